What follows belongs to an exercise in optimizing a design on an open flow for small area; a production flow would make more cautious choices.
Where RTL was checked, it was by simulation tests only, not by an equivalence proof against the original.
The runs stand in the order in which they began. Some may have run side by side, so a run need not build on the results above it, and the first need not be the original design.
Some runs may be left out. An edit can pass the tests and still lose a function that they never use.
No functional check of the RTL was part of run 8.
In runs 10 to 15 the design's own scripts or RTL, not TritonCTS, make the clock network.
The clock port is modelled as an ideal driver, which makes a skipped or thinned clock tree look cheaper than it is; a real chip needs a root buffer or a tree.

==> design.v <==
module frequency_meter #(parameter INVERT_RST = 1, DEBOUNCE_THRESHOLD = 5000, SEGMENTOS = 7, BIT_SIZE = 20, FREQ = 1, DATA_IN_SIZE = 6)(
    input clk,                     
    input rst,                     
    input signal_in,               
    output [0:SEGMENTOS-1] un, dec, cen, un_millar, dec_millar, cen_millar  
);
    wire clean_rst;
    debouncer_one_shot #(.INVERT_LOGIC(INVERT_RST), .DEBOUNCE_THRESHOLD(DEBOUNCE_THRESHOLD)) DEB_ONE_SHOT_RST (
        .clk(clk),
        .signal(rst),
        .signal_one_shot(clean_rst)
    );
    wire edge_pulse;
    signal_processor SIGNAL_PROC (
        .clock(clk),
        .raw_signal(signal_in),
        .pos_pulse(edge_pulse)
    );
    wire [BIT_SIZE-1:0] freq_result;
    frequency_measurement FREQ_MEASURE (
        .clock(clk),
        .clear_all(clean_rst),
        .edge_detected(edge_pulse),
        .freq_value(freq_result)
    );
    bcd_decoder #(.N(BIT_SIZE)) DISPLAY(
        .switches(freq_result),
        .display_unidades(un),
        .display_decenas(dec),
        .display_centenas(cen),
        .display_unidades_millar(un_millar),
        .display_decenas_millar(dec_millar),
        .display_centenas_millar(cen_millar)
    );
endmodule
module debouncer_one_shot #(parameter INVERT_LOGIC = 0, DEBOUNCE_THRESHOLD = 5000)(
    input clk, 
	 input signal,
    output signal_one_shot
);
wire debouncer_out;
debouncer #(.INVERT_LOGIC(INVERT_LOGIC), .DEBOUNCE_THRESHOLD(DEBOUNCE_THRESHOLD)) DEBOUNCER (
    .clk(clk),
    .debouncer_in(signal),
    .debouncer_out(debouncer_out)
);
one_shot ONE_SHOT(
    .clk(clk),
    .boton_a(debouncer_out),
    .signal_with_one_shot(signal_one_shot)
);
endmodule
module debouncer #(parameter DEBOUNCE_THRESHOLD = 5000, INVERT_LOGIC = 0)(
	input clk, 					 
		  debouncer_in,			 
	output reg debouncer_out	 
);
wire [ceillog2(DEBOUNCE_THRESHOLD) - 1: 0] counter_out;  
wire counter_match;						   
wire debouncer_in_processed;
assign debouncer_in_processed = (INVERT_LOGIC) ? ~debouncer_in : debouncer_in;  
counter_debouncer #(.STABILITY_TIME(DEBOUNCE_THRESHOLD)) CONTADOR_ESTABILIDAD(
	.clock(clk),
	.tick_count(counter_out),
	.stability_flag(counter_match)
);
always @(posedge clk)
begin
	if(counter_match)
		debouncer_out <= debouncer_in_processed; 	 
	else
		debouncer_out <= debouncer_out;  
end
function integer ceillog2;
	input integer data;
	integer i, result;
	begin
		for(i = 0; 2**i < data; i = i + 1)
			result = i + 1;
		ceillog2 = result;
	end
endfunction
endmodule
module counter_debouncer #(parameter STABILITY_TIME = 5000)(
	input clock,                                           
    output reg [calculate_bits(STABILITY_TIME)-1:0] tick_count,
    output reg stability_flag                              
);
always @(posedge clock)  
begin
    if(tick_count >= STABILITY_TIME - 1)  
    begin
        tick_count <= 0;        
        stability_flag <= 1;    
    end
    else
    begin
        tick_count <= tick_count + 1;  
        stability_flag <= 0;           
    end
end
function integer calculate_bits;
	input integer data;
	integer i, result;
	begin
		for(i = 0; 2**i < data; i = i + 1)
			result = i + 1;
		calculate_bits = result;
	end
endfunction
endmodule
module one_shot(
    input clk,                    
    input boton_a,                
    output reg signal_with_one_shot    
);
reg delay_boton_a;                
reg signal_clk;                   
always @(posedge clk) begin
    delay_boton_a <= boton_a;     
    signal_clk = delay_boton_a ^ 1'b1;  
    signal_with_one_shot = signal_clk & boton_a;  
end
endmodule
module signal_processor(
    input clock,                     
    input raw_signal,                
    output pos_pulse                 
);
    reg intermediate;
    reg clean_signal;
    reg data_prev;
    always @(posedge clock) begin
        intermediate <= raw_signal;    
        clean_signal <= intermediate;  
    end
    always @(posedge clock) begin
        data_prev <= clean_signal;
    end
    assign pos_pulse = clean_signal & ~data_prev;
endmodule
module frequency_measurement(
    input clock,                      
    input clear_all,                  
    input edge_detected,              
    output reg [19:0] freq_value      
);
    reg [23:0] time_counter;          
    reg [23:0] last_edge_time;        
    reg initial_edge;                 
    reg [23:0] time_measure;          
    always @(posedge clock) begin
        if (clear_all) begin
            time_counter <= 0;
            last_edge_time <= 0;
            time_measure <= 0;
            initial_edge <= 1;        
            freq_value <= 0;          
        end else begin
            time_counter <= time_counter + 1;
            if (edge_detected) begin
                if (initial_edge) begin
                    last_edge_time <= time_counter;
                    initial_edge <= 0;
                end else begin
                    time_measure <= time_counter - last_edge_time;
                    last_edge_time <= time_counter;
                    if (time_counter != last_edge_time)  
                        freq_value <= 50000000 / (time_counter - last_edge_time);
                end
            end
        end
    end
endmodule
module bcd_decoder #(parameter N = 10, SEG = 7)(
    input [N-1:0] switches,  
    output [0:SEG -1] display_unidades,  
    output [0:SEG -1] display_decenas, 
    output [0:SEG -1] display_centenas, 
    output [0:SEG -1] display_unidades_millar,
    output [0:SEG -1] display_decenas_millar,
    output [0:SEG -1] display_centenas_millar
);
wire [3:0] unidades;
wire [3:0] decenas;
wire [3:0] centenas; 
wire [3:0] unidades_millar; 
wire [3:0] decenas_millar;
wire [3:0] centenas_millar;
bin_a_dec #(.N(N)) DUT(
    .bin(switches),
	 .cm(centenas_millar),
	 .dm(decenas_millar),
    .um(unidades_millar),
    .cen(centenas),
    .dec(decenas),
    .un(unidades)
);
decoder_7_seg DISPLAY_UM (
    .decoder_in(unidades_millar),
    .decoder_out(display_unidades_millar)
);
decoder_7_seg DISPLAY_CEN (
    .decoder_in(centenas),
    .decoder_out(display_centenas)
);
decoder_7_seg DISPLAY_DEC ( 
    .decoder_in(decenas),
    .decoder_out(display_decenas)
);
decoder_7_seg DISPLAY_UN (
    .decoder_in(unidades),
    .decoder_out(display_unidades)
);
decoder_7_seg DISPALY_DM(
	 .decoder_in(decenas_millar),
    .decoder_out(display_decenas_millar)
);
decoder_7_seg DISPALY_CM(
	 .decoder_in(centenas_millar),
    .decoder_out(display_centenas_millar)
);
endmodule
module bin_a_dec #(parameter N = 17, SEG = 7)(
    input [N-1:0] bin,
    output reg [3:0] cm, dm, um, cen, dec, un
);
    always @(*) begin
        cm = (bin / 100000) % 10;
        dm = (bin / 10000) % 10;
        um = (bin / 1000) % 10;
        cen = (bin / 100) % 10;
        dec = (bin / 10) % 10;
        un = bin % 10;
    end
endmodule
module decoder_7_seg(
    input wire [3:0] decoder_in,      
    output reg [0:6] decoder_out      
);
    always @(*) begin
        case (decoder_in)
            4'h0: decoder_out = 7'b1000000;  
            4'h1: decoder_out = 7'b1111001;  
            4'h2: decoder_out = 7'b0100100;  
            4'h3: decoder_out = 7'b0110000;  
            4'h4: decoder_out = 7'b0011001;  
            4'h5: decoder_out = 7'b0010010;  
            4'h6: decoder_out = 7'b0000010;  
            4'h7: decoder_out = 7'b1111000;  
            4'h8: decoder_out = 7'b0000000;  
            4'h9: decoder_out = 7'b0010000;  
            default: decoder_out = 7'b1111111;  
        endcase
    end
endmodule
==> run.sh <==
#!/bin/bash
# synth_recipe.tcl (not shown) runs the flow's synth.tcl, then flattens the netlist and writes it again
# the make line also repeats each setting of config.mk as NAME=value (left out here)
make -C /OpenROAD-flow-scripts/flow DESIGN_CONFIG=/design/flow/config.mk WORK_HOME=/design/flow/orfs CLKGATE_MAP_FILE= SYNTH_SCRIPT=/design/flow/synth_recipe.tcl finish
==> config.mk <==
export PLATFORM = sky130hd
export DESIGN_NAME = frequency_meter
export DESIGN_NICKNAME = frequency_meter
export VERILOG_FILES = /design/flow/design.v
export SDC_FILE = /design/flow/constraint.sdc
export NUM_CORES = 4
export LEC_CHECK = 0
export CAP_MARGIN = 20
export CORE_MARGIN = 2
export CORE_UTILIZATION = 40
export SLEW_MARGIN = 20
==> constraint.sdc <==
create_clock -name core_clock -period 140.0 [get_ports {clk}]
set_input_delay 28.0000 -clock core_clock [delete_from_list [all_inputs] [get_ports {clk}]]
set_output_delay 28.0000 -clock core_clock [all_outputs]
set_load 0.01 [all_outputs]
==> impl_metrics.py, run 1 <==
metrics = {
    "status": {
        "run_status": "no timing/DRC/antenna violations",
    },
    "worst_hold_path": {
        "whs_path_depth": 0,
        "hp-class": "reg2reg",
        "hold_end": "SIGNAL_PROC.clean_signal",
        "hold_start": "SIGNAL_PROC.intermediate",
    },
    "floorplan": {
        "die-area_sq_um": 112000,
        "die_h_microns": 334,
        "top_level_ports": 45,
        "die_w_microns": 334,
        "placementRows": 121,
        "core_area_sq_um": 109000,
        "start_util_pct": 40.2,
    },
    "place": {
        "hpwl_microns": 111000,
        "gp_congestion": 0.937,
        "port_buffers": 44,
    },
    "global_routing": {
        "grt_start_max_net_pins": 69,
        "grt_usage_pct": 25.1,
        "grt_pass1_wl_microns": 233000,
        "grt_pass1_vias": 44090,
        "antenna_found_initial": 0,
        "grt_remaining_overflow": 0,
    },
    "timing": {
        "hold_viol": 0,
        "finalCritPeriodShare_pct": 84.2,
        "slew_viol_final": 0,
        "fin_skew_ps": 4.67,
        "fmaxAchievable_mhz": 8.48,
        "period_needed_ps": 117870,
        "rsz0062_at_grt": "no",
        "tightest_slew_ps": 1080,
        "setup_viol": 0,
        "finalSetupTns_ps": 0,
        "slew_headroom_pct": 27.9,
    },
    "cts": {
        "clock-sinks": 89,
        "numCtsBuffers": 9,
        "cts_tree": "yes",
        "postCtsSetupBuffers": 0,
        "cts_hold_buf": 0,
        "clk_pin_slew_worst_paths_ps": 80,
        "cts_resized": 0,
        "cts_max_level": 3,
        "clock_latency_ps": 390,
        "root_buffer": "clkbuf_16",
        "cts_buffer_depth": 2,
    },
    "yosys": {
        "yosys_warnings": 7,
        "postSynthAreaPerCell_sq_um": 6.76,
        "syn_inst": 6462,
        "synthArstFlopShare_pct": 0,
        "ys.flop_type": "dfxtp_1",
        "seq_area_frac_synth_pct": 4.10,
        "synth.distinct_cells": 131,
        "syn-cell-area_sq_um": 43700,
        "ys_ff_latch": 89,
        "syn_nets": 7041,
        "synth_edf_count": 1,
    },
    "setup_path": {
        "rr_endpoint": "FREQ_MEASURE.freq_value[0]",
        "critPathLaunchType": "register",
        "worstSetupPathType": "reg2reg",
        "reg2reg_from": "FREQ_MEASURE.time_counter[0]",
        "critical_path.startpoint": "FREQ_MEASURE.time_counter[0]",
        "critPathBufInv": 16,
        "r2r_slack_ps": 22130,
        "crit_arrival_ps": 118160,
        "critical_path.endpoint": "FREQ_MEASURE.freq_value[0]",
        "max_stage_delay_ps": 660,
        "worst-path-max-fanout": 54,
        "worst-path-stages": 658,
        "cp_slowest_cell": "a21oi_1",
        "critPathCaptureType": "register",
        "critical_path_required_ps": 140280,
        "crit_top_cell": "a21oi_1",
        "r2r_cells": 658,
        "cpLargestDelayFamily": "compound AO/OA/AOI/OAI gates",
    },
    "drt": {
        "post-route-drc-count": 0,
        "drt_iter0_markers": 3807,
        "wl_per_cell_microns": 18.8,
        "via_count": 47064,
        "antenna_left": 0,
        "wl_microns": 146000,
        "drt-pass1-iter-count": 6,
        "drt-vias-per-instance": 6.08,
    },
    "finish": {
        "drive_gt1_share_pct": 5.88,
        "fillers": 11344,
        "final_common_cell": "nor2_1",
        "antenna_cells": 0,
        "area_delta_synth_final_pct": 4.90,
        "layout_common_cells": "671 x nor2_1, 590 x nand2_1, 574 x ha_1",
        "nets": 6903,
    },
    "job": {
        "cap_viol_max_count": 0,
    },
}
-- cells in the mapped netlist, types with 16 or more instances --
master	n	area (sq um)
nor2b_1	99	619
a31oi_1	84	526
or3_1	58	363
ha_1	575	7190
nand2_1	590	2210
mux2i_1	63	631
o31ai_1	55	413
buf_1	29	109
nand4_1	90	563
a21boi_0	19	143
a211oi_1	61	458
o21bai_1	189	1420
o31a_1	23	201
nor4_1	46	288
nor2_1	672	2520
o221ai_1	28	245
o21ai_1	28	140
o211ai_1	56	420
o211a_1	16	160
a31o_2	16	140
xor2_1	144	1260
a21oi_1	565	2830
or2_2	29	181
nand2b_1	137	857
nor3_1	176	881
o22ai_1	31	194
buf_2	30	150
xnor2_1	384	3360
dfxtp_1	88	1760
and2_1	55	344
mux2_2	102	1150
inv_1	350	1310
o21ai_0	353	1770
and3_1	54	338
clkbuf_1	206	773
a211o_1	22	193
nand3_1	163	816
o21a_1	169	1270
a311oi_1	16	140
a21o_1	202	1520
-- final cells by class --
| class | instances | area, sq um | area share (%) |
|---|---|---|---|
| Multi-Input combinational cell | 5726 | 39500 | 86.1 |
| Inverter | 360 | 1350 | 2.95 |
| Clock inverter | 6 | 58.8 | 0.128 |
| Sequential cell | 89 | 1790 | 3.91 |
| Tap cell | 1414 | 1770 | 3.86 |
| Timing Repair Buffer | 138 | 1150 | 2.50 |
| Clock buffer | 10 | 239 | 0.521 |
-- metrics by stage --
step	setup slack, ps	util, %	cells	instance area [sq um]	hold WS [ps]
final	22130	42.2	7743	45800	347
after global routing	10020	42.2	7743	45800	350
after CTS	23360	42.2	7743	45800	355
after detailed placement	23970	41.9	7727	45500	333
after global placement	26570	41.9	7727	45500	315
after floorplan	34050	-	6462	43700	310
-- registers in the layout (all words and copies together) (netlist names), named ones only --
| name | cells |
|---|---|
| FREQ_MEASURE.last_edge_time | 24 |
| FREQ_MEASURE.time_counter | 24 |
| FREQ_MEASURE.freq_value | 20 |
| DEB_ONE_SHOT_RST.DEBOUNCER.CONTADOR_ESTABILIDAD.tick_count | 13 |
| DEB_ONE_SHOT_RST.DEBOUNCER.debouncer_out | 1 |
| DEB_ONE_SHOT_RST.ONE_SHOT.delay_boton_a | 1 |
| DEB_ONE_SHOT_RST.ONE_SHOT.signal_with_one_shot | 1 |
| FREQ_MEASURE.initial_edge | 1 |
| SIGNAL_PROC.clean_signal | 1 |
| SIGNAL_PROC.data_prev | 1 |
| SIGNAL_PROC.intermediate | 1 |
-- cells by family after synthesis --
logic type	share of synthesized area, %
AOI/OAI and AO/OA	33.5
xor gates and xnor gates	10.8
adders and majority gates	16.9
buffers and inverters	5.91
DFF	4.10
muxes	4.22
other	0.00858
and+or+nand+nor	24.6
-- per-layer routing --
| metal | vias up | GRT usage (%) | routed length (microns) |
|---|---|---|---|
| met2 | 1400 | 44.6 | 69900 |
| li1 | 23363 | - | - |
| met5 | - | 0 | 0 |
| met3 | 256 | 2.06 | 7620 |
| met4 | 0 | 7.33 | 4230 |
| met1 | 22045 | 32.1 | 64100 |
Power of run 1 is not shown: the default activity estimate is doubtful for this run.
==> run 2: changes to the inputs <==
--- a/design.v
+++ b/design.v
@@ -2,36 +2,77 @@
     input clk,                     
     input rst,                     
     input signal_in,               
-    output [0:SEGMENTOS-1] un, dec, cen, un_millar, dec_millar, cen_millar  
-);
-    wire clean_rst;
-    debouncer_one_shot #(.INVERT_LOGIC(INVERT_RST), .DEBOUNCE_THRESHOLD(DEBOUNCE_THRESHOLD)) DEB_ONE_SHOT_RST (
-        .clk(clk),
-        .signal(rst),
-        .signal_one_shot(clean_rst)
-    );
-    wire edge_pulse;
-    signal_processor SIGNAL_PROC (
-        .clock(clk),
-        .raw_signal(signal_in),
-        .pos_pulse(edge_pulse)
-    );
-    wire [BIT_SIZE-1:0] freq_result;
-    frequency_measurement FREQ_MEASURE (
-        .clock(clk),
-        .clear_all(clean_rst),
-        .edge_detected(edge_pulse),
-        .freq_value(freq_result)
-    );
-    bcd_decoder #(.N(BIT_SIZE)) DISPLAY(
-        .switches(freq_result),
-        .display_unidades(un),
-        .display_decenas(dec),
-        .display_centenas(cen),
-        .display_unidades_millar(un_millar),
-        .display_decenas_millar(dec_millar),
-        .display_centenas_millar(cen_millar)
-    );
+    output [0:SEGMENTOS-1] un, dec, cen, un_millar, dec_millar, cen_millar
+);
+    reg        prev_rst;
+    reg        prev_sig;
+    reg        first;              
+    reg  [4:0] step;               
+    reg [21:0] period;             
+    reg [21:0] rem_n;              
+    reg [22:0] work;               
+    reg [22:0] shown;              
+    wire clear = prev_rst & ~rst;            
+    wire rise  = signal_in & ~prev_sig;      
+    wire idle  = ~|step;
+    wire last  = &step;
+    localparam [31:0] DBITS = 32'h0087afa0;
+    wire dbit = DBITS[step];
+    wire [5:0] sc;
+    wire [4:0] step_inc;
+    assign sc[0] = ~idle | rise;
+    genvar i;
+    generate for (i = 0; i < 5; i = i + 1) begin : g_step
+        assign step_inc[i] = step[i] ^ sc[i];
+        assign sc[i+1]     = step[i] & sc[i];
+    end endgenerate
+    wire [22:0] pc;
+    wire [21:0] period_inc;
+    assign pc[0] = idle;
+    generate for (i = 0; i < 22; i = i + 1) begin : g_period
+        assign period_inc[i] = period[i] ^ pc[i];
+        assign pc[i+1]       = period[i] & pc[i];
+    end endgenerate
+    wire [22:0] trial_n = {rem_n, ~dbit};
+    wire [22:0] sum;
+    wire [23:0] cy;
+    assign cy[0] = 1'b0;
+    generate for (i = 0; i < 23; i = i + 1) begin : g_sub
+        wire pb = (i < 22) ? period[i] : 1'b0;
+        assign sum[i]  = trial_n[i] ^ pb ^ cy[i];
+        assign cy[i+1] = (trial_n[i] & pb) | (trial_n[i] & cy[i]) | (pb & cy[i]);
+    end endgenerate
+    wire qbit = ~cy[23] & ~idle;
+    wire [22:0] adj;
+    assign adj[22:20] = work[22:20];
+    generate for (i = 0; i < 5; i = i + 1) begin : g_dabble
+        wire [3:0] d = work[4*i+3:4*i];
+        wire c = ~idle & (d[3] | (d[2] & (d[1] | d[0])));
+        assign adj[4*i+3] = d[3] | c;
+        assign adj[4*i+2] = d[2] ^ (c & (d[2] | d[0]));
+        assign adj[4*i+1] = d[1] ^ (c & ~d[0]);
+        assign adj[4*i]   = d[0] ^ c;
+    end endgenerate
+    always @(posedge clk) begin
+        prev_rst <= rst;
+        prev_sig <= signal_in;
+        step     <= step_inc;
+        period   <= last ? 22'd31 : period_inc;
+        rem_n    <= qbit ? sum[21:0] : trial_n[21:0];
+        work     <= {adj[21:0], qbit};
+        if (clear || (last && !first))
+            shown <= work;
+        if (clear)
+            first <= 1'b1;
+        else if (last)
+            first <= 1'b0;
+    end
+    decoder_7_seg SEG_CM (.decoder_in({1'b0, shown[22:20]}), .decoder_out(cen_millar));
+    decoder_7_seg SEG_DM (.decoder_in(shown[19:16]), .decoder_out(dec_millar));
+    decoder_7_seg SEG_UM (.decoder_in(shown[15:12]), .decoder_out(un_millar));
+    decoder_7_seg SEG_C  (.decoder_in(shown[11:8]),  .decoder_out(cen));
+    decoder_7_seg SEG_D  (.decoder_in(shown[7:4]),   .decoder_out(dec));
+    decoder_7_seg SEG_U  (.decoder_in(shown[3:0]),   .decoder_out(un));
 endmodule
 module debouncer_one_shot #(parameter INVERT_LOGIC = 0, DEBOUNCE_THRESHOLD = 5000)(
     input clk, 
@@ -236,21 +277,16 @@
 endmodule
 module decoder_7_seg(
     input wire [3:0] decoder_in,      
-    output reg [0:6] decoder_out      
-);
-    always @(*) begin
-        case (decoder_in)
-            4'h0: decoder_out = 7'b1000000;  
-            4'h1: decoder_out = 7'b1111001;  
-            4'h2: decoder_out = 7'b0100100;  
-            4'h3: decoder_out = 7'b0110000;  
-            4'h4: decoder_out = 7'b0011001;  
-            4'h5: decoder_out = 7'b0010010;  
-            4'h6: decoder_out = 7'b0000010;  
-            4'h7: decoder_out = 7'b1111000;  
-            4'h8: decoder_out = 7'b0000000;  
-            4'h9: decoder_out = 7'b0010000;  
-            default: decoder_out = 7'b1111111;  
-        endcase
-    end
-endmodule
+    output wire [0:6] decoder_out     
+);
+    wire b3 = decoder_in[3], b2 = decoder_in[2], b1 = decoder_in[1], b0 = decoder_in[0];
+    wire low1 = ~b3 & ~b2 & ~b1;       
+    wire x    = b1 ^ b0;
+    assign decoder_out[0] = low1 | (b2 & b1 & b0);
+    assign decoder_out[1] = (~b2 & b1) | (b1 & b0) | (~b3 & ~b2 & b0);
+    assign decoder_out[2] = b0 | (b2 & ~b1);
+    assign decoder_out[3] = (b2 & ~x) | (low1 & b0);
+    assign decoder_out[4] = ~b2 & b1 & ~b0;
+    assign decoder_out[5] = b2 & x;
+    assign decoder_out[6] = (b2 & ~b1 & ~b0) | (low1 & b0);
+endmodule
==> run 2 against run 1 <==
Clock skew is 9.3 ps higher. Final area is 89% lower. Synthesized cell count is 94% lower. Sequential cell count is 9 higher. Hold slack better by 9.2 ps. Register-to-register slack better by 110000 ps. Die area is 89% lower. Sequential share of layout area is 38 points higher. Critical endpoint is now dec[3].
==> impl_metrics.py, run 2 <==
metrics = {
    "status": {
        "run_status": "no timing/DRC/antenna violations",
    },
    "timing": {
        "setup_viol": 0,
        "slew_headroom_pct": 51.7,
        "fmaxAchievable_mhz": 33.4,
        "finalCritPeriodShare_pct": 21.4,
        "rsz0062_at_grt": "no",
        "period_needed_ps": 29940,
        "slew_viol_final": 0,
        "finalSetupTns_ps": 0,
        "tightest_slew_ps": 721,
        "fin_skew_ps": 13.9,
        "hold_viol": 0,
    },
    "yosys": {
        "synth_top_area_cell": "dfxtp_1",
        "syn-cell-area_sq_um": 4420,
        "synth_edf_count": 23,
        "synth.top_cells.by_count": "75 x dfxtp_1, 38 x ha_1, 26 x inv_1",
        "yosysTopAreaCellShare_pct": 33.9,
        "synthArstFlopShare_pct": 0,
        "yosys_warnings": 1,
        "syn_nets": 423,
        "syn_inst": 361,
        "ys_ff_latch": 98,
        "ys.flop_type": "dfxtp_1",
        "synthTopCellsByArea": "dfxtp_1 34%, edfxtp_1 16%, ha_1 11%, fa_1 9.5%, mux2_1 4.8%",
        "synth.distinct_cells": 31,
        "seq_area_frac_synth_pct": 49.5,
        "yosysMostFrequentCell": "dfxtp_1",
        "postSynthAreaPerCell_sq_um": 12.3,
    },
    "drt": {
        "drt-pass1-iter-count": 4,
        "wl_microns": 6150,
        "via_count": 2576,
        "drt_iter0_markers": 86,
        "wl_per_cell_microns": 11.2,
        "antenna_left": 0,
        "drt-vias-per-instance": 4.68,
        "post-route-drc-count": 0,
    },
    "finish": {
        "drive_gt1_share_pct": 8.27,
        "fin_cells": 551,
        "nets": 468,
        "layout_common_cells": "75 x dfxtp_1, 44 x clkdlybuf4s50_1, 38 x ha_1",
        "antenna_cells": 0,
        "fin_util_pct": 48.1,
        "final_common_cell": "dfxtp_1",
        "reg_top3": "shown x23, work x23",
        "fillers": 995,
        "area_delta_synth_final_pct": 17.3,
    },
    "floorplan": {
        "die_h_microns": 109,
        "placementRows": 38,
        "start_util_pct": 41.0,
        "core_area_sq_um": 10800,
        "die_w_microns": 109,
        "die-area_sq_um": 11900,
        "top_level_ports": 45,
    },
    "cts": {
        "root_buffer": "clkbuf_8",
        "postCtsSetupBuffers": 0,
        "cts_max_level": 3,
        "cts_buffer_depth": 2,
        "clock_latency_ps": 360,
        "cts_tree": "yes",
        "cts_resized": 0,
        "clock-sinks": 98,
        "clk_pin_slew_worst_paths_ps": 100,
        "numCtsBuffers": 9,
        "cts_hold_buf": 0,
    },
    "setup_path": {
        "worst-path-max-fanout": 6,
        "crit_arrival_ps": 1940,
        "worstSetupPathType": "reg2out",
        "max_stage_delay_ps": 570,
        "critPathCaptureType": "output port",
        "path_cells": "ha_1 -> nand2b_1 -> o31ai_1 -> clkdlybuf4s50_1",
        "critPathBufInv": 1,
        "critPathLaunchType": "register",
        "cp_slowest_cell": "clkdlybuf4s50_1",
        "critical_path_required_ps": 112000,
        "cpLargestDelayFamily": "buffers and inverters",
    },
    "global_routing": {
        "grt_usage_pct": 11.1,
        "grt_start_max_net_pins": 25,
        "antenna_found_initial": 0,
        "grt_pass1_vias": 2475,
        "grt_pass1_wl_microns": 10400,
        "grt_remaining_overflow": 0,
    },
    "place": {
        "gp_congestion": 0.739,
        "hpwl_microns": 4540,
        "placed_cells": 534,
        "port_buffers": 44,
    },
    "job": {
        "cap_viol_max_count": 0,
    },
    "worst_hold_path": {
        "hp-class": "reg2reg",
    },
}
==> run 2: changes by cell type after synthesis, sizes merged, moves of 195 or more <==
cell,delta
a21oi,-560
nand2,-590
clkbuf,-198
nor2,-667
a21o,-195
o21ai,-369
ha,-537
inv,-329
xnor2,-384
==> run 2: final timing paths <==
| kind | to | slack [ps] | cells after the start | startpoint |
|---|---|---|---|---|
| setup / recovery | dec[3] | 110060 | 4 | shown[4] |
| hold / removal | work[22] | 360 | 0 | work[21] |
| hold reg to reg | work[22] | 360 | 0 | work[21] |
| setup reg to reg | rem_n[5] | 129510 | 27 | step[0] |
==> run 2: logic make-up after synthesis <==
family                   after synthesis  synth area share, %
AND/OR/NAND/NOR                       76                 10.1
multiplexers                          28                 7.10
adder cells (fa/ha/maj)               59                 20.2
buffers and inverters                 38                 3.62
AO/OA/AOI/OAI                         53                 7.58
XOR/XNOR                               9                 1.78
flip-flops                            98                 49.5
==> run 2: metrics by stage <==
step	hold slack (ps)	setup slack [ps]	cell area [sq um]
floorplan	327	110630	4420
global placement	335	110470	4990
detailed placement	338	110440	5000
CTS	358	110040	5180
global route	361	109940	5190
finish	356	110060	5190
==> run 2: layout make-up <==
cell class | instances | area [sq um] | share of cell area [%]
clock inverters | 7 | 58.8 | 1.13
repair buffers | 46 | 459 | 8.85
multi-input cells | 225 | 2080 | 40.1
clock buffers | 9 | 124 | 2.39
well taps | 140 | 175 | 3.38
inverters | 26 | 97.6 | 1.88
flip-flops and latches | 98 | 2190 | 42.2
==> run 2: routing by layer <==
metal | global-route usage [%] | up-vias | part of all wire (%)
li1 | - | 1334 | -
met1 | 13.4 | 1188 | 45
met2 | 19.2 | 45 | 49
met3 | 1.97 | 9 | 4.1
met4 | 5.15 | 0 | 1.7
met5 | 0 | - | 0
Power of run 2 is not shown: the default activity estimate is doubtful for this run.
==> run 3: changes to the inputs <==
==> flow/run.sh (new file) <==
#!/bin/bash
# Standard layout, but the port buffers use the smallest buffer cell.
set -euo pipefail
export BUFFER_PORTS_ARGS="-buffer_cell sky130_fd_sc_hd__buf_1"
bash standard.sh > standard.log 2>&1
==> standard.sh (new file) <==
#!/bin/bash
# synth_recipe.tcl (not shown) runs the flow's synth.tcl, then flattens the netlist and writes it again
# the make line also repeats each setting of config.mk as NAME=value (left out here)
make -C /OpenROAD-flow-scripts/flow DESIGN_CONFIG=/design/flow/config.mk WORK_HOME=/design/flow/orfs CLKGATE_MAP_FILE= SYNTH_SCRIPT=/design/flow/synth_recipe.tcl "${@:-finish}"
removed: run.sh
==> run 3 against run 2 <==
Largest cell class unchanged. Routed wire length is 0.15% lower. Worst setup slack better by 390 ps. Synthesized cell count stayed put. Clock-buffer cell count is 1 higher. Hold slack worse by 0.53 ps. Die area stayed put. Via count is 0.35% higher. Still clean on timing, DRC and antenna. Final area is 4.8% lower. Highest routed layer unchanged.
==> impl_metrics.py, run 3 <==
metrics = {
    "cts": {
        "clock-sinks": 98,
        "cts_max_level": 3,
        "numCtsBuffers": 9,
        "cts_resized": 0,
        "cts_buffer_depth": 2,
        "cts_tree": "yes",
        "root_buffer": "clkbuf_8",
        "cts_hold_buf": 0,
        "clock_latency_ps": 350,
        "clk_pin_slew_worst_paths_ps": 100,
        "postCtsSetupBuffers": 0,
    },
    "timing": {
        "period_needed_ps": 29550,
        "slew_viol_final": 0,
        "setup_viol": 0,
        "holdWs_ps": 355,
        "fmaxAchievable_mhz": 33.8,
        "finalCritPeriodShare_pct": 21.1,
        "finalSetupTns_ps": 0,
        "fin_skew_ps": 15.3,
        "rsz0062_at_grt": "no",
        "tightest_slew_ps": 877,
        "hold_viol": 0,
        "slew_headroom_pct": 41.4,
    },
    "floorplan": {
        "die_w_microns": 109,
        "die_h_microns": 109,
        "die-area_sq_um": 11900,
        "top_level_ports": 45,
        "start_util_pct": 41.0,
        "placementRows": 38,
        "core_area_sq_um": 10800,
    },
    "finish": {
        "nets": 467,
        "final_common_cell": "dfxtp_1",
        "area_delta_synth_final_pct": 11.7,
        "antenna_cells": 0,
        "fillers": 976,
        "reg_top3": "shown x23, work x23",
        "layout_common_cells": "75 x dfxtp_1, 44 x buf_1, 38 x ha_1",
        "drive_gt1_share_pct": 7.80,
    },
    "global_routing": {
        "grt_remaining_overflow": 0,
        "grt_pass1_vias": 2552,
        "grt_pass1_wl_microns": 10600,
        "grt_start_max_net_pins": 25,
        "antenna_found_initial": 0,
        "grt_usage_pct": 11.1,
    },
    "place": {
        "port_buffers": 44,
        "gp_congestion": 0.745,
        "hpwl_microns": 4450,
    },
    "drt": {
        "wl_per_cell_microns": 11.2,
        "post-route-drc-count": 0,
        "drt-vias-per-instance": 4.70,
        "drt_iter0_markers": 70,
        "drt-pass1-iter-count": 4,
        "antenna_left": 0,
        "via_count": 2585,
        "wl_microns": 6150,
    },
    "yosys": {
        "synth_edf_count": 23,
        "postSynthAreaPerCell_sq_um": 12.3,
        "seq_area_frac_synth_pct": 49.5,
        "synth.top_cells.by_count": "75 x dfxtp_1, 38 x ha_1, 26 x inv_1",
        "synthArstFlopShare_pct": 0,
        "yosysMostFrequentCell": "dfxtp_1",
        "synth_top_area_cell": "dfxtp_1",
        "synth.distinct_cells": 31,
        "syn-cell-area_sq_um": 4420,
        "yosys_warnings": 1,
        "syn_inst": 361,
        "yosysTopAreaCellShare_pct": 33.9,
        "syn_nets": 423,
        "ys.flop_type": "dfxtp_1",
        "synthTopCellsByArea": "dfxtp_1 34%, edfxtp_1 16%, ha_1 11%, fa_1 9.5%, mux2_1 4.8%",
        "ys_ff_latch": 98,
    },
    "setup_path": {
        "crit_arrival_ps": 1550,
        "critPathCaptureType": "output port",
        "critPathLaunchType": "register",
        "worstSetupPathType": "reg2out",
        "critical_path_required_ps": 112000,
        "worst-path-max-fanout": 6,
    },
    "worst_hold_path": {
        "hp-class": "reg2reg",
    },
    "job": {
        "cap_viol_max_count": 0,
    },
    "status": {
        "run_status": "no timing/DRC/antenna violations",
    },
}
run 3: cell count changes in the layout (fill, tap and decap cells not counted), sizes merged:
cell           delta
clkbuf            +1
clkdlybuf4s50    -44
buf              +43
inv               -3
bufinv            +2
run 3: logic make-up (layout without fill, tap and decap cells):
family                     count (synthesis)  in the layout  synth area share [%]
and+or+nand+nor                           76             76                  10.1
xor gates and xnor gates                   9              9                  1.78
muxes                                     28             28                  7.10
DFF                                       98             98                  49.5
adders and majority gates                 59             59                  20.2
buffers and inverters                     38             87                  3.62
AOI/OAI and AO/OA                         53             53                  7.58
run 3: critical path, stage by stage (launching register included):
cell and delay [ps]:
edfxtp_1 470, ha_1 340, nand2b_1 140, o31ai_1 60
buf_1 180
run 3: per-layer routing:
layer	vias up	GRT usage (%)	part of all wire [%]	wire, microns
met5	-	0	0	0
met4	0	4.88	0.96	59
met3	5	2.33	4.1	252
met2	40	20.3	49	2990
met1	1211	12.5	46	2850
li1	1329	-	-	-
run 3: through the flow:
stage / setup slack, ps / util (%) / area [sq um] / cells
after floorplan: 110630 / - / 4420 / 361
after global placement: 110870 / 43.6 / 4710 / 533
after detailed placement: 110830 / 43.6 / 4710 / 533
after CTS: 110430 / 45.6 / 4920 / 549
after global routing: 110350 / 45.8 / 4940 / 550
final: 110450 / 45.8 / 4940 / 550
run 3: area by class of cell:
| cell class | instances | area, sq um | area share [%] |
|---|---|---|---|
| Clock inverter | 6 | 90.1 | 1.82 |
| Clock buffer | 10 | 128 | 2.58 |
| Multi-Input combinational cell | 225 | 2080 | 42.2 |
| Inverter | 26 | 97.6 | 1.97 |
| Sequential cell | 98 | 2190 | 44.4 |
| Tap cell | 140 | 175 | 3.54 |
| Timing Repair Buffer | 45 | 176 | 3.57 |
run 3: path summary, 6_finish.rpt:
check / from / end / slack [ps] / cells after the start
max reg2reg: step[0] / rem_n[9] / 129550 / 27
max: shown[4] / dec[3] / 110450 / 4
min reg2reg: work[20] / work[21] / 360 / 0
min: work[20] / work[21] / 360 / 0
Power of run 3 is not shown: the default activity estimate is doubtful for this run.
==> run 4: changes to the inputs <==
==> flow/run.sh (replaced) <==
#!/bin/bash
# Own layout flow: the standard ORFS flow (standard.sh) with three changes
# that only cut cell area:
#  - the port buffers use the smallest buffer cell (buf_1);
#  - before the post-placement repair, every logic cell is set to the
#    smallest drive strength of its kind (repair_design then fixes any slew or
#    capacitance violation this makes);
#  - clock tree synthesis adds no dummy loads.
set -euo pipefail
cd "$(dirname "$0")/.."
work=$(pwd)
export BUFFER_PORTS_ARGS="-buffer_cell sky130_fd_sc_hd__buf_1"
export PRE_RESIZE_TCL=$work/flow/downsize.tcl
export CTS_ARGS="-sink_clustering_enable -repair_clock_nets -dont_use_dummy_load"
bash standard.sh > standard.log 2>&1
==> flow/downsize.tcl (new file) <==
# Set every logic cell to the smallest-area drive strength of its kind.
# Registers and port buffers are left as they are.
set n 0
set saved 0.0
foreach inst [get_cells *] {
  set master [get_property $inst ref_name]
  if { ![regexp {^(sky130_fd_sc_hd__[a-z0-9]+)_([0-9]+)$} $master -> base drive] } { continue }
  if { [regexp {df|dl|tap|fill|decap|conb|clk} $base] } { continue }
  set cur [get_lib_cells $master]
  set best $master
  set best_area [get_property $cur area]
  foreach lc [get_lib_cells ${base}_*] {
    set name [get_name $lc]
    if { ![regexp "^${base}_\[0-9\]+\$" $name] } { continue }
    if { [lsearch -exact $::env(DONT_USE_CELLS) $name] >= 0 } { continue }
    set a [get_property $lc area]
    if { $a < $best_area } { set best $name; set best_area $a }
  }
  if { $best ne $master } {
    set saved [expr { $saved + [get_property $cur area] - $best_area }]
    replace_cell $inst $best
    incr n
  }
}
puts "downsize: $n cells set to their smallest drive strength, [format %.1f $saved] um2 less"
==> run 4 against run 3 <==
Worst setup slack got worse by 1.0 ps. Still clean on timing, DRC and antenna. Clock-buffer cell count decreased by 1. Sequential cell count unchanged. Die area unchanged. First-iteration DRC count decreased by 10%.
==> impl_metrics.py, run 4 <==
metrics = {
    "drt": {
        "post-route-drc-count": 0,
        "via_count": 2556,
        "wl_microns": 5960,
        "drt_iter0_markers": 63,
        "drt-pass1-iter-count": 6,
        "wl_per_cell_microns": 10.9,
        "antenna_left": 0,
        "drt-vias-per-instance": 4.69,
    },
    "yosys": {
        "syn_nets": 423,
        "syn_inst": 361,
        "ys.flop_type": "dfxtp_1",
        "yosysMostFrequentCell": "dfxtp_1",
        "ys_ff_latch": 98,
        "synth_edf_count": 23,
        "postSynthAreaPerCell_sq_um": 12.3,
        "seq_area_frac_synth_pct": 49.5,
        "synthArstFlopShare_pct": 0,
        "synth.distinct_cells": 31,
        "syn-cell-area_sq_um": 4420,
        "yosys_warnings": 1,
        "synth.top_cells.by_count": "75 x dfxtp_1, 38 x ha_1, 26 x inv_1",
        "synth_top_area_cell": "dfxtp_1",
        "yosysTopAreaCellShare_pct": 33.9,
        "synthTopCellsByArea": "dfxtp_1 34%, edfxtp_1 16%, ha_1 11%, fa_1 9.5%, mux2_1 4.8%",
    },
    "place": {
        "place_area_sq_um": 4720,
        "placed_cells": 536,
        "port_buffers": 44,
        "hpwl_microns": 4470,
        "gp_congestion": 0.745,
    },
    "setup_path": {
        "critical_path_required_ps": 112000,
        "worst-path-max-fanout": 6,
        "critPathLaunchType": "register",
        "critical_path.endpoint": "un[3]",
        "critPathCaptureType": "output port",
        "critical_path.startpoint": "shown[0]",
        "reg2reg_from": "step[0]",
        "worstSetupPathType": "reg2out",
        "crit_arrival_ps": 1550,
        "rr_endpoint": "rem_n[4]",
        "r2r_slack_ps": 129340,
        "r2r_cells": 27,
    },
    "floorplan": {
        "die-area_sq_um": 11900,
        "placementRows": 38,
        "top_level_ports": 45,
        "die_w_microns": 109,
        "die_h_microns": 109,
        "start_util_pct": 41.0,
        "core_area_sq_um": 10800,
    },
    "timing": {
        "finalCritPeriodShare_pct": 21.1,
        "fin_skew_ps": 21.6,
        "fmaxAchievable_mhz": 33.8,
        "setup_viol": 0,
        "slew_viol_final": 0,
        "tightest_slew_ps": 947,
        "period_needed_ps": 29550,
        "finalSetupTns_ps": 0,
        "slew_headroom_pct": 36.8,
        "rsz0062_at_grt": "no",
        "hold_viol": 0,
    },
    "global_routing": {
        "grt_pass1_vias": 2508,
        "antenna_found_initial": 0,
        "grt_start_max_net_pins": 25,
        "grt_pass1_wl_microns": 10300,
        "grt_usage_pct": 10.9,
        "grt_remaining_overflow": 0,
    },
    "job": {
        "cap_viol_max_count": 0,
    },
    "worst_hold_path": {
        "hp-class": "reg2reg",
    },
    "cts": {
        "cts_tree": "yes",
        "cts_resized": 0,
        "cts_max_level": 3,
        "numCtsBuffers": 9,
        "postCtsSetupBuffers": 0,
        "cts_hold_buf": 0,
        "root_buffer": "clkbuf_8",
        "clk_pin_slew_worst_paths_ps": 90,
        "clock-sinks": 98,
        "clock_latency_ps": 350,
        "cts_buffer_depth": 2,
    },
    "finish": {
        "final_common_cell": "dfxtp_1",
        "layout_common_cells": "75 x dfxtp_1, 44 x buf_1, 38 x ha_1",
        "fin_area_sq_um": 4840,
        "antenna_cells": 0,
        "reg_top3": "shown x23, work x23",
        "area_delta_synth_final_pct": 9.47,
        "fin_cells": 545,
        "drive_gt1_share_pct": 6.67,
        "fin_util_pct": 44.9,
        "nets": 469,
    },
    "status": {
        "run_status": "no timing/DRC/antenna violations",
    },
}
run 4: cell counts after synthesis:
Identical to the previous run, type by type.
run 4: how the worst min path moves through the flow:
stage | depth (start not counted) | start | slack, ps | to
floorplan | 0 | work[20] | 330 | work[21]
global placement | 0 | work[20] | 330 | work[21]
detailed placement | 0 | work[20] | 340 | work[21]
CTS | 0 | work[20] | 360 | work[21]
global route | 0 | work[20] | 360 | work[21]
finish | 0 | work[20] | 350 | work[21]
run 4: kinds of logic after synthesis:
| group | share of synthesized area (%) |
|---|---|
| AO/OA/AOI/OAI | 7.58 |
| XOR/XNOR | 1.78 |
| adder cells (fa/ha/maj) | 20.2 |
| buffers and inverters | 3.62 |
| flip-flops | 49.5 |
| multiplexers | 7.10 |
| AND/OR/NAND/NOR | 10.1 |
run 4: through the flow:
step                worst slack (ps)  hold WS, ps
finish                        110450          355
global route                  110350          363
CTS                           110430          357
detailed placement            110830          340
global placement              110870          333
floorplan                     110630          327
run 4: worst max-delay path: stages (launching register included):
cell,delay [ps]
edfxtp_1,470
ha_1,330
nand2b_1,150
o31ai_1,70
buf_1,180
run 4: area by class of cell:
| class | instances | area, sq um |
|---|---|---|
| clock buffers | 9 | 124 |
| inverters | 26 | 97.6 |
| repair buffers | 47 | 189 |
| fillers | 979 | 5950 |
| multi-input cells | 225 | 2070 |
| flip-flops and latches | 98 | 2190 |
| well taps | 140 | 175 |
run 4: layer usage:
| metal | vias to the layer above | part of all wire, % | track usage [%] |
|---|---|---|---|
| li1 | 1332 | - | - |
| met4 | 0 | 1.6 | 5.33 |
| met2 | 41 | 47 | 19.3 |
| met3 | 8 | 4.3 | 2.39 |
| met5 | - | 0 | 0 |
| met1 | 1175 | 47 | 12.3 |
Power of run 4 is not shown: the default activity estimate is doubtful for this run.
==> run 5: changes to the inputs <==
--- a/design.v
+++ b/design.v
@@ -14,18 +14,13 @@
     reg [22:0] shown;              
     wire clear = prev_rst & ~rst;            
     wire rise  = signal_in & ~prev_sig;      
-    wire idle  = ~|step;
-    wire last  = &step;
-    localparam [31:0] DBITS = 32'h0087afa0;
+    wire low4  = |step[3:0];
+    wire idle  = ~low4 & ~step[4];
+    wire last  = ~low4 & step[4];
+    wire [4:0] step_next = {step[3:0], ((step[4] ^ step[2]) & low4) | rise};
+    localparam [31:0] DBITS = 32'h53ce9800;
     wire dbit = DBITS[step];
-    wire [5:0] sc;
-    wire [4:0] step_inc;
-    assign sc[0] = ~idle | rise;
     genvar i;
-    generate for (i = 0; i < 5; i = i + 1) begin : g_step
-        assign step_inc[i] = step[i] ^ sc[i];
-        assign sc[i+1]     = step[i] & sc[i];
-    end endgenerate
     wire [22:0] pc;
     wire [21:0] period_inc;
     assign pc[0] = idle;
@@ -56,7 +51,7 @@
     always @(posedge clk) begin
         prev_rst <= rst;
         prev_sig <= signal_in;
-        step     <= step_inc;
+        step     <= step_next;
         period   <= last ? 22'd31 : period_inc;
         rem_n    <= qbit ? sum[21:0] : trial_n[21:0];
         work     <= {adj[21:0], qbit};
==> run 5 against run 4 <==
Sequential cell count did not move. Critical path depth did not move. Largest cell class unchanged. First-iteration DRC count rose by 120%. Final cell count rose by 0.37%. Synthesized cell count rose by 1.1%. Clock-buffer cell count did not move. Utilization fell by 0.79 points. Hold slack got worse by 0.60 ps.
==> impl_metrics.py, run 5 <==
metrics = {
    "drt": {
        "drt-pass1-iter-count": 4,
        "post-route-drc-count": 0,
        "antenna_left": 0,
        "wl_microns": 6050,
        "via_count": 2578,
        "drt-vias-per-instance": 4.71,
        "drt_iter0_markers": 136,
        "wl_per_cell_microns": 11.1,
    },
    "global_routing": {
        "grt_usage_pct": 11.4,
        "antenna_found_initial": 0,
        "grt_remaining_overflow": 0,
        "grt_pass1_vias": 2524,
        "grt_start_max_net_pins": 24,
        "grt_pass1_wl_microns": 10900,
    },
    "cts": {
        "cts_hold_buf": 0,
        "cts_resized": 0,
        "clock-sinks": 98,
        "cts_buffer_depth": 2,
        "root_buffer": "clkbuf_8",
        "cts_max_level": 3,
        "clock_latency_ps": 350,
        "clk_pin_slew_worst_paths_ps": 100,
        "numCtsBuffers": 9,
        "cts_tree": "yes",
        "postCtsSetupBuffers": 0,
    },
    "timing": {
        "slew_viol_final": 0,
        "slew_headroom_pct": 38.9,
        "worst_slack_ps": 110430,
        "finalSetupTns_ps": 0,
        "tightest_slew_ps": 915,
        "setup_viol": 0,
        "finalCritPeriodShare_pct": 21.1,
        "rsz0062_at_grt": "no",
        "hold_viol": 0,
        "fin_skew_ps": 23.4,
        "period_needed_ps": 29570,
        "fmaxAchievable_mhz": 33.8,
    },
    "finish": {
        "fin_cells": 547,
        "fillers": 1024,
        "final_common_cell": "dfxtp_1",
        "fin_util_pct": 44.1,
        "area_delta_synth_final_pct": 6.91,
        "reg_top3": "shown x23, work x23",
        "nets": 468,
        "drive_gt1_share_pct": 6.88,
        "antenna_cells": 0,
        "layout_common_cells": "75 x dfxtp_1, 46 x buf_1, 35 x ha_1",
    },
    "setup_path": {
        "critPathCaptureType": "output port",
        "critical_path_required_ps": 112000,
        "cp_slowest_cell": "edfxtp_1",
        "r2r_slack_ps": 129340,
        "reg2reg_from": "step[0]",
        "rr_endpoint": "rem_n[4]",
        "critPathLaunchType": "register",
        "worstSetupPathType": "reg2out",
        "crit_arrival_ps": 1570,
        "r2r_cells": 30,
        "max_stage_delay_ps": 480,
        "path_cells": "ha_1 -> nand2b_1 -> o31ai_1 -> buf_1",
        "worst-path-max-fanout": 6,
    },
    "yosys": {
        "synth_top_area_cell": "dfxtp_1",
        "synthTopCellsByArea": "dfxtp_1 33%, edfxtp_1 15%, ha_1 9.8%, fa_1 9.4%, mux2_4 6.0%",
        "ys.flop_type": "dfxtp_1",
        "synth.distinct_cells": 33,
        "syn_inst": 365,
        "yosysMostFrequentCell": "dfxtp_1",
        "synthAdderAreaFrac_pct": 19.1,
        "synth.top_cells.by_count": "75 x dfxtp_1, 35 x ha_1, 28 x inv_1",
        "postSynthAreaPerCell_sq_um": 12.3,
        "ys_ff_latch": 98,
        "syn-cell-area_sq_um": 4490,
        "synthMuxAreaShare_pct": 8.25,
        "synth_top_family_by_area": "adder cells",
        "synth-simple-area-share_pct": 10.5,
        "seq_area_frac_synth_pct": 48.8,
        "synth_compound_area_share_pct": 8.05,
        "yosys_warnings": 1,
        "synth_xor_xnor_area_share_pct": 1.37,
        "synth_edf_count": 23,
        "syn_nets": 424,
        "yosysTopAreaCellShare_pct": 33.4,
        "synthArstFlopShare_pct": 0,
    },
    "place": {
        "placed_cells": 538,
        "place_ws_ps": 110650,
        "port_buffers": 44,
        "hpwl_microns": 4420,
        "gp_congestion": 0.681,
    },
    "floorplan": {
        "core_area_sq_um": 10900,
        "die_w_microns": 110,
        "start_util_pct": 41.2,
        "die_h_microns": 110,
        "die-area_sq_um": 12100,
        "top_level_ports": 45,
        "placementRows": 38,
    },
    "worst_hold_path": {
        "hp-class": "reg2reg",
        "hold_end": "work[21]",
        "whs_path_depth": 0,
        "hold_start": "work[20]",
    },
    "job": {
        "cap_viol_max_count": 0,
    },
    "status": {
        "run_status": "no timing/DRC/antenna violations",
    },
}
## run 5: changes by cell type after synthesis, sizes merged, moves of 2 or more
| cell | before | now |
|---|---|---|
| inv | 26 | 28 |
| clkbuf | 8 | 10 |
| ha | 38 | 35 |
| nor2b | 2 | 16 |
| xor2 | 7 | 5 |
| and2 | 23 | 6 |
| nand2b | 17 | 14 |
| nand2 | 2 | 5 |
| o221ai | 0 | 2 |
| o22a | 0 | 2 |
| or2 | 5 | 10 |
## run 5: through the flow
stage	hold WS (ps)	cell area (sq um)
detailed placement	333	4670
global route	371	4800
finish	354	4800
global placement	337	4770
floorplan	327	4490
CTS	357	4800
## run 5: kinds of logic after synthesis
family          count (synthesis)
fa+ha+maj                      56
flops                          98
mux                            27
xor+xnor                        7
buf+inv                        41
simple gates                   80
compound gates                 56
## run 5: area by class of cell
type / count / area (sq um) / area share, %
Sequential cell: 98 / 2190 / 45.7
Inverter: 28 / 105 / 2.19
Multi-Input combinational cell: 226 / 2030 / 42.3
Tap cell: 140 / 175 / 3.65
Clock buffer: 9 / 124 / 2.58
Timing Repair Buffer: 46 / 173 / 3.60
## run 5: critical path, delay by kind of cell, from the launching register on
family                     cells  cell delay (ps)
buffers and inverters          1              180
DFF                            1              480
adders and majority gates      1              340
AOI/OAI and AO/OA              1               70
and+or+nand+nor                1              150
## run 5: metal layers
layer  GRT usage (%)  share of wire (%)
met1            13.2                 46
met3            3.38                4.2
met2            20.2                 49
met5               0                  0
met4            3.53                1.2
## run 5: how the worst max path moves through the flow
stage,to,cells past startpoint,from,slack [ps]
6_report,dec[3],4,shown[4],110430
2_1_floorplan,cen[6],3,shown[10],110940
5_1_grt,cen[3],4,shown[8],110330
4_1_cts,un_millar[3],4,shown[12],110420
3_3_place_gp,shown[0],3,rst,110720
3_5_place_dp,shown[0],3,rst,110650
Power of run 5 is not shown: the default activity estimate is doubtful for this run.
==> run 6: changes to the inputs <==
==> flow/run.sh (replaced) <==
#!/bin/bash
# Own layout flow: the standard ORFS flow (standard.sh) with changes that
# only cut cell area:
#  - synthesis is the standard flow's (synth_recipe.tcl) except that abc maps the logic
#    with an area script (abc_area.script) instead of ORFS's delay script;
#    the registers are the standard synthesis's;
#  - the port buffers use the smallest buffer cell (buf_1);
#  - before the post-placement repair, every logic cell is set to the
#    smallest drive strength of its kind (repair_design then fixes any slew or
#    capacitance violation this makes);
#  - clock tree synthesis adds no dummy loads.
set -euo pipefail
cd "$(dirname "$0")/.."
work=$(pwd)
export BUFFER_PORTS_ARGS="-buffer_cell sky130_fd_sc_hd__buf_1"
export PRE_RESIZE_TCL=$work/flow/downsize.tcl
export CTS_ARGS="-sink_clustering_enable -repair_clock_nets -dont_use_dummy_load -buf_list sky130_fd_sc_hd__clkbuf_8 -sink_clustering_size 30 -sink_clustering_max_diameter 200"
sed "s#SYNTH_SCRIPT=[^ ]*#SYNTH_SCRIPT=$work/flow/synth.tcl#" standard.sh > own_synth.sh
bash own_synth.sh synth > synth.log 2>&1
bash standard.sh > standard.log 2>&1
==> flow/abc_area.script (new file) <==
strash
&get -n
&deepsyn -T 30
&put
dch
amap
topo
==> flow/synth.tcl (new file) <==
# The standard flow's synthesis script (synth_recipe.tcl, beside flow/), with one change:
# abc maps the logic with the area-oriented script abc_area.script (beside
# this file) instead of ORFS's delay-oriented one. Everything else, the
# registers included, is as the standard synthesis makes it.
set own_flow_dir [file dirname [file normalize [info script]]]
proc abc {args} {
  global own_flow_dir
  set i [lsearch -exact $args -script]
  if { $i >= 0 } {
    lset args [expr { $i + 1 }] [file join $own_flow_dir abc_area.script]
  }
  yosys abc {*}$args
}
source [file join [file dirname $own_flow_dir] synth_recipe.tcl]
--- a/config.mk
+++ b/config.mk
@@ -7,5 +7,5 @@
 export LEC_CHECK = 0
 export CAP_MARGIN = 20
 export CORE_MARGIN = 2
-export CORE_UTILIZATION = 40
+export CORE_UTILIZATION = 70
 export SLEW_MARGIN = 20
==> run 6 against run 5 <==
Synthesized cell count fell by 0.27%. Final cell count fell by 9.5%. Hold slack barely moved. Critical path depth did not move. Via count rose by 2.8%. Sequential share of layout area rose by 2.0 points. Clock-buffer cell count did not move. First-iteration DRC count fell by 18%. Final area fell by 4.2%. Routed wire length fell by 3.1%. Highest routed layer unchanged.
==> impl_metrics.py, run 6 <==
metrics = {
    "status": {
        "run_status": "no timing/DRC/antenna violations",
    },
    "cts": {
        "clock_latency_ps": 360,
        "cts_max_level": 3,
        "cts_hold_buf": 0,
        "root_buffer": "clkbuf_8",
        "cts_resized": 0,
        "cts_buffer_depth": 2,
        "clk_pin_slew_worst_paths_ps": 80,
        "numCtsBuffers": 9,
        "postCtsSetupBuffers": 0,
        "clock-sinks": 98,
        "cts_tree": "yes",
    },
    "global_routing": {
        "grt_pass1_vias": 2357,
        "antenna_found_initial": 0,
        "grt_start_max_net_pins": 25,
        "grt_pass1_wl_microns": 9580,
        "grt_usage_pct": 19.4,
        "grt_remaining_overflow": 0,
    },
    "floorplan": {
        "die_w_microns": 81.4,
        "start_util_pct": 71.6,
        "core_area_sq_um": 5850,
        "die-area_sq_um": 6620,
        "placementRows": 28,
        "die_h_microns": 81.4,
        "top_level_ports": 45,
    },
    "finish": {
        "layout_common_cells": "75 x dfxtp_1, 46 x buf_1, 39 x clkinv_1, 39 x nor2_1, 35 x ha_1",
        "antenna_cells": 0,
        "area_delta_synth_final_pct": 9.73,
        "drive_gt1_share_pct": 2.62,
        "nets": 481,
        "fin_util_pct": 78.6,
        "final_common_cell": "dfxtp_1",
        "reg_top3": "shown x23, work x23",
    },
    "setup_path": {
        "crit_arrival_ps": 1590,
        "worstSetupPathType": "reg2out",
        "critical_path_required_ps": 112000,
        "worst-path-max-fanout": 7,
        "critPathCaptureType": "output port",
        "critPathLaunchType": "register",
    },
    "place": {
        "gp_congestion": 0.752,
        "port_buffers": 44,
        "hpwl_microns": 4410,
    },
    "drt": {
        "drt-vias-per-instance": 5.35,
        "wl_per_cell_microns": 11.8,
        "post-route-drc-count": 0,
        "drt_iter0_markers": 111,
        "drt-pass1-iter-count": 5,
        "via_count": 2649,
        "wl_microns": 5860,
        "antenna_left": 0,
    },
    "yosys": {
        "syn_nets": 423,
        "seq_area_frac_synth_pct": 52.3,
        "synthArstFlopShare_pct": 0,
        "yosysTopAreaCellShare_pct": 35.8,
        "synth_edf_count": 23,
        "yosysMostFrequentCell": "dfxtp_1",
        "ys.flop_type": "dfxtp_1",
        "syn-cell-area_sq_um": 4190,
        "yosys_warnings": 1,
        "synth.top_cells.by_count": "75 x dfxtp_1, 39 x clkinv_1, 39 x nor2_1",
        "ys_ff_latch": 98,
        "synthTopCellsByArea": "dfxtp_1 36%, edfxtp_1 16%, ha_1 10%, fa_1 10%, o22a_1 4.6%",
        "synth_top_area_cell": "dfxtp_1",
        "synth.distinct_cells": 24,
        "syn_inst": 364,
        "postSynthAreaPerCell_sq_um": 11.5,
    },
    "timing": {
        "tightest_slew_ps": 1050,
        "fin_skew_ps": 28.5,
        "hold_viol": 0,
        "rsz0062_at_grt": "no",
        "period_needed_ps": 29580,
        "slew_headroom_pct": 30.2,
        "slew_viol_final": 0,
        "fmaxAchievable_mhz": 33.8,
        "finalCritPeriodShare_pct": 21.1,
        "finalSetupTns_ps": 0,
        "setup_viol": 0,
    },
    "job": {
        "cap_viol_max_count": 0,
    },
    "worst_hold_path": {
        "hp-class": "reg2reg",
    },
}
-- run 6: cell count changes after synthesis, sizes merged, moves of 7 or more --
cell | previous run | this run
clkinv | 0 | 39
nor2 | 8 | 39
inv | 28 | 0
mux2 | 26 | 0
o22a | 2 | 22
nand2b | 14 | 0
nand2 | 5 | 16
o21ai | 18 | 7
clkbuf | 10 | 0
nand3 | 8 | 1
nor2b | 16 | 23
-- run 6: final timing paths --
kind | end | slack [ps] | cells past startpoint | from
max | un[3] | 110420 | 4 | shown[0]
min | work[21] | 350 | 0 | work[20]
max reg2reg | rem_n[8] | 127710 | 30 | step[1]
min reg2reg | work[21] | 350 | 0 | work[20]
-- run 6: logic make-up (layout without fill, tap and decap cells) --
| family | count (synthesis) | after routing | share of synthesized area, % |
|---|---|---|---|
| compound gates | 75 | 75 | 12.9 |
| fa+ha+maj | 56 | 56 | 20.5 |
| buf+inv | 39 | 95 | 3.49 |
| flops | 98 | 98 | 52.3 |
| simple gates | 96 | 96 | 10.8 |
-- run 6: per-layer routing --
metal | global-route usage [%] | up-vias | wire, microns
met5 | 0 | - | 0
met4 | 12.0 | 0 | 148
met3 | 4.33 | 17 | 249
met2 | 33.7 | 57 | 2860
met1 | 21.6 | 1206 | 2600
li1 | - | 1369 | -
-- run 6: stage by stage --
step | area (sq um) | cells | worst slack [ps] | hold slack (ps)
2_1_floorplan | 4190 | 364 | 110440 | 327
3_3_place_gp | 4470 | 485 | 110670 | 335
3_5_place_dp | 4470 | 486 | 110790 | 343
4_1_cts | 4600 | 495 | 110400 | 355
5_1_grt | 4600 | 495 | 110320 | 362
6_report | 4600 | 495 | 110420 | 354
-- run 6: worst max-delay path: stages (launching register included) --
cell and delay [ps]:
edfxtp_1 480, ha_1 320, nor2b_1 140, nor2_1 110
buf_1 180
-- run 6: cell type report --
| type | instances | area, sq um |
|---|---|---|
| repair buffers | 47 | 184 |
| inverters | 39 | 146 |
| well taps | 75 | 93.8 |
| clock buffers | 9 | 124 |
| flip-flops and latches | 98 | 2190 |
| fillers | 392 | 1250 |
| multi-input cells | 227 | 1860 |
Power of run 6 is not shown: the default activity estimate is doubtful for this run.
==> run 7: changes to the inputs <==
--- a/flow/run.sh
+++ b/flow/run.sh
@@ -14,7 +14,7 @@
 work=$(pwd)
 export BUFFER_PORTS_ARGS="-buffer_cell sky130_fd_sc_hd__buf_1"
 export PRE_RESIZE_TCL=$work/flow/downsize.tcl
-export CTS_ARGS="-sink_clustering_enable -repair_clock_nets -dont_use_dummy_load -buf_list sky130_fd_sc_hd__clkbuf_8 -sink_clustering_size 30 -sink_clustering_max_diameter 200"
+export CTS_ARGS="-sink_clustering_enable -repair_clock_nets -dont_use_dummy_load"
 sed "s#SYNTH_SCRIPT=[^ ]*#SYNTH_SCRIPT=$work/flow/synth.tcl#" standard.sh > own_synth.sh
 bash own_synth.sh synth > synth.log 2>&1
 bash standard.sh > standard.log 2>&1
==> run 7 against run 6 <==
Still clean. Hold slack is the same. Highest routed layer unchanged. Final area is the same. Final cell count is the same. Register-to-register slack is essentially flat. Critical endpoint unchanged. Synthesized cell count is the same. Clock skew is the same. Utilization is the same.
==> impl_metrics.py, run 7 <==
metrics = {
    "yosys": {
        "yosysTopAreaCellShare_pct": 35.8,
        "ys_ff_latch": 98,
        "seq_area_frac_synth_pct": 52.3,
        "yosys_warnings": 1,
        "postSynthAreaPerCell_sq_um": 11.5,
        "synth_top_family_by_area": "adder cells",
        "synth_compound_area_share_pct": 12.9,
        "yosysMostFrequentCell": "dfxtp_1",
        "synth_top_area_cell": "dfxtp_1",
        "synth_edf_count": 23,
        "synthAdderAreaFrac_pct": 20.5,
        "syn-cell-area_sq_um": 4190,
        "synth.top_cells.by_count": "75 x dfxtp_1, 39 x clkinv_1, 39 x nor2_1",
        "synthArstFlopShare_pct": 0,
        "syn_inst": 364,
        "synth-simple-area-share_pct": 10.8,
        "synthMuxAreaShare_pct": 0,
        "synth_xor_xnor_area_share_pct": 0,
        "syn_nets": 423,
        "synthTopCellsByArea": "dfxtp_1 36%, edfxtp_1 16%, ha_1 10%, fa_1 10%, o22a_1 4.6%",
        "synth.distinct_cells": 24,
        "ys.flop_type": "dfxtp_1",
    },
    "job": {
        "cap_viol_max_count": 0,
    },
    "place": {
        "port_buffers": 44,
        "place_ws_ps": 110790,
        "gp_congestion": 0.752,
        "hpwl_microns": 4410,
    },
    "floorplan": {
        "placementRows": 28,
        "core_area_sq_um": 5850,
        "die_h_microns": 81.4,
        "start_util_pct": 71.6,
        "die-area_sq_um": 6620,
        "die_w_microns": 81.4,
        "top_level_ports": 45,
    },
    "finish": {
        "reg_top3": "shown x23, work x23",
        "regArea_sq_um": 2190,
        "layout_common_cells": "75 x dfxtp_1, 46 x buf_1, 39 x clkinv_1, 39 x nor2_1, 35 x ha_1",
        "antenna_cells": 0,
        "final_common_cell": "dfxtp_1",
        "drive_gt1_share_pct": 2.62,
        "fin_util_pct": 78.6,
        "fillers": 392,
        "multiInputGateArea_sq_um": 1860,
        "area_delta_synth_final_pct": 9.73,
        "nets": 481,
    },
    "cts": {
        "clk_pin_slew_worst_paths_ps": 80,
        "numCtsBuffers": 9,
        "cts_max_level": 3,
        "cts_resized": 0,
        "root_buffer": "clkbuf_8",
        "cts_buffer_depth": 2,
        "cts_hold_buf": 0,
        "cts_tree": "yes",
        "clock_latency_ps": 360,
        "clock-sinks": 98,
        "postCtsSetupBuffers": 0,
    },
    "timing": {
        "fin_skew_ps": 28.5,
        "fmaxAchievable_mhz": 33.8,
        "slew_headroom_pct": 30.2,
        "hold_viol": 0,
        "tightest_slew_ps": 1050,
        "worst_slack_ps": 110420,
        "rsz0062_at_grt": "no",
        "finalSetupTns_ps": 0,
        "finalCritPeriodShare_pct": 21.1,
        "slew_viol_final": 0,
        "period_needed_ps": 29580,
        "setup_viol": 0,
    },
    "global_routing": {
        "antenna_found_initial": 0,
        "grt_pass1_vias": 2357,
        "grt_usage_pct": 19.4,
        "grt_start_max_net_pins": 25,
        "grt_pass1_wl_microns": 9580,
        "grt_remaining_overflow": 0,
    },
    "status": {
        "run_status": "no timing/DRC/antenna violations",
    },
    "drt": {
        "drt_iter0_markers": 111,
        "drt-vias-per-instance": 5.35,
        "drt-pass1-iter-count": 5,
        "via_count": 2649,
        "wl_per_cell_microns": 11.8,
        "wl_microns": 5860,
        "antenna_left": 0,
        "post-route-drc-count": 0,
    },
    "setup_path": {
        "critPathCaptureType": "output port",
        "critical_path.endpoint": "un[3]",
        "crit_arrival_ps": 1590,
        "reg2reg_from": "step[1]",
        "worst-path-max-fanout": 7,
        "r2r_slack_ps": 127710,
        "rr_endpoint": "rem_n[8]",
        "critical_path_required_ps": 112000,
        "r2r_cells": 30,
        "critical_path.startpoint": "shown[0]",
        "critPathLaunchType": "register",
        "worstSetupPathType": "reg2out",
    },
    "worst_hold_path": {
        "hp-class": "reg2reg",
    },
}
run 7: routing by layer:
metal / wire length, microns / global-route usage (%)
met2: 2860 / 33.7
met3: 249 / 4.33
met1: 2600 / 21.6
met5: 0 / 0
met4: 148 / 12.0
run 7: layout make-up:
| type | instances | area share, % |
|---|---|---|
| Sequential cell | 98 | 47.7 |
| Clock buffer | 9 | 2.69 |
| Multi-Input combinational cell | 227 | 40.4 |
| Inverter | 39 | 3.18 |
| Timing Repair Buffer | 47 | 4.00 |
| Tap cell | 75 | 2.04 |
run 7: how the worst min path moves through the flow:
stage / cells after the start / endpoint / slack (ps) / start
2_1_floorplan: 0 / work[21] / 330 / work[20]
3_3_place_gp: 0 / work[22] / 330 / work[21]
3_5_place_dp: 0 / work[22] / 340 / work[21]
4_1_cts: 0 / work[21] / 360 / work[20]
5_1_grt: 0 / work[21] / 360 / work[20]
6_report: 0 / work[21] / 350 / work[20]
run 7: logic make-up after synthesis:
group           count (synthesis)
flops                          98
buf+inv                        39
fa+ha+maj                      56
simple gates                   96
compound gates                 75
run 7: through the flow:
| stage | hold WS (ps) | area, sq um | instances |
|---|---|---|---|
| after global placement | 335 | 4470 | 485 |
| final | 354 | 4600 | 495 |
| after floorplan | 327 | 4190 | 364 |
| after global routing | 362 | 4600 | 495 |
| after CTS | 355 | 4600 | 495 |
| after detailed placement | 343 | 4470 | 486 |
run 7: worst max-delay path, cell delays in order (launching register included):
cell and delay, ps:
edfxtp_1 480, ha_1 320, nor2b_1 140, nor2_1 110
buf_1 180
Power of run 7 is not shown: the default activity estimate is doubtful for this run.
==> run 8: changes to the inputs <==
--- a/design.v
+++ b/design.v
@@ -41,12 +41,7 @@
     wire [22:0] adj;
     assign adj[22:20] = work[22:20];
     generate for (i = 0; i < 5; i = i + 1) begin : g_dabble
-        wire [3:0] d = work[4*i+3:4*i];
-        wire c = ~idle & (d[3] | (d[2] & (d[1] | d[0])));
-        assign adj[4*i+3] = d[3] | c;
-        assign adj[4*i+2] = d[2] ^ (c & (d[2] | d[0]));
-        assign adj[4*i+1] = d[1] ^ (c & ~d[0]);
-        assign adj[4*i]   = d[0] ^ c;
+        bcd_dabble_digit DIG (.en(~idle), .d(work[4*i+3:4*i]), .q(adj[4*i+3:4*i]));
     end endgenerate
     always @(posedge clk) begin
         prev_rst <= rst;
@@ -62,7 +57,7 @@
         else if (last)
             first <= 1'b0;
     end
-    decoder_7_seg SEG_CM (.decoder_in({1'b0, shown[22:20]}), .decoder_out(cen_millar));
+    decoder_7_seg_top SEG_CM (.decoder_in(shown[22:20]), .decoder_out(cen_millar));
     decoder_7_seg SEG_DM (.decoder_in(shown[19:16]), .decoder_out(dec_millar));
     decoder_7_seg SEG_UM (.decoder_in(shown[15:12]), .decoder_out(un_millar));
     decoder_7_seg SEG_C  (.decoder_in(shown[11:8]),  .decoder_out(cen));
@@ -208,80 +203,44 @@
         end
     end
 endmodule
-module bcd_decoder #(parameter N = 10, SEG = 7)(
-    input [N-1:0] switches,  
-    output [0:SEG -1] display_unidades,  
-    output [0:SEG -1] display_decenas, 
-    output [0:SEG -1] display_centenas, 
-    output [0:SEG -1] display_unidades_millar,
-    output [0:SEG -1] display_decenas_millar,
-    output [0:SEG -1] display_centenas_millar
-);
-wire [3:0] unidades;
-wire [3:0] decenas;
-wire [3:0] centenas; 
-wire [3:0] unidades_millar; 
-wire [3:0] decenas_millar;
-wire [3:0] centenas_millar;
-bin_a_dec #(.N(N)) DUT(
-    .bin(switches),
-	 .cm(centenas_millar),
-	 .dm(decenas_millar),
-    .um(unidades_millar),
-    .cen(centenas),
-    .dec(decenas),
-    .un(unidades)
-);
-decoder_7_seg DISPLAY_UM (
-    .decoder_in(unidades_millar),
-    .decoder_out(display_unidades_millar)
-);
-decoder_7_seg DISPLAY_CEN (
-    .decoder_in(centenas),
-    .decoder_out(display_centenas)
-);
-decoder_7_seg DISPLAY_DEC ( 
-    .decoder_in(decenas),
-    .decoder_out(display_decenas)
-);
-decoder_7_seg DISPLAY_UN (
-    .decoder_in(unidades),
-    .decoder_out(display_unidades)
-);
-decoder_7_seg DISPALY_DM(
-	 .decoder_in(decenas_millar),
-    .decoder_out(display_decenas_millar)
-);
-decoder_7_seg DISPALY_CM(
-	 .decoder_in(centenas_millar),
-    .decoder_out(display_centenas_millar)
-);
-endmodule
-module bin_a_dec #(parameter N = 17, SEG = 7)(
-    input [N-1:0] bin,
-    output reg [3:0] cm, dm, um, cen, dec, un
-);
-    always @(*) begin
-        cm = (bin / 100000) % 10;
-        dm = (bin / 10000) % 10;
-        um = (bin / 1000) % 10;
-        cen = (bin / 100) % 10;
-        dec = (bin / 10) % 10;
-        un = bin % 10;
-    end
+module decoder_7_seg_top(
+    input wire [2:0] decoder_in,      
+    output wire [0:6] decoder_out     
+);
+    localparam [7:0] SEG0 = 8'b10000011;
+    localparam [7:0] SEG1 = 8'b10001110;
+    localparam [7:0] SEG2 = 8'b10111010;
+    localparam [7:0] SEG3 = 8'b10010010;
+    localparam [7:0] SEG4 = 8'b00000100;
+    localparam [7:0] SEG5 = 8'b01100000;
+    localparam [7:0] SEG6 = 8'b00010010;
+    assign decoder_out = {SEG0[decoder_in], SEG1[decoder_in], SEG2[decoder_in],
+                          SEG3[decoder_in], SEG4[decoder_in], SEG5[decoder_in],
+                          SEG6[decoder_in]};
+endmodule
+module bcd_dabble_digit(
+    input wire en,
+    input wire [3:0] d,
+    output wire [3:0] q
+);
+    localparam [31:0] OUT0 = 32'b01010101010010101010101010101010;
+    localparam [31:0] OUT1 = 32'b10001101100011001100110011001100;
+    localparam [31:0] OUT2 = 32'b00011010000100001111000011110000;
+    localparam [31:0] OUT3 = 32'b11111111111000001111111100000000;
+    assign q = {OUT3[{en, d}], OUT2[{en, d}], OUT1[{en, d}], OUT0[{en, d}]};
 endmodule
 module decoder_7_seg(
     input wire [3:0] decoder_in,      
     output wire [0:6] decoder_out     
 );
-    wire b3 = decoder_in[3], b2 = decoder_in[2], b1 = decoder_in[1], b0 = decoder_in[0];
-    wire low1 = ~b3 & ~b2 & ~b1;       
-    wire x    = b1 ^ b0;
-    assign decoder_out[0] = low1 | (b2 & b1 & b0);
-    assign decoder_out[1] = (~b2 & b1) | (b1 & b0) | (~b3 & ~b2 & b0);
-    assign decoder_out[2] = b0 | (b2 & ~b1);
-    assign decoder_out[3] = (b2 & ~x) | (low1 & b0);
-    assign decoder_out[4] = ~b2 & b1 & ~b0;
-    assign decoder_out[5] = b2 & x;
-    assign decoder_out[6] = (b2 & ~b1 & ~b0) | (low1 & b0);
-endmodule
+    localparam [15:0] SEG0 = 16'b0000110010000011;
+    localparam [15:0] SEG1 = 16'b1000110010001110;
+    localparam [15:0] SEG2 = 16'b1011101010111010;
+    localparam [15:0] SEG3 = 16'b1001000010010010;
+    localparam [15:0] SEG4 = 16'b0000010000000100;
+    localparam [15:0] SEG5 = 16'b1100000001100000;
+    localparam [15:0] SEG6 = 16'b0001000000010010;
+    assign decoder_out = {SEG0[decoder_in], SEG1[decoder_in], SEG2[decoder_in],
+                          SEG3[decoder_in], SEG4[decoder_in], SEG5[decoder_in],
+                          SEG6[decoder_in]};
+endmodule
==> flow/synth.tcl (replaced) <==
# The standard flow's synthesis script (synth_recipe.tcl, beside flow/), with two changes:
#  - abc maps the logic with the area-oriented script abc_area.script (beside
#    this file) instead of ORFS's delay-oriented one;
#  - full and half adder cells are extracted only in the top module, which
#    holds the counter and the subtractor, not in the small logic modules
#    (digit decoders and converter digits), where abc does better alone.
# Everything else, the registers included, is as the standard synthesis
# makes it.
set own_flow_dir [file dirname [file normalize [info script]]]
proc abc {args} {
  global own_flow_dir
  set i [lsearch -exact $args -script]
  if { $i >= 0 } {
    lset args [expr { $i + 1 }] [file join $own_flow_dir abc_area.script]
  }
  yosys abc {*}$args
}
proc extract_fa {args} {
  yosys extract_fa {*}$args $::env(DESIGN_NAME)
}
source [file join [file dirname $own_flow_dir] synth_recipe.tcl]
--- a/config.mk
+++ b/config.mk
@@ -9,3 +9,4 @@
 export CORE_MARGIN = 2
 export CORE_UTILIZATION = 70
 export SLEW_MARGIN = 20
+export SYNTH_HIERARCHICAL = 1
==> run 8 against run 7 <==
Still clean on timing, DRC and antenna. Non-clock buffer count fell by 1. Critical path depth rose by 2. Global-route usage rose by 1.1 points. Synthesized cell count fell by 5.5%. Synthesized area fell by 4.0%. Worst setup slack got worse by 64 ps. Critical endpoint is now dec_millar[3].
==> impl_metrics.py, run 8 <==
metrics = {
    "status": {
        "run_status": "no timing/DRC/antenna violations",
    },
    "floorplan": {
        "die_h_microns": 79.8,
        "placementRows": 27,
        "core_area_sq_um": 5540,
        "start_util_pct": 72.6,
        "die_w_microns": 79.8,
        "die-area_sq_um": 6370,
        "top_level_ports": 45,
    },
    "global_routing": {
        "grt_start_max_net_pins": 24,
        "antenna_found_initial": 0,
        "grt_remaining_overflow": 0,
        "grt_usage_pct": 20.6,
        "grt_pass1_vias": 2337,
        "grt_pass1_wl_microns": 9980,
    },
    "drt": {
        "drt_iter0_markers": 127,
        "drt-pass1-iter-count": 4,
        "drt-vias-per-instance": 5.54,
        "antenna_left": 0,
        "via_count": 2610,
        "wl_microns": 5870,
        "wl_per_cell_microns": 12.5,
        "post-route-drc-count": 0,
    },
    "timing": {
        "holdWs_ps": 338,
        "setup_viol": 0,
        "rsz0062_at_grt": "no",
        "tightest_slew_ps": 1030,
        "fmaxAchievable_mhz": 33.7,
        "slew_viol_final": 0,
        "period_needed_ps": 29650,
        "fin_skew_ps": 24.8,
        "hold_viol": 0,
        "worst_slack_ps": 110350,
        "finalSetupTns_ps": 0,
        "finalCritPeriodShare_pct": 21.2,
        "slew_headroom_pct": 31.6,
    },
    "finish": {
        "nets": 449,
        "area_delta_synth_final_pct": 9.95,
        "final_common_cell": "dfxtp_1",
        "reg_top3": "shown x23, work x23",
        "fillers": 349,
        "antenna_cells": 0,
        "drive_gt1_share_pct": 2.76,
        "layout_common_cells": "75 x dfxtp_1, 45 x buf_1, 40 x nor2_1",
    },
    "yosys": {
        "syn-cell-area_sq_um": 4020,
        "synthTopCellsByArea": "dfxtp_1 37%, edfxtp_1 17%, fa_1 10%, ha_1 7.5%, a22o_1 4.8%",
        "synth_top_area_cell": "dfxtp_1",
        "yosysMostFrequentCell": "dfxtp_1",
        "seq_area_frac_synth_pct": 54.5,
        "synthArstFlopShare_pct": 0,
        "yosysTopAreaCellShare_pct": 37.3,
        "synth.distinct_cells": 24,
        "syn_nets": 392,
        "postSynthAreaPerCell_sq_um": 11.7,
        "ys.flop_type": "dfxtp_1",
        "synth_edf_count": 23,
        "ys_ff_latch": 98,
        "yosys_warnings": 7,
        "syn_inst": 344,
        "synth.top_cells.by_count": "75 x dfxtp_1, 40 x nor2_1, 27 x clkinv_1",
    },
    "place": {
        "gp_congestion": 0.711,
        "place_ws_ps": 110750,
        "port_buffers": 44,
        "hpwl_microns": 4170,
    },
    "worst_hold_path": {
        "hp-class": "reg2reg",
    },
    "setup_path": {
        "crit_top_cell": "o22ai_1",
        "cpLargestDelayFamily": "compound AO/OA/AOI/OAI gates",
        "crit_arrival_ps": 1650,
        "worst-path-max-fanout": 5,
        "critPathCaptureType": "output port",
        "critPathBufInv": 2,
        "critical_path_required_ps": 112000,
        "critPathLaunchType": "register",
        "worstSetupPathType": "reg2out",
        "cp_slowest_cell": "edfxtp_1",
        "path_cells": "clkinv_1 -> o22ai_1 -> nor2_1 -> a21oi_1 -> o22ai_1 -> buf_1",
        "max_stage_delay_ps": 360,
    },
    "cts": {
        "clock_latency_ps": 360,
        "cts_resized": 0,
        "postCtsSetupBuffers": 0,
        "cts_max_level": 3,
        "clock-sinks": 98,
        "cts_tree": "yes",
        "clk_pin_slew_worst_paths_ps": 90,
        "cts_buffer_depth": 2,
        "root_buffer": "clkbuf_8",
        "numCtsBuffers": 9,
        "cts_hold_buf": 0,
    },
    "job": {
        "cap_viol_max_count": 0,
    },
}
## run 8: cell families after synthesis
logic type,count (synthesis),share of synthesized area (%)
AOI/OAI and AO/OA,93,15.8
adders and majority gates,45,17.9
buffers and inverters,27,2.52
DFF,98,54.5
and+or+nand+nor,81,9.30
## run 8: through the flow
stage	instances	util (%)	cell area, sq um
2_1_floorplan	344	-	4020
3_3_place_gp	461	77.5	4290
3_5_place_dp	462	77.6	4300
4_1_cts	471	79.8	4420
5_1_grt	471	79.8	4420
6_report	471	79.8	4420
## run 8: modules after synthesis (local to each module, per instance)
module	cells inside	flops+latches	copies in the design	cell area, sq um
frequency_meter	212	98	1	3370
decoder_7_seg_top	12	0	1	60.1
decoder_7_seg	15	0	5	68.8
bcd_dabble_digit	9	0	5	50.0
## run 8: routing by layer
layer / part of all wire, % / up-vias / global-route usage, %
met5: 0 / - / 0
met3: 4.0 / 13 / 3.73
met1: 47 / 1197 / 25.7
li1: - / 1332 / -
met2: 46 / 68 / 34.1
met4: 2.6 / 0 / 11.0
## run 8: area by class of cell
cell class              count  area [sq um]  share of cell area (%)
inverters                  27           101                    2.29
flip-flops and latches     98          2190                    49.6
well taps                  72          90.1                    2.04
multi-input cells         219          1740                    39.2
clock buffers               9           124                    2.80
repair buffers             46           180                    4.07
## run 8: worst reg2reg max path: cells and delay by family, from the launching register on
kind	cells	cell delay [ps]
adder cells (fa/ha/maj)	23	8850
AO/OA/AOI/OAI	5	980
buffers and inverters	2	890
flip-flops	1	380
## run 8: path summary, 6_finish.rpt
kind	slack, ps	end	start	depth (start not counted)
worst min-delay path	340	step[4]	step[3]	0
worst max-delay path	110350	dec_millar[3]	shown[18]	6
worst min register to register	340	step[4]	step[3]	0
worst max register to register	128850	rem_n[2]	step[1]	30
Power of run 8 is not shown: the default activity estimate is doubtful for this run.
==> run 9: changes to the inputs <==
--- a/design.v
+++ b/design.v
@@ -18,7 +18,7 @@
     wire idle  = ~low4 & ~step[4];
     wire last  = ~low4 & step[4];
     wire [4:0] step_next = {step[3:0], ((step[4] ^ step[2]) & low4) | rise};
-    localparam [31:0] DBITS = 32'h53ce9800;
+    localparam [31:0] DBITS = 32'h53cf9800;
     wire dbit = DBITS[step];
     genvar i;
     wire [22:0] pc;
--- a/flow/run.sh
+++ b/flow/run.sh
@@ -2,7 +2,8 @@
 # Own layout flow: the standard ORFS flow (standard.sh) with changes that
 # only cut cell area:
 #  - synthesis is the standard flow's (synth_recipe.tcl) except that abc maps the logic
-#    with an area script (abc_area.script) instead of ORFS's delay script;
+#    with an area script (abc_area.script) instead of ORFS's delay script,
+#    and adder cells are extracted only in the top module (see synth.tcl);
 #    the registers are the standard synthesis's;
 #  - the port buffers use the smallest buffer cell (buf_1);
 #  - before the post-placement repair, every logic cell is set to the
==> run 9 against run 8 <==
Routed wire length shrank 1.8%. Clock-buffer cell count stayed put. Still clean. Register-to-register slack gained 170 ps.
==> impl_metrics.py, run 9 <==
metrics = {
    "status": {
        "run_status": "no timing/DRC/antenna violations",
    },
    "job": {
        "cap_viol_max_count": 0,
    },
    "cts": {
        "cts_resized": 0,
        "cts_max_level": 3,
        "cts_buffer_depth": 2,
        "cts_tree": "yes",
        "clk_pin_slew_worst_paths_ps": 90,
        "numCtsBuffers": 9,
        "cts_hold_buf": 0,
        "root_buffer": "clkbuf_8",
        "clock-sinks": 98,
        "postCtsSetupBuffers": 0,
        "clock_latency_ps": 360,
    },
    "floorplan": {
        "die_w_microns": 79.8,
        "placementRows": 27,
        "die_h_microns": 79.8,
        "top_level_ports": 45,
        "die-area_sq_um": 6370,
        "start_util_pct": 72.7,
        "core_area_sq_um": 5540,
    },
    "global_routing": {
        "grt_remaining_overflow": 0,
        "grt_usage_pct": 20.5,
        "grt_pass1_vias": 2365,
        "grt_pass1_wl_microns": 9960,
        "grt_start_max_net_pins": 25,
        "antenna_found_initial": 0,
    },
    "place": {
        "hpwl_microns": 4150,
        "gp_congestion": 0.740,
        "port_buffers": 44,
    },
    "drt": {
        "drt-pass1-iter-count": 4,
        "post-route-drc-count": 0,
        "via_count": 2593,
        "drt-vias-per-instance": 5.44,
        "antenna_left": 0,
        "wl_microns": 5760,
        "drt_iter0_markers": 84,
        "wl_per_cell_microns": 12.1,
    },
    "yosys": {
        "synthTopCellsByArea": "dfxtp_1 37%, edfxtp_1 17%, fa_1 10%, ha_1 7.5%, o22a_1 4.6%",
        "syn_inst": 348,
        "yosys_warnings": 7,
        "synth.distinct_cells": 23,
        "yosysMostFrequentCell": "dfxtp_1",
        "synth.top_cells.by_count": "75 x dfxtp_1, 43 x nor2_1, 30 x clkinv_1",
        "seq_area_frac_synth_pct": 54.4,
        "synthArstFlopShare_pct": 0,
        "postSynthAreaPerCell_sq_um": 11.6,
        "ys.flop_type": "dfxtp_1",
        "synth_edf_count": 23,
        "yosysTopAreaCellShare_pct": 37.3,
        "synth_top_area_cell": "dfxtp_1",
        "syn_nets": 396,
        "ys_ff_latch": 98,
        "syn-cell-area_sq_um": 4030,
    },
    "timing": {
        "finalCritPeriodShare_pct": 21.2,
        "tightest_slew_ps": 936,
        "finalSetupTns_ps": 0,
        "setup_viol": 0,
        "period_needed_ps": 29690,
        "fmaxAchievable_mhz": 33.7,
        "hold_viol": 0,
        "fin_skew_ps": 19.0,
        "rsz0062_at_grt": "no",
        "slew_headroom_pct": 37.6,
        "slew_viol_final": 0,
    },
    "setup_path": {
        "critPathCaptureType": "output port",
        "critPathLaunchType": "register",
        "cp_slowest_cell": "edfxtp_1",
        "rr_endpoint": "rem_n[2]",
        "r2r_slack_ps": 129020,
        "crit_arrival_ps": 1690,
        "path_cells": "clkinv_1 -> o22ai_1 -> nor2_1 -> a21oi_1 -> o22ai_1 -> buf_1",
        "critical_path_required_ps": 112000,
        "r2r_cells": 31,
        "max_stage_delay_ps": 360,
        "worst-path-max-fanout": 5,
        "reg2reg_from": "step[0]",
        "worstSetupPathType": "reg2out",
        "crit_top_cell": "o22ai_1",
    },
    "worst_hold_path": {
        "hold_start": "work[20]",
        "whs_path_depth": 0,
        "hold_end": "work[21]",
        "hp-class": "reg2reg",
    },
    "finish": {
        "fillers": 326,
        "reg_top3": "shown x23, work x23",
        "regArea_sq_um": 2190,
        "drive_gt1_share_pct": 2.96,
        "area_delta_synth_final_pct": 10.3,
        "final_common_cell": "dfxtp_1",
        "nets": 455,
        "multiInputGateArea_sq_um": 1730,
        "antenna_cells": 0,
        "layout_common_cells": "75 x dfxtp_1, 46 x buf_1, 43 x nor2_1",
    },
}
[run 9: metal layers]
| metal | up-vias | track usage [%] | share of wire (%) |
|---|---|---|---|
| met1 | 1190 | 24.7 | 46 |
| met2 | 48 | 34.9 | 48 |
| met5 | - | 0 | 0 |
| li1 | 1342 | - | - |
| met4 | 0 | 10.3 | 2.0 |
| met3 | 13 | 4.41 | 3.8 |
[run 9: cell type report]
| type | instances | area share (%) |
|---|---|---|
| clock buffers | 9 | 2.79 |
| flip-flops and latches | 98 | 49.4 |
| inverters | 30 | 2.54 |
| repair buffers | 48 | 4.39 |
| multi-input cells | 220 | 38.9 |
| well taps | 72 | 2.03 |
[run 9: cells by family (layout without fill, tap and decap cells)]
family / Yosys count / in the layout / share of synthesized area [%]
buffers and inverters: 30 / 87 / 2.80
AO/OA/AOI/OAI: 92 / 92 / 15.4
AND/OR/NAND/NOR: 83 / 83 / 9.42
flip-flops: 98 / 98 / 54.4
adder cells (fa/ha/maj): 45 / 45 / 17.9
[run 9: worst max path at each step]
stage | cells past startpoint | slack (ps) | from | endpoint
2_1_floorplan | 1 | 110440 | rst | shown[0]
3_3_place_gp | 2 | 110690 | rst | shown[10]
3_5_place_dp | 6 | 110730 | shown[10] | cen[3]
4_1_cts | 6 | 110330 | shown[10] | cen[3]
5_1_grt | 6 | 110180 | shown[10] | cen[3]
6_report | 6 | 110310 | shown[10] | cen[3]
[run 9: Yosys stat by module (local to each module, per instance)]
module / cell area, sq um / times used
decoder_7_seg_top: 60.1 / 1
decoder_7_seg: 68.8 / 5
bcd_dabble_digit: 50.0 / 5
frequency_meter: 3370 / 1
[run 9: stage by stage]
step / hold WS, ps / area [sq um] / util (%) / cells / setup slack, ps
after floorplan: 327 / 4030 / - / 348 / 110440
after global placement: 336 / 4300 / 77.7 / 466 / 110690
after detailed placement: 337 / 4310 / 77.7 / 467 / 110730
after CTS: 355 / 4430 / 80.0 / 476 / 110330
after global routing: 367 / 4440 / 80.2 / 477 / 110180
final: 354 / 4440 / 80.2 / 477 / 110310
[run 9: critical path, delay by kind of cell, from the launching register on]
family	cells	cell delay [ps]
and+or+nand+nor	1	110
buffers and inverters	2	270
AOI/OAI and AO/OA	3	580
DFF	1	360
Power of run 9 is not shown: the default activity estimate is doubtful for this run.
==> run 10: changes to the inputs <==
--- a/flow/run.sh
+++ b/flow/run.sh
@@ -9,12 +9,14 @@
 #  - before the post-placement repair, every logic cell is set to the
 #    smallest drive strength of its kind (repair_design then fixes any slew or
 #    capacitance violation this makes);
-#  - clock tree synthesis adds no dummy loads.
+#  - clock tree synthesis adds no dummy loads, and its tree is then rebuilt
+#    as one level of 4 buffers (clockmerge.tcl).
 set -euo pipefail
 cd "$(dirname "$0")/.."
 work=$(pwd)
 export BUFFER_PORTS_ARGS="-buffer_cell sky130_fd_sc_hd__buf_1"
 export PRE_RESIZE_TCL=$work/flow/downsize.tcl
+export POST_CTS_TCL=$work/flow/clockmerge.tcl
 export CTS_ARGS="-sink_clustering_enable -repair_clock_nets -dont_use_dummy_load"
 sed "s#SYNTH_SCRIPT=[^ ]*#SYNTH_SCRIPT=$work/flow/synth.tcl#" standard.sh > own_synth.sh
 bash own_synth.sh synth > synth.log 2>&1
==> flow/clockmerge.tcl (new file) <==
# Run after clock tree synthesis (POST_CTS_TCL). Rebuilds the clock tree CTS
# made as a single level of 4 buffers, each driving the clock pins of a
# quarter of the registers, grouped by position, and each driven straight from
# the clock port (4 cells on the port). Every register's clock goes through
# exactly one buffer of the same kind with about the same load, as balanced
# as CTS's tree, with fewer buffers. The new buffers start at their group's
# centre and detailed placement legalizes them.
set nleaf 4
set leafcell sky130_fd_sc_hd__buf_12
set block [ord::get_db_block]
set clkport_net [$block findNet clk]
# collect register clock pins and the clock buffers CTS made
set sinks {}
set bufs {}
foreach inst [$block getInsts] {
  set m [[$inst getMaster] getName]
  if { [string match "clkbuf_*" [$inst getName]] } { lappend bufs $inst; continue }
  set it [$inst findITerm CLK]
  if { $it ne "NULL" } { lappend sinks $it }
}
puts "clockmerge: [llength $sinks] clock pins, [llength $bufs] CTS buffers"
# split sinks recursively by the wider coordinate
proc split_groups { items n } {
  if { $n <= 1 } { return [list $items] }
  set xs {}; set ys {}
  foreach it $items { set b [[$it getInst] getBBox]; lappend xs [$b xMin]; lappend ys [$b yMin] }
  set dx [expr {[tcl::mathfunc::max {*}$xs] - [tcl::mathfunc::min {*}$xs]}]
  set dy [expr {[tcl::mathfunc::max {*}$ys] - [tcl::mathfunc::min {*}$ys]}]
  set keyed {}
  foreach it $items x $xs y $ys { lappend keyed [list [expr {$dx >= $dy ? $x : $y}] $it] }
  set sorted [lsort -integer -index 0 $keyed]
  set half [expr {[llength $sorted] / 2}]
  set a {}; set b {}
  set i 0
  foreach k $sorted { if { $i < $half } { lappend a [lindex $k 1] } else { lappend b [lindex $k 1] }; incr i }
  set n1 [expr {$n / 2}]
  return [concat [split_groups $a $n1] [split_groups $b [expr {$n - $n1}]]]
}
set groups [split_groups $sinks $nleaf]
# remove CTS buffers and their nets
foreach inst $bufs {
  foreach it [$inst getITerms] {
    set net [$it getNet]
    if { $net ne "NULL" && [$net getName] ne "clk" } { $it disconnect; if { [llength [$net getITerms]] == 0 && [llength [$net getBTerms]] == 0 } { odb::dbNet_destroy $net } } else { $it disconnect }
  }
  odb::dbInst_destroy $inst
}
set master [[ord::get_db] findMaster $leafcell]
set gi 0
foreach g $groups {
  set sx 0; set sy 0
  foreach it $g { set b [[$it getInst] getBBox]; incr sx [$b xMin]; incr sy [$b yMin] }
  set cx [expr {$sx / [llength $g]}]; set cy [expr {$sy / [llength $g]}]
  set buf [odb::dbInst_create $block $master "clkleaf_$gi"]
  set net [odb::dbNet_create $block "clknet_leaf_$gi"]
  $net setSigType CLOCK
  [$buf findITerm A] connect $clkport_net
  [$buf findITerm X] connect $net
  foreach it $g { set old [$it getNet]; $it disconnect; $it connect $net; if { $old ne "NULL" && [llength [$old getITerms]] == 0 && [llength [$old getBTerms]] == 0 } { odb::dbNet_destroy $old } }
  $buf setLocation $cx $cy
  $buf setPlacementStatus PLACED
  puts "clockmerge: leaf $gi drives [llength $g] clock pins"
  incr gi
}

detailed_placement
check_placement -verbose
==> run 10 against run 9 <==
Still clean. Hold slack got worse by 1.2 ps. Final cell count is 1.0% lower. Die area did not move. Sequential share of layout area up 0.49 points. Synthesized area did not move. Routed wire length up 0.90%. Critical path type unchanged. Highest routed layer unchanged. Worst setup slack improved by 230 ps. Utilization down 0.79 points. Register-to-register slack about the same.
==> impl_metrics.py, run 10 <==
metrics = {
    "status": {
        "run_status": "no timing/DRC/antenna violations",
    },
    "setup_path": {
        "cpLargestDelayFamily": "compound AO/OA/AOI/OAI gates",
        "cp_slowest_cell": "edfxtp_1",
        "critPathBufInv": 2,
        "reg2reg_from": "step[0]",
        "r2r_cells": 31,
        "path_cells": "clkinv_1 -> o22ai_1 -> nor2_1 -> a21oi_1 -> o22ai_1 -> buf_1",
        "critPathLaunchType": "register",
        "r2r_slack_ps": 129020,
        "crit_arrival_ps": 1460,
        "worst-path-max-fanout": 5,
        "critical_path_required_ps": 112000,
        "rr_endpoint": "rem_n[2]",
        "max_stage_delay_ps": 360,
        "crit_top_cell": "o22ai_1",
        "critPathCaptureType": "output port",
        "worstSetupPathType": "reg2out",
    },
    "worst_hold_path": {
        "whs_path_depth": 0,
        "hold_end": "work[21]",
        "hold_start": "work[20]",
        "hp-class": "reg2reg",
    },
    "cts": {
        "clk_pin_slew_worst_paths_ps": 90,
        "clock-sinks": 98,
        "clock_latency_ps": 130,
    },
    "yosys": {
        "seq_area_frac_synth_pct": 54.4,
        "syn-cell-area_sq_um": 4030,
        "postSynthAreaPerCell_sq_um": 11.6,
        "syn_inst": 348,
        "yosysTopAreaCellShare_pct": 37.3,
        "synth.distinct_cells": 23,
        "synthArstFlopShare_pct": 0,
        "syn_nets": 396,
        "ys_ff_latch": 98,
        "yosysMostFrequentCell": "dfxtp_1",
        "yosys_warnings": 7,
        "synth_edf_count": 23,
        "synth.top_cells.by_count": "75 x dfxtp_1, 43 x nor2_1, 30 x clkinv_1",
        "synth_top_area_cell": "dfxtp_1",
        "synthTopCellsByArea": "dfxtp_1 37%, edfxtp_1 17%, fa_1 10%, ha_1 7.5%, o22a_1 4.6%",
        "ys.flop_type": "dfxtp_1",
    },
    "drt": {
        "drt-vias-per-instance": 5.52,
        "drt_iter0_markers": 76,
        "antenna_left": 0,
        "wl_per_cell_microns": 12.3,
        "via_count": 2604,
        "wl_microns": 5820,
        "drt-pass1-iter-count": 4,
        "post-route-drc-count": 0,
    },
    "timing": {
        "finalCritPeriodShare_pct": 21.0,
        "setup_viol": 0,
        "holdWs_ps": 353,
        "slew_viol_final": 0,
        "rsz0062_at_grt": "no",
        "period_needed_ps": 29460,
        "finalSetupTns_ps": 0,
        "fin_skew_ps": 4.49,
        "tightest_slew_ps": 948,
        "slew_headroom_pct": 36.8,
        "fmaxAchievable_mhz": 33.9,
        "hold_viol": 0,
    },
    "finish": {
        "layout_common_cells": "75 x dfxtp_1, 46 x buf_1, 43 x nor2_1",
        "nets": 450,
        "drive_gt1_share_pct": 1.75,
        "antenna_cells": 0,
        "final_common_cell": "dfxtp_1",
        "reg_top3": "shown x23, work x23",
        "area_delta_synth_final_pct": 9.23,
        "fin_area_sq_um": 4400,
    },
    "floorplan": {
        "die-area_sq_um": 6370,
        "top_level_ports": 45,
        "die_w_microns": 79.8,
        "die_h_microns": 79.8,
        "placementRows": 27,
        "core_area_sq_um": 5540,
        "start_util_pct": 72.7,
    },
    "global_routing": {
        "antenna_found_initial": 0,
        "grt_start_max_net_pins": 26,
        "grt_remaining_overflow": 0,
        "grt_pass1_wl_microns": 9960,
        "grt_pass1_vias": 2349,
        "grt_usage_pct": 20.0,
    },
    "place": {
        "hpwl_microns": 4150,
        "gp_congestion": 0.740,
        "port_buffers": 44,
        "place_area_sq_um": 4310,
    },
    "job": {
        "cap_viol_max_count": 0,
    },
}
==> run 10: cell counts after synthesis <==
No cell type changed its count.
==> run 10: worst max path at each step <==
| stage | startpoint | endpoint | slack, ps | cells past startpoint |
|---|---|---|---|---|
| floorplan | rst | shown[0] | 110440 | 1 |
| global placement | rst | shown[10] | 110690 | 2 |
| detailed placement | shown[10] | cen[3] | 110730 | 6 |
| global route | shown[10] | cen[3] | 110410 | 6 |
| finish | shown[10] | cen[3] | 110540 | 6 |
==> run 10: Yosys stat by module (local to each module, per instance) <==
module	area [sq um]	cells	flops+latches
frequency_meter	3370	216	98
decoder_7_seg_top	60.1	12	0
bcd_dabble_digit	50.0	9	0
decoder_7_seg	68.8	15	0
==> run 10: cell type report <==
| class | instances | area [sq um] |
|---|---|---|
| Timing Repair Buffer | 48 | 195 |
| Multi-Input combinational cell | 220 | 1730 |
| Fill cell | 331 | 1140 |
| Sequential cell | 98 | 2190 |
| Buffer | 4 | 80.1 |
| Tap cell | 72 | 90.1 |
| Inverter | 30 | 113 |
==> run 10: cell families (layout without fill, tap and decap cells) <==
kind of cell,Yosys count,count (layout),synth area share (%)
buf+inv,30,82,2.80
fa+ha+maj,45,45,17.9
simple gates,83,83,9.42
flops,98,98,54.4
compound gates,92,92,15.4
==> run 10: routing by layer <==
layer,vias up,GRT usage (%),part of all wire [%]
li1,1335,-,-
met1,1204,23.9,45
met2,59,36.9,50
met3,6,2.71,3.5
met4,0,6.78,1.4
met5,-,0,0
==> run 10: through the flow <==
stage,std cells,utilization (%),setup WS (ps)
finish,472,79.4,110540
global route,472,79.4,110410
detailed placement,467,77.7,110730
global placement,466,77.7,110690
floorplan,348,-,110440
Power of run 10 is not shown: the default activity estimate is doubtful for this run.
==> run 11: changes to the inputs <==
--- a/config.mk
+++ b/config.mk
@@ -5,8 +5,9 @@
 export SDC_FILE = /design/flow/constraint.sdc
 export NUM_CORES = 4
 export LEC_CHECK = 0
-export CAP_MARGIN = 20
+export CAP_MARGIN = 0
 export CORE_MARGIN = 2
-export CORE_UTILIZATION = 70
-export SLEW_MARGIN = 20
+export CORE_UTILIZATION = 80
+export GPL_TIMING_DRIVEN = 0
+export SLEW_MARGIN = 0
 export SYNTH_HIERARCHICAL = 1
==> run 11 against run 10 <==
Critical endpoint unchanged. Final cell count is 1.5% lower. Synthesized area unchanged. Worst setup slack got worse by 170 ps.
==> impl_metrics.py, run 11 <==
metrics = {
    "timing": {
        "rsz0062_at_grt": "no",
        "fin_skew_ps": 5.99,
        "hold_viol": 0,
        "finalCritPeriodShare_pct": 21.2,
        "fmaxAchievable_mhz": 33.8,
        "slew_viol_final": 0,
        "slew_headroom_pct": 41.1,
        "setup_viol": 0,
        "period_needed_ps": 29630,
        "tightest_slew_ps": 882,
        "finalSetupTns_ps": 0,
    },
    "yosys": {
        "synthTopCellsByArea": "dfxtp_1 37%, edfxtp_1 17%, fa_1 10%, ha_1 7.5%, o22a_1 4.6%",
        "synth_top_area_cell": "dfxtp_1",
        "yosys_warnings": 7,
        "postSynthAreaPerCell_sq_um": 11.6,
        "syn_inst": 348,
        "synth_edf_count": 23,
        "ys.flop_type": "dfxtp_1",
        "synth.top_cells.by_count": "75 x dfxtp_1, 43 x nor2_1, 30 x clkinv_1",
        "syn-cell-area_sq_um": 4030,
        "seq_area_frac_synth_pct": 54.4,
        "yosysTopAreaCellShare_pct": 37.3,
        "ys_ff_latch": 98,
        "synth.distinct_cells": 23,
        "yosysMostFrequentCell": "dfxtp_1",
        "synthArstFlopShare_pct": 0,
        "syn_nets": 396,
    },
    "setup_path": {
        "worstSetupPathType": "reg2out",
        "r2r_slack_ps": 127900,
        "reg2reg_from": "step[0]",
        "crit_arrival_ps": 1630,
        "rr_endpoint": "rem_n[20]",
        "worst-path-max-fanout": 5,
        "critical_path_required_ps": 112000,
        "critPathCaptureType": "output port",
        "r2r_cells": 32,
        "critPathLaunchType": "register",
    },
    "drt": {
        "drt-pass1-iter-count": 5,
        "via_count": 2924,
        "post-route-drc-count": 0,
        "drt_iter0_markers": 233,
        "wl_microns": 9100,
        "antenna_left": 0,
        "drt-vias-per-instance": 6.29,
        "wl_per_cell_microns": 19.6,
    },
    "global_routing": {
        "grt_usage_pct": 34.8,
        "grt_remaining_overflow": 0,
        "grt_start_max_net_pins": 26,
        "antenna_found_initial": 0,
        "grt_pass1_vias": 2881,
        "grt_pass1_wl_microns": 14200,
    },
    "finish": {
        "layout_common_cells": "75 x dfxtp_1, 44 x buf_1, 42 x nor2_1",
        "final_common_cell": "dfxtp_1",
        "antenna_cells": 0,
        "fillers": 162,
        "drive_gt1_share_pct": 2.26,
        "fin_cells": 465,
        "area_delta_synth_final_pct": 9.14,
        "reg_top3": "shown x23, work x23",
        "fin_util_pct": 91.8,
        "nets": 448,
    },
    "place": {
        "port_buffers": 44,
        "placed_cells": 461,
        "gp_congestion": 0.742,
        "hpwl_microns": 6190,
    },
    "floorplan": {
        "die-area_sq_um": 5620,
        "die_w_microns": 74.9,
        "placementRows": 25,
        "start_util_pct": 84.1,
        "core_area_sq_um": 4790,
        "top_level_ports": 45,
        "die_h_microns": 74.9,
    },
    "worst_hold_path": {
        "hp-class": "reg2reg",
        "hold_end": "work[21]",
        "hold_start": "work[20]",
        "whs_path_depth": 0,
    },
    "cts": {
        "clock-sinks": 98,
        "clock_latency_ps": 130,
        "clk_pin_slew_worst_paths_ps": 90,
    },
    "status": {
        "run_status": "no timing/DRC/antenna violations",
    },
    "job": {
        "cap_viol_max_count": 0,
    },
}
-- run 11: area by class of cell --
cell class,instances,area [sq um],area share [%]
flip-flops and latches,98,2190,49.9
repair buffers,46,191,4.36
well taps,67,83.8,1.91
plain buffers,4,80.1,1.82
inverters,30,113,2.56
multi-input cells,220,1730,39.5
-- run 11: kinds of logic (layout without fill, tap and decap cells) --
kind of cell             count (synthesis)  count (layout)  share of synthesized area (%)
AND/OR/NAND/NOR                         83              83                           9.42
adder cells (fa/ha/maj)                 45              45                           17.9
AO/OA/AOI/OAI                           92              92                           15.4
buffers and inverters                   30              80                           2.80
flip-flops                              98              98                           54.4
-- run 11: worst max path at each step --
stage / from / end / slack [ps] / cells after the start
after floorplan: rst / shown[0] / 110440 / 1
after global placement: rst / shown[10] / 110050 / 2
after detailed placement: shown[10] / cen[3] / 110620 / 6
after global routing: shown[22] / cen_millar[5] / 110380 / 6
final: shown[10] / cen[3] / 110370 / 6
-- run 11: Yosys stat by module (local to each module, per instance) --
module	copies in the design	flops+latches
bcd_dabble_digit	5	0
decoder_7_seg	5	0
decoder_7_seg_top	1	0
frequency_meter	1	98
-- run 11: routing by layer --
layer | wire [microns] | vias to the layer above | track usage, %
li1 | - | 1332 | -
met1 | 3390 | 1352 | 38.1
met2 | 4630 | 183 | 62.7
met3 | 518 | 57 | 6.56
met4 | 551 | 0 | 20.0
met5 | 0 | - | 0
-- run 11: worst max-delay path, cell delays in order (launching register included) --
cell and delay (ps):
edfxtp_1 390, clkinv_1 160, o22ai_1 330, nor2_1 120, a21oi_1 220, o22ai_1 120
buf_1 160
-- run 11: through the flow --
| step | worst slack [ps] | hold slack [ps] | area [sq um] |
|---|---|---|---|
| 6_report | 110370 | 358 | 4390 |
| 5_1_grt | 110380 | 373 | 4390 |
| 3_5_place_dp | 110620 | 341 | 4310 |
| 3_3_place_gp | 110050 | 336 | 4280 |
| 2_1_floorplan | 110440 | 327 | 4030 |
Power of run 11 is not shown: the default activity estimate is doubtful for this run.
==> run 12: changes to the inputs <==
--- a/config.mk
+++ b/config.mk
@@ -7,7 +7,6 @@
 export LEC_CHECK = 0
 export CAP_MARGIN = 0
 export CORE_MARGIN = 2
-export CORE_UTILIZATION = 80
-export GPL_TIMING_DRIVEN = 0
+export CORE_UTILIZATION = 70
 export SLEW_MARGIN = 0
 export SYNTH_HIERARCHICAL = 1
==> run 12 against run 11 <==
Sequential share of layout area is essentially flat. Hold slack lost 4.0 ps. Sequential cell count is the same. Critical path type unchanged. Largest cell class unchanged. Highest routed layer unchanged.
==> impl_metrics.py, run 12 <==
metrics = {
    "cts": {
        "clock-sinks": 98,
        "clk_pin_slew_worst_paths_ps": 90,
        "clock_latency_ps": 130,
    },
    "finish": {
        "antenna_cells": 0,
        "fin_area_sq_um": 4390,
        "fillers": 343,
        "layout_common_cells": "75 x dfxtp_1, 46 x buf_1, 43 x nor2_1",
        "nets": 449,
        "fin_cells": 471,
        "drive_gt1_share_pct": 1.50,
        "area_delta_synth_final_pct": 9.04,
        "reg_top3": "shown x23, work x23",
        "final_common_cell": "dfxtp_1",
    },
    "floorplan": {
        "placementRows": 27,
        "die_w_microns": 79.8,
        "start_util_pct": 72.7,
        "top_level_ports": 45,
        "die_h_microns": 79.8,
        "core_area_sq_um": 5540,
        "die-area_sq_um": 6370,
    },
    "drt": {
        "drt_iter0_markers": 98,
        "wl_microns": 5730,
        "wl_met3_microns": 180,
        "antenna_left": 0,
        "via_count": 2570,
        "wl_met1_microns": 2650,
        "drt-pass1-iter-count": 4,
        "dr.max_layer_used": "met4",
        "post-route-drc-count": 0,
        "met2_wirelength_microns": 2830,
        "drt-vias-per-instance": 5.46,
        "wl_per_cell_microns": 12.2,
    },
    "global_routing": {
        "grt_pass1_vias": 2385,
        "grt_pass1_wl_microns": 9860,
        "antenna_found_initial": 0,
        "grt_usage_pct": 19.5,
        "grt_start_max_net_pins": 26,
        "grt_remaining_overflow": 0,
    },
    "timing": {
        "slew_viol_final": 0,
        "rsz0062_at_grt": "no",
        "period_needed_ps": 29430,
        "holdWs_ps": 354,
        "finalSetupTns_ps": 0,
        "setup_viol": 0,
        "slew_headroom_pct": 29.2,
        "finalCritPeriodShare_pct": 21.0,
        "hold_viol": 0,
        "fmaxAchievable_mhz": 34.0,
        "tightest_slew_ps": 1060,
        "fin_skew_ps": 6.23,
    },
    "setup_path": {
        "critical_path_required_ps": 112000,
        "critPathCaptureType": "output port",
        "r2r_slack_ps": 128820,
        "crit_arrival_ps": 1430,
        "reg2reg_from": "step[0]",
        "worstSetupPathType": "reg2out",
        "r2r_cells": 31,
        "critical_path.startpoint": "shown[10]",
        "critPathLaunchType": "register",
        "worst-path-max-fanout": 5,
    },
    "yosys": {
        "syn_inst": 348,
        "seq_area_frac_synth_pct": 54.4,
        "yosysMostFrequentCell": "dfxtp_1",
        "ys_ff_latch": 98,
        "synth.distinct_cells": 23,
        "synth_edf_count": 23,
        "syn-cell-area_sq_um": 4030,
        "synth.top_cells.by_count": "75 x dfxtp_1, 43 x nor2_1, 30 x clkinv_1",
        "synthTopCellsByArea": "dfxtp_1 37%, edfxtp_1 17%, fa_1 10%, ha_1 7.5%, o22a_1 4.6%",
        "synthArstFlopShare_pct": 0,
        "yosysTopAreaCellShare_pct": 37.3,
        "postSynthAreaPerCell_sq_um": 11.6,
        "synth_top_area_cell": "dfxtp_1",
        "yosys_warnings": 7,
        "ys.flop_type": "dfxtp_1",
        "syn_nets": 396,
    },
    "worst_hold_path": {
        "hold_start": "work[21]",
        "hp-class": "reg2reg",
        "whs_path_depth": 0,
    },
    "place": {
        "gp_congestion": 0.740,
        "placed_cells": 467,
        "hpwl_microns": 4190,
        "port_buffers": 44,
        "place_area_sq_um": 4310,
    },
    "status": {
        "run_status": "no timing/DRC/antenna violations",
    },
    "job": {
        "cap_viol_max_count": 0,
    },
}
run 12: cell count changes in the layout (fill, tap and decap cells not counted):
cell,delta
buf_1,+2
a21oi_1,+1
a21oi_2,-1
nor2_2,-1
nor2_1,+1
buf_6,-1
run 12: worst paths after layout:
| check | endpoint |
|---|---|
| max reg2reg | rem_n[0] |
| min reg2reg | work[22] |
| max | cen[3] |
| min | work[22] |
run 12: per-stage QoR:
stage	setup WS, ps	utilization, %
global route	110420	79.2
floorplan	110440	-
global placement	110690	77.7
detailed placement	110740	77.8
finish	110570	79.2
run 12: critical path, stage by stage (launching register included):
cell and delay (ps):
edfxtp_1 360, clkinv_1 130, o22ai_1 270, nor2_1 110, a21oi_1 190, o22ai_1 100
buf_1 130
run 12: logic make-up after synthesis:
logic type | count (synthesis) | synth area share (%)
flip-flops | 98 | 54.4
AND/OR/NAND/NOR | 83 | 9.42
buffers and inverters | 30 | 2.80
adder cells (fa/ha/maj) | 45 | 17.9
AO/OA/AOI/OAI | 92 | 15.4
run 12: layout make-up:
class                      count  area (sq um)  area share [%]
sequential                    98          2190            49.9
multi-input combinational    220          1730            39.4
inverter                      30           113            2.56
buffer                         4          80.1            1.82
timing repair buffer          47           188            4.27
tap                           72          90.1            2.05
run 12: metal layers:
metal  vias up  track usage [%]
li1       1329                -
met1      1183             23.5
met2        52             36.8
met3         6             2.38
met4         0             5.25
met5         -                0
run 12: modules after synthesis, one instance, submodules excluded:
module             copies in the design  cells  cell area [sq um]  flops+latches
decoder_7_seg                         5     15               68.8              0
frequency_meter                       1    216               3370             98
decoder_7_seg_top                     1     12               60.1              0
bcd_dabble_digit                      5      9               50.0              0
Power of run 12 is not shown: the default activity estimate is doubtful for this run.
==> run 13: changes to the inputs <==
--- a/design.v
+++ b/design.v
@@ -5,7 +5,6 @@
     output [0:SEGMENTOS-1] un, dec, cen, un_millar, dec_millar, cen_millar
 );
     reg        prev_rst;
-    reg        prev_sig;
     reg        first;              
     reg  [4:0] step;               
     reg [21:0] period;             
@@ -13,12 +12,14 @@
     reg [22:0] work;               
     reg [22:0] shown;              
     wire clear = prev_rst & ~rst;            
-    wire rise  = signal_in & ~prev_sig;      
     wire low4  = |step[3:0];
-    wire idle  = ~low4 & ~step[4];
-    wire last  = ~low4 & step[4];
-    wire [4:0] step_next = {step[3:0], ((step[4] ^ step[2]) & low4) | rise};
-    localparam [31:0] DBITS = 32'h53cf9800;
+    wire idle  = ~low4;                        
+    wire armed = ~low4 & ~step[4];             
+    wire last  = step == 5'b01000;
+    wire [4:0] step_next = {(step[3] & ~last) | ((last | (idle & step[4])) & signal_in),
+                            step[2:0],
+                            ((step[4] ^ step[2]) & low4) | (armed & signal_in)};
+    localparam [31:0] DBITS = 32'hdb401ba0;
     wire dbit = DBITS[step];
     genvar i;
     wire [22:0] pc;
@@ -45,9 +46,8 @@
     end endgenerate
     always @(posedge clk) begin
         prev_rst <= rst;
-        prev_sig <= signal_in;
         step     <= step_next;
-        period   <= last ? 22'd31 : period_inc;
+        period   <= last ? 22'd30 : period_inc;
         rem_n    <= qbit ? sum[21:0] : trial_n[21:0];
         work     <= {adj[21:0], qbit};
         if (clear || (last && !first))
==> run 13 against run 12 <==
Largest cell class unchanged. Hold slack worse by 2.0 ps. Synthesized area is 1.5% lower. Clock skew barely moved. Sequential share of layout area is 0.22 points higher. Critical path depth did not move. Final cell count shrank 1.7%. Critical path type unchanged. First-iteration DRC count grew 54%. Worst setup slack improved by 5.0 ps. Maximum frequency about the same. Critical endpoint is now un[3]. Synthesized cell count shrank 2.3%. Utilization shrank 0.58 points.
==> impl_metrics.py, run 13 <==
metrics = {
    "yosys": {
        "synth_edf_count": 23,
        "yosysTopAreaCellShare_pct": 37.3,
        "syn-cell-area_sq_um": 3970,
        "yosys_warnings": 7,
        "synth-simple-area-share_pct": 9.40,
        "synth_top_family_by_area": "adder cells",
        "syn_nets": 386,
        "synthArstFlopShare_pct": 0,
        "seq_area_frac_synth_pct": 54.7,
        "syn_inst": 340,
        "synth_xor_xnor_area_share_pct": 0,
        "ys.flop_type": "dfxtp_1",
        "synth.distinct_cells": 22,
        "yosysMostFrequentCell": "dfxtp_1",
        "synthMuxAreaShare_pct": 0,
        "synthTopCellsByArea": "dfxtp_1 37%, edfxtp_1 17%, fa_1 11%, ha_1 6.9%, a22o_1 4.9%",
        "synthAdderAreaFrac_pct": 17.5,
        "synth.top_cells.by_count": "74 x dfxtp_1, 38 x nor2_1, 25 x clkinv_1",
        "synth_top_area_cell": "dfxtp_1",
        "postSynthAreaPerCell_sq_um": 11.7,
        "synth_compound_area_share_pct": 16.0,
        "ys_ff_latch": 97,
    },
    "global_routing": {
        "grt_remaining_overflow": 0,
        "grt_pass1_wl_microns": 9940,
        "grt_pass1_vias": 2354,
        "grt_start_max_net_pins": 26,
        "antenna_found_initial": 0,
        "grt_usage_pct": 20.1,
    },
    "drt": {
        "drt-vias-per-instance": 5.57,
        "post-route-drc-count": 0,
        "wl_per_cell_microns": 12.9,
        "antenna_left": 0,
        "wl_microns": 5950,
        "drt-pass1-iter-count": 4,
        "drt_iter0_markers": 151,
        "via_count": 2581,
    },
    "finish": {
        "regArea_sq_um": 2170,
        "fin_util_pct": 78.7,
        "layout_common_cells": "74 x dfxtp_1, 46 x buf_1, 38 x nor2_1",
        "reg_top3": "shown x23, work x23",
        "multiInputGateArea_sq_um": 1710,
        "fin_area_sq_um": 4330,
        "drive_gt1_share_pct": 1.53,
        "antenna_cells": 0,
        "nets": 439,
        "fillers": 347,
        "final_common_cell": "dfxtp_1",
        "area_delta_synth_final_pct": 9.18,
    },
    "place": {
        "gp_congestion": 0.721,
        "hpwl_microns": 4330,
        "place_area_sq_um": 4250,
        "port_buffers": 44,
    },
    "setup_path": {
        "rr_endpoint": "rem_n[16]",
        "crit_arrival_ps": 1420,
        "critical_path_required_ps": 112000,
        "worst-path-max-fanout": 5,
        "r2r_cells": 29,
        "critPathLaunchType": "register",
        "reg2reg_from": "step[1]",
        "r2r_slack_ps": 127700,
        "worstSetupPathType": "reg2out",
        "critPathCaptureType": "output port",
    },
    "timing": {
        "finalSetupTns_ps": 0,
        "tightest_slew_ps": 1020,
        "fin_skew_ps": 6.40,
        "finalCritPeriodShare_pct": 21.0,
        "fmaxAchievable_mhz": 34.0,
        "setup_viol": 0,
        "slew_viol_final": 0,
        "slew_headroom_pct": 31.7,
        "hold_viol": 0,
        "period_needed_ps": 29420,
        "rsz0062_at_grt": "no",
        "holdWs_ps": 352,
    },
    "status": {
        "run_status": "no timing/DRC/antenna violations",
    },
    "job": {
        "cap_viol_max_count": 0,
    },
    "floorplan": {
        "die_h_microns": 79.3,
        "die_w_microns": 79.3,
        "start_util_pct": 72.1,
        "die-area_sq_um": 6290,
        "placementRows": 27,
        "core_area_sq_um": 5510,
        "top_level_ports": 45,
    },
    "cts": {
        "clock_latency_ps": 130,
        "clock-sinks": 97,
        "clk_pin_slew_worst_paths_ps": 80,
    },
    "worst_hold_path": {
        "whs_path_depth": 0,
        "hp-class": "reg2reg",
        "hold_end": "work[21]",
        "hold_start": "work[20]",
    },
}
==> run 13: modules after synthesis, one instance, submodules excluded <==
module / flip-flops and latches / copies in the design / cells / area (sq um)
decoder_7_seg_top: 0 / 1 / 12 / 60.1
bcd_dabble_digit: 0 / 5 / 9 / 50.0
frequency_meter: 97 / 1 / 208 / 3310
decoder_7_seg: 0 / 5 / 15 / 68.8
==> run 13: worst max-delay path by stage <==
stage	startpoint	end	slack [ps]	depth (start not counted)
finish	shown[2]	un[3]	110580	6
global route	shown[6]	dec[3]	110400	6
detailed placement	shown[22]	cen_millar[5]	110750	6
global placement	rst	shown[16]	110730	2
floorplan	rst	shown[0]	110430	1
==> run 13: layout make-up <==
class                   instances  area share, %
flip-flops and latches         97           50.1
multi-input cells             218           39.4
repair buffers                 47           4.33
inverters                      25           2.17
well taps                      72           2.08
plain buffers                   4           1.85
==> run 13: cells by family (layout without fill, tap and decap cells) <==
logic type                 after synthesis  after routing
DFF                                     97             97
AOI/OAI and AO/OA                       95             95
buffers and inverters                   25             76
and+or+nand+nor                         80             80
adders and majority gates               43             43
==> run 13: routing by layer <==
metal	track usage, %	wire length (microns)
met4	5.00	76
met2	35.9	2890
met3	3.98	235
met1	25.1	2750
met5	0	0
==> run 13: worst max-delay path, cell delays in order (launching register included) <==
cell and delay, ps:
edfxtp_1 360, clkinv_1 130, o22ai_1 290, nor2_1 100, a21oi_1 180, o22ai_1 100, buf_1 140
==> run 13: metrics by stage <==
step / cells / setup WS [ps]
after floorplan: 340 / 110430
after global placement: 458 / 110730
after global routing: 463 / 110400
final: 463 / 110580
after detailed placement: 459 / 110750
Power of run 13 is not shown: the default activity estimate is doubtful for this run.
==> run 14: changes to the inputs <==
--- a/design.v
+++ b/design.v
@@ -44,14 +44,19 @@
     generate for (i = 0; i < 5; i = i + 1) begin : g_dabble
         bcd_dabble_digit DIG (.en(~idle), .d(work[4*i+3:4*i]), .q(adj[4*i+3:4*i]));
     end endgenerate
+    wire load_lo, load_hi;
+    display_load LOAD_LO (.clear(clear), .last(last), .first(first), .load(load_lo));
+    display_load LOAD_HI (.clear(clear), .last(last), .first(first), .load(load_hi));
     always @(posedge clk) begin
         prev_rst <= rst;
         step     <= step_next;
         period   <= last ? 22'd30 : period_inc;
         rem_n    <= qbit ? sum[21:0] : trial_n[21:0];
         work     <= {adj[21:0], qbit};
-        if (clear || (last && !first))
-            shown <= work;
+        if (load_lo)
+            shown[11:0] <= work[11:0];
+        if (load_hi)
+            shown[22:12] <= work[22:12];
         if (clear)
             first <= 1'b1;
         else if (last)
@@ -63,6 +68,14 @@
     decoder_7_seg SEG_C  (.decoder_in(shown[11:8]),  .decoder_out(cen));
     decoder_7_seg SEG_D  (.decoder_in(shown[7:4]),   .decoder_out(dec));
     decoder_7_seg SEG_U  (.decoder_in(shown[3:0]),   .decoder_out(un));
+endmodule
+module display_load(
+    input wire clear,
+    input wire last,
+    input wire first,
+    output wire load
+);
+    assign load = clear | (last & ~first);
 endmodule
 module debouncer_one_shot #(parameter INVERT_LOGIC = 0, DEBOUNCE_THRESHOLD = 5000)(
     input clk, 
--- a/flow/clockmerge.tcl
+++ b/flow/clockmerge.tcl
@@ -6,7 +6,7 @@
 # as CTS's tree, with fewer buffers. The new buffers start at their group's
 # centre and detailed placement legalizes them.
 set nleaf 4
-set leafcell sky130_fd_sc_hd__buf_12
+set leafcell sky130_fd_sc_hd__buf_8
 set block [ord::get_db_block]
 set clkport_net [$block findNet clk]
 # collect register clock pins and the clock buffers CTS made
==> run 14 against run 13 <==
Clock skew is essentially flat. Routed wire length grew 1.5%. Critical endpoint is now un_millar[3]. Critical path type unchanged. Highest routed layer unchanged. Via count grew 0.62%.
==> impl_metrics.py, run 14 <==
metrics = {
    "yosys": {
        "postSynthAreaPerCell_sq_um": 11.6,
        "syn-cell-area_sq_um": 3990,
        "synth.top_cells.by_count": "74 x dfxtp_1, 44 x nor2_1, 26 x clkinv_1",
        "synthMuxAreaShare_pct": 0,
        "syn_inst": 345,
        "synth_edf_count": 23,
        "synth_top_area_cell": "dfxtp_1",
        "ys_ff_latch": 97,
        "synth_top_family_by_area": "adder cells",
        "yosysTopAreaCellShare_pct": 37.1,
        "ys.flop_type": "dfxtp_1",
        "synthTopCellsByArea": "dfxtp_1 37%, edfxtp_1 17%, fa_1 11%, ha_1 6.9%, a22o_1 4.8%",
        "synth.distinct_cells": 23,
        "synthArstFlopShare_pct": 0,
        "yosysMostFrequentCell": "dfxtp_1",
        "yosys_warnings": 7,
        "synth_xor_xnor_area_share_pct": 0,
        "synth_compound_area_share_pct": 15.9,
        "synthAdderAreaFrac_pct": 17.4,
        "synth-simple-area-share_pct": 9.90,
        "seq_area_frac_synth_pct": 54.4,
        "syn_nets": 391,
    },
    "drt": {
        "met2_wirelength_microns": 2890,
        "drt-vias-per-instance": 5.57,
        "wl_microns": 6040,
        "drt-pass1-iter-count": 4,
        "drt_iter0_markers": 149,
        "wl_met1_microns": 2850,
        "dr.max_layer_used": "met4",
        "wl_per_cell_microns": 13.0,
        "post-route-drc-count": 0,
        "via_count": 2597,
        "antenna_left": 0,
        "wl_met3_microns": 241,
    },
    "finish": {
        "reg_top3": "shown x23, work x23",
        "antenna_cells": 0,
        "area_delta_synth_final_pct": 7.99,
        "drive_gt1_share_pct": 1.02,
        "final_common_cell": "dfxtp_1",
        "nets": 442,
        "layout_common_cells": "74 x dfxtp_1, 45 x buf_1, 44 x nor2_1",
    },
    "global_routing": {
        "grt_usage_pct": 20.3,
        "grt_start_max_net_pins": 26,
        "grt_pass1_wl_microns": 10200,
        "antenna_found_initial": 0,
        "grt_remaining_overflow": 0,
        "grt_pass1_vias": 2482,
    },
    "job": {
        "cap_viol_max_count": 0,
    },
    "setup_path": {
        "critical_path_required_ps": 112000,
        "max_stage_delay_ps": 380,
        "reg2reg_from": "step[2]",
        "cpLargestDelayFamily": "compound AO/OA/AOI/OAI gates",
        "critPathLaunchType": "register",
        "worst-path-max-fanout": 5,
        "cp_slowest_cell": "edfxtp_1",
        "critPathCaptureType": "output port",
        "critPathBufInv": 2,
        "r2r_slack_ps": 129110,
        "path_cells": "clkinv_1 -> o22ai_1 -> nor2_1 -> a21oi_1 -> o22ai_1 -> buf_1",
        "rr_endpoint": "rem_n[4]",
        "crit_top_cell": "o22ai_1",
        "r2r_cells": 28,
        "worstSetupPathType": "reg2out",
        "crit_arrival_ps": 1510,
    },
    "worst_hold_path": {
        "whs_path_depth": 0,
        "hold_start": "work[21]",
        "hp-class": "reg2reg",
        "hold_end": "work[22]",
    },
    "floorplan": {
        "die_w_microns": 79.5,
        "top_level_ports": 45,
        "placementRows": 27,
        "start_util_pct": 72.5,
        "die_h_microns": 79.5,
        "die-area_sq_um": 6330,
        "core_area_sq_um": 5510,
    },
    "timing": {
        "fmaxAchievable_mhz": 33.9,
        "setup_viol": 0,
        "finalSetupTns_ps": 0,
        "rsz0062_at_grt": "no",
        "hold_viol": 0,
        "finalCritPeriodShare_pct": 21.1,
        "fin_skew_ps": 6.00,
        "tightest_slew_ps": 1020,
        "slew_headroom_pct": 31.9,
        "slew_viol_final": 0,
        "period_needed_ps": 29510,
    },
    "place": {
        "hpwl_microns": 4390,
        "gp_congestion": 0.766,
        "port_buffers": 44,
    },
    "cts": {
        "clk_pin_slew_worst_paths_ps": 110,
        "clock_latency_ps": 140,
        "clock-sinks": 97,
    },
    "status": {
        "run_status": "no timing/DRC/antenna violations",
    },
}
## run 14: changes by cell type after synthesis, sizes merged, moves of 2 or more
| cell | change |
|---|---|
| a21oi | -2 |
| nor2 | +6 |
| a31oi | -2 |
| o21bai | +2 |
| o21ai | -2 |
## run 14: cell families (layout without fill, tap and decap cells)
kind of cell	Yosys count	in the layout
AOI/OAI and AO/OA	93	93
adders and majority gates	43	43
buffers and inverters	26	75
DFF	97	97
and+or+nand+nor	86	86
## run 14: per-module statistics from Yosys (local to each module, per instance)
module	cells	times used	area, sq um	flip-flops and latches
display_load	2	2	11.3	0
frequency_meter	209	1	3320	97
decoder_7_seg	15	5	68.8	0
bcd_dabble_digit	9	5	50.0	0
decoder_7_seg_top	12	1	60.1	0
## run 14: area by class of cell
cell class                 instances  area [sq um]
sequential                        97          2170
multi-input combinational        222          1720
fill                             348          1190
timing repair buffer              45           169
inverter                          26          97.6
tap                               72          90.1
buffer                             4          60.1
## run 14: metrics by stage
stage	area (sq um)	hold WS (ps)	setup WS (ps)	std cells	util (%)
2_1_floorplan	3990	327	110590	345	-
3_3_place_gp	4260	333	110820	462	77.3
3_5_place_dp	4250	343	110720	462	77.2
5_1_grt	4310	366	110310	466	78.3
6_report	4310	363	110490	466	78.3
## run 14: worst max-delay path by stage
stage | startpoint | endpoint | slack (ps) | cells past startpoint
5_1_grt | shown[14] | un_millar[3] | 110310 | 6
3_3_place_gp | shown[2] | un[3] | 110820 | 6
3_5_place_dp | shown[14] | un_millar[3] | 110720 | 6
6_report | shown[14] | un_millar[3] | 110490 | 6
2_1_floorplan | shown[22] | cen_millar[5] | 110590 | 5
## run 14: layer usage
layer	vias up	track usage, %
li1	1322	-
met1	1196	24.7
met2	71	36.8
met3	8	4.07
met4	0	5.17
met5	-	0
Power of run 14 is not shown: the default activity estimate is doubtful for this run.
==> run 15: changes to the inputs <==
--- a/flow/clockmerge.tcl
+++ b/flow/clockmerge.tcl
@@ -6,7 +6,7 @@
 # as CTS's tree, with fewer buffers. The new buffers start at their group's
 # centre and detailed placement legalizes them.
 set nleaf 4
-set leafcell sky130_fd_sc_hd__buf_8
+set leafcell sky130_fd_sc_hd__buf_12
 set block [ord::get_db_block]
 set clkport_net [$block findNet clk]
 # collect register clock pins and the clock buffers CTS made
==> run 15 against run 14 <==
Sequential cell count is the same. Hold slack lost 4.2 ps. Maximum frequency is essentially flat. Utilization grew 0.36 points. Final cell count is the same. Synthesized cell count is the same. Clock skew is essentially flat. Largest cell class unchanged. Global-route usage grew 0.27 points. Via count is the same. Worst setup slack gained 24 ps. Die area is the same. First-iteration DRC count grew 14%.
==> impl_metrics.py, run 15 <==
metrics = {
    "timing": {
        "rsz0062_at_grt": "no",
        "setup_viol": 0,
        "period_needed_ps": 29480,
        "finalCritPeriodShare_pct": 21.1,
        "tightest_slew_ps": 1010,
        "slew_headroom_pct": 32.3,
        "finalSetupTns_ps": 0,
        "fmaxAchievable_mhz": 33.9,
        "fin_skew_ps": 6.40,
        "hold_viol": 0,
        "slew_viol_final": 0,
    },
    "yosys": {
        "syn-cell-area_sq_um": 3990,
        "yosysTopAreaCellShare_pct": 37.1,
        "yosys_warnings": 7,
        "synthTopCellsByArea": "dfxtp_1 37%, edfxtp_1 17%, fa_1 11%, ha_1 6.9%, a22o_1 4.8%",
        "syn_inst": 345,
        "ys.flop_type": "dfxtp_1",
        "synth_top_area_cell": "dfxtp_1",
        "seq_area_frac_synth_pct": 54.4,
        "synth_edf_count": 23,
        "yosysMostFrequentCell": "dfxtp_1",
        "synthArstFlopShare_pct": 0,
        "postSynthAreaPerCell_sq_um": 11.6,
        "ys_ff_latch": 97,
        "synth.distinct_cells": 23,
        "syn_nets": 391,
        "synth.top_cells.by_count": "74 x dfxtp_1, 44 x nor2_1, 26 x clkinv_1",
    },
    "drt": {
        "wl_per_cell_microns": 13.2,
        "drt_iter0_markers": 170,
        "wl_microns": 6140,
        "via_count": 2597,
        "drt-vias-per-instance": 5.57,
        "post-route-drc-count": 0,
        "antenna_left": 0,
        "drt-pass1-iter-count": 4,
    },
    "place": {
        "port_buffers": 44,
        "gp_congestion": 0.766,
        "hpwl_microns": 4390,
        "place_area_sq_um": 4250,
    },
    "finish": {
        "nets": 442,
        "fin_area_sq_um": 4330,
        "fillers": 343,
        "area_delta_synth_final_pct": 8.49,
        "antenna_cells": 0,
        "layout_common_cells": "74 x dfxtp_1, 45 x buf_1, 44 x nor2_1",
        "final_common_cell": "dfxtp_1",
        "drive_gt1_share_pct": 1.02,
        "reg_top3": "shown x23, work x23",
    },
    "setup_path": {
        "worstSetupPathType": "reg2out",
        "critPathLaunchType": "register",
        "critPathCaptureType": "output port",
        "critical_path_required_ps": 112000,
        "r2r_slack_ps": 129140,
        "worst-path-max-fanout": 5,
        "crit_arrival_ps": 1480,
    },
    "global_routing": {
        "use_met1_pct": 25.4,
        "top_usage_layer": "met2",
        "antenna_found_initial": 0,
        "grt_pass1_vias": 2480,
        "use_met2_pct": 36.7,
        "grt_usage_pct": 20.6,
        "grt_start_max_net_pins": 26,
        "grt_pass1_wl_microns": 10300,
        "gr-usage-met3_pct": 4.07,
        "grt_remaining_overflow": 0,
    },
    "floorplan": {
        "start_util_pct": 72.5,
        "top_level_ports": 45,
        "die-area_sq_um": 6330,
        "placementRows": 27,
        "die_w_microns": 79.5,
        "die_h_microns": 79.5,
        "core_area_sq_um": 5510,
    },
    "job": {
        "cap_viol_max_count": 0,
    },
    "cts": {
        "clk_pin_slew_worst_paths_ps": 90,
        "clock-sinks": 97,
        "clock_latency_ps": 130,
    },
    "worst_hold_path": {
        "hp-class": "reg2reg",
    },
    "status": {
        "run_status": "no timing/DRC/antenna violations",
    },
}
==> run 15: area by class of cell <==
type / count / area (sq um) / area share (%)
sequential: 97 / 2170 / 50.1
multi-input combinational: 222 / 1720 / 39.8
timing repair buffer: 45 / 169 / 3.90
inverter: 26 / 97.6 / 2.25
tap: 72 / 90.1 / 2.08
buffer: 4 / 80.1 / 1.85
==> run 15: cells by family after synthesis <==
group,count (synthesis),share of synthesized area [%]
buffers and inverters,26,2.44
adder cells (fa/ha/maj),43,17.4
AO/OA/AOI/OAI,93,15.9
flip-flops,97,54.4
AND/OR/NAND/NOR,86,9.90
==> run 15: Yosys stat by module, one instance, submodules excluded <==
| module | cells inside | area, sq um | flip-flops and latches |
|---|---|---|---|
| frequency_meter | 209 | 3320 | 97 |
| display_load | 2 | 11.3 | 0 |
| bcd_dabble_digit | 9 | 50.0 | 0 |
| decoder_7_seg_top | 12 | 60.1 | 0 |
| decoder_7_seg | 15 | 68.8 | 0 |
==> run 15: layer usage <==
layer / wire length [microns] / vias to the layer above
met4: 64 / 0
li1: - / 1324
met2: 2960 / 77
met5: 0 / -
met1: 2890 / 1190
met3: 219 / 6
==> run 15: final timing paths <==
kind / start / end / depth (start not counted)
worst max-delay path: shown[14] / un_millar[3] / 6
worst min-delay path: work[21] / work[22] / 0
worst max register to register: step[2] / rem_n[4] / 28
worst min register to register: work[21] / work[22] / 0
==> run 15: through the flow <==
step	util, %	std cells	setup WS, ps	hold slack, ps
6_report	78.7	466	110520	358
5_1_grt	78.7	466	110340	361
3_5_place_dp	77.2	462	110720	343
3_3_place_gp	77.3	462	110820	333
2_1_floorplan	-	345	110590	327
==> run 15: worst max-delay path, stage by stage, from the launching register on <==
cell and delay [ps]:
edfxtp_1 370, clkinv_1 140, o22ai_1 280, nor2_1 120
a21oi_1 200, o22ai_1 110, buf_1 140
Power of run 15 is not shown: the default activity estimate is doubtful for this run.

==> separate check: timing with driven ports <==
The results above use ideal ports. As a check the final layouts listed here were re-extracted and re-timed, cells and wires unchanged. Step 1 (the two cells are an assumption about what drives the block):
set clk [get_ports {clk}]
set_driving_cell -lib_cell sky130_fd_sc_hd__clkbuf_16 $clk
set_driving_cell -lib_cell sky130_fd_sc_hd__buf_2 [delete_from_list [all_inputs] $clk]
Step 2 moves the port delays by t, midway between the first and last clock arrival at a register: inputs arrive t later, outputs are due t later. That takes back most of the time a late clock gives input paths. Slacks: no drivers / after step 1 / after step 2; pairs: no drivers / after step 1.
run | t, ns | setup WS [ns] | cell pins on the clock port's net
run 1 | 0.446 | 22.126 / 22.126 / 22.126 | 1
run 2 | 0.378 | 110.059 / 110.030 / 110.408 | 1
run 3 | 0.371 | 110.454 / 110.423 / 110.795 | 1
run 4 | 0.365 | 110.453 / 110.422 / 110.788 | 1
run 5 | 0.371 | 110.434 / 110.404 / 110.699 | 1
run 6 | 0.376 | 110.415 / 110.387 / 110.763 | 1
run 7 | 0.376 | 110.415 / 110.387 / 110.763 | 1
run 8 | 0.374 | 110.351 / 110.323 / 110.697 | 1
run 9 | 0.379 | 110.309 / 110.280 / 110.658 | 1
run 10 | 0.207 | 110.544 / 110.461 / 110.668 | 4
run 11 | 0.204 | 110.374 / 110.297 / 110.501 | 4
run 12 | 0.203 | 110.572 / 110.495 / 110.697 | 4
run 13 | 0.204 | 110.577 / 110.495 / 110.699 | 4
run 14 | 0.210 | 110.492 / 110.423 / 110.633 | 4
run 15 | 0.205 | 110.516 / 110.437 / 110.642 | 4
After both steps every run listed still meets setup and hold.
